Background: an optimization exercise with open tools, aiming at a short achievable clock period and few clock cycles. Do not read the settings as production practice. Only simulation tests tie the RTL to the original design; equivalence was not proved. The runs stand in the order in which they began. Some may have run side by side, so a run need not build on the results above it, and the first need not be the original design. Not every run is shown, and edits may drop behaviour that the tests do not exercise. Power is estimated from default activity; no workload was simulated.

==> design/flow/run.sh <==
#!/bin/bash
# synth_recipe.tcl (not shown) runs the flow's synth.tcl, then flattens the netlist and writes it again
# the make line also repeats each setting of config.mk as NAME=value (left out here)
make -C /OpenROAD-flow-scripts/flow DESIGN_CONFIG=/design/flow/config.mk WORK_HOME=/design/flow/orfs CLKGATE_MAP_FILE= SYNTH_SCRIPT=/design/flow/synth_recipe.tcl finish
==> design/flow/config.mk <==
export PLATFORM = sky130hd
export DESIGN_NAME = LEGLiteSingle
export DESIGN_NICKNAME = LEGLiteSingle
export VERILOG_FILES = /design/flow/design.v
export SDC_FILE = /design/flow/constraint.sdc
export NUM_CORES = 4
export LEC_CHECK = 0
export CAP_MARGIN = 20
export CORE_MARGIN = 2
export CORE_UTILIZATION = 40
export SLEW_MARGIN = 20
==> design/flow/constraint.sdc <==
create_clock -name core_clock -period 9.0 [get_ports {clock}]
set_input_delay 1.8000 -clock core_clock [delete_from_list [all_inputs] [get_ports {clock}]]
set_output_delay 1.8000 -clock core_clock [all_outputs]
set_load 0.01 [all_outputs]
==> design/flow/design.v <==
module RegFile(
	rdata1,   
	rdata2,   
	clock,		
	wdata,    
	waddr,    
	raddr1,   
	raddr2,   
	write     
	);			
output [15:0] rdata1, rdata2; 	
input clock;
input [15:0] wdata; 			
input [2:0] raddr1, raddr2; 	
input [2:0] waddr; 			
input write;					
reg [15:0] rdata1, rdata2;
reg [15:0] regcell[0:7];		 
always @(posedge clock) if (write==1) regcell[waddr]<=wdata;
always @(*) 
	if (raddr1 == 7) 	rdata1 = 0;
	else 				rdata1 = regcell[raddr1];
always @(*) 
	if (raddr2 == 7) 	rdata2 = 0;
	else 				rdata2 = regcell[raddr2];
endmodule
module ALU(
	result,       
	zero_result,  
	indata0,      
	indata1,      
	select        
	);		
output [15:0] result;
output zero_result;
input [15:0] indata0, indata1;
input [2:0] select;
reg [15:0] result;
reg zero_result;
always @(indata0 or indata1 or select)
	case(select)
	0: result = indata0 + indata1;
	1: result = indata0 - indata1;
	2: result = indata1;
	3: result = indata0 | indata1;
	4: result = indata0 & indata1;
	default: result = 0;
	endcase
always @(result)  
	if (result == 0) 	zero_result = 1;
	else 			  	zero_result = 0;
endmodule
module MUX2(
	result,    
	indata0,   
	indata1,   
	select     
	);	
output [15:0] result;
input [15:0] indata0, indata1;
input select;
reg [15:0] result;
always @(indata0 or indata1 or select)
	case(select)
	0: result = indata0;
	1: result = indata1;
	endcase
endmodule
module Control(
		reg2loc,
		branch,
		memread,
		memtoreg,
		alu_select,
		memwrite,
		alusrc,
		regwrite,
		opcode
		);
output reg2loc;
output branch;
output memread;
output memtoreg;
output [2:0] alu_select;  
output memwrite;
output alusrc;
output regwrite;
input  [2:0] opcode;
reg reg2loc;
reg branch;
reg memread;
reg memtoreg;
reg [2:0] alu_select;
reg memwrite;
reg alusrc;
reg regwrite;
always @(opcode)
	case(opcode)
	0:			 
		begin
		reg2loc = 0;    
		branch = 0;     
		memread = 0;    
		memtoreg = 0;   
		alu_select = 0;  
		memwrite = 0;   
		alusrc = 0;     
		regwrite = 1;   
		end
	3:             
        begin
        reg2loc = 0;    
        branch = 0;     
        memread = 1;    
        memtoreg = 1;   
        alu_select = 0;  
        memwrite = 0;   
        alusrc = 1;     
        regwrite = 1;   
        end
	4:             
        begin
        reg2loc = 1;   
        branch = 0;    
        memread = 0;  
        memtoreg = 0;  
        alu_select = 0; 
        memwrite = 1;  
        alusrc = 1;    
        regwrite = 0;  
        end
	5:             
        begin
        reg2loc = 1;   
        branch = 1;    
        memread = 0;  
        memtoreg = 0;  
        alu_select = 2; 
        memwrite = 0;  
        alusrc = 0;    
        regwrite = 0;  
        end
	6:             
        begin
        reg2loc = 0;   
        branch = 0;    
        memread = 0;  
        memtoreg = 0;  
        alu_select = 0;  
        memwrite = 0;  
        alusrc = 1;    
        regwrite = 1;  
        end
	7:             
        begin
        reg2loc = 0;   
        branch = 0;    
        memread = 0;  
        memtoreg = 0;  
        alu_select = 4;  
        memwrite = 0;  
        alusrc = 1;    
        regwrite = 1;  
        end
	default:   
	begin
	reg2loc = 0;   
	branch = 0;     
	memread = 0;   
	memtoreg = 0;  
	alu_select = 0; 
	memwrite = 0;   
	alusrc = 0;    
	regwrite = 0;   
	end
	endcase
endmodule
module PCLogic(
		pc,		 
		clock,	 
		signext,	 
		branch,	 
		alu_zero,	 
		reset		 
		);
output [15:0] pc;
input clock;
input [15:0] signext;   
input branch;
input alu_zero;
input reset;
reg [15:0] pc; 
always @(posedge clock)
	begin
	if (reset==1) pc <= 0;
	else if(branch==1 && alu_zero==1) pc <= pc + (signext<<1);
	else pc <= pc+2;  
	end
endmodule
module LEGLiteSingle(
	iaddr,		 
	daddr,		 
	dwrite,		 
	dread,		 
	dwdata,		 
	clock,
	idata,		 
	ddata,		 
	reset
	);
output [15:0] iaddr;
output [15:0] daddr;	
output dwrite;
output dread;
output [15:0] dwdata;
input clock;
input [15:0] idata;  
input [15:0] ddata;	
input reset;
wire [2:0] regmux_result;
wire [15:0] signext;
wire reset;
wire [15:0] rdata1, rdata2;
wire [15:0] ALU_result;
wire zero_result;
wire [15:0] ALUmux_result;
wire [15:0] DMemMux_result;
wire reg2loc, branch, memread, memtoreg, memwrite, alusrc, regwrite;
wire [2:0] alu_select;
assign signext = {{9{idata[12]}}, idata[12:6]};
assign daddr = ALU_result;
assign dwrite = memwrite;
assign dread = memread;
assign dwdata = rdata2;
MUX2 ALUMux(ALUmux_result,rdata2,signext,alusrc);
ALU alu(ALU_result,zero_result,rdata1,ALUmux_result,alu_select);
PCLogic ProgramCounter(iaddr,clock,signext,branch,zero_result,reset);
Control ControlUnit(reg2loc,branch,memread,memtoreg,alu_select,memwrite,alusrc,regwrite,idata[15:13]);
MUX2 RegMux(regmux_result,idata[12:10],idata[2:0],reg2loc);
RegFile Registers(rdata1,rdata2,clock,DMemMux_result,idata[2:0],idata[5:3],regmux_result,regwrite);
MUX2 DMemMux(DMemMux_result,ALU_result,ddata,memtoreg);
endmodule
==> results.json, run 1 <==
{
  "wl_per_cell_microns": 22.2,
  "ys_seq_elements": 133,
  "synth.most_common_cell": "edfxtp_1",
  "clk_path_buf_depth": 2,
  "async_flop_share_pct": 0,
  "cp-end-kind": "output port",
  "htreeDepth": 4,
  "r2r_cells": 32,
  "cts_tree": "done",
  "clock-sinks": 133,
  "drive_gt1_share_pct": 23.7,
  "r2r_start": "Registers.regcell[4][0]",
  "start_util_pct": 40.7,
  "core_sq_um": 21800,
  "arrival_ps": 6780,
  "num_vias": 7825,
  "synth.distinct_cells": 84,
  "synth_common_cells": "118 x edfxtp_1, 84 x nor2_1, 78 x nand2_1, 44 x mux2i_1, 37 x o21ai_0",
  "r2r_slack_ps": 2370,
  "skew_ps": 12.3,
  "synth_edf_count": 118,
  "synthTopCellsByArea": "edfxtp_1 40%, mux2i_1 5.0%, ha_1 4.4%",
  "grt_pass1_wl_microns": 44900,
  "required_ps": 7200,
  "routed_wl_microns": 29700,
  "die_w_microns": 153,
  "min_path_type": "reg -> reg",
  "syn2layout_area_growth_pct": 30.6,
  "synth_mux_area_share_pct": 11.9,
  "hold_viol": 0,
  "worst_slew_pin_slew_ps": 956,
  "synth_largest_area_cell": "edfxtp_1",
  "synth_top_family_by_area": "compound AO/OA/AOI/OAI gates",
  "syn_area_sq_um": 8850,
  "critPathMostFrequentCell": "or2_2",
  "cpPeakStageDelay_ps": 610,
  "synthAdderAreaFrac_pct": 4.83,
  "cp_slowest_cell": "clkdlybuf4s50_1",
  "path_class": "in -> out",
  "grt.total_usage_pct": 25.2,
  "start_kind": "input port",
  "path_clk_slew_ps": 70,
  "drtAntennaViolNets": 0,
  "max_freq_mhz": 116,
  "synth_xor_area_share_pct": 3.36,
  "rsz0062_at_grt": "no",
  "yosysTopAreaCellShare_pct": 40.0,
  "top_level_ports": 84,
  "hpwl_microns": 22500,
  "yosysWarnings": 8,
  "crit_chain": "clkdlybuf4s50_1, nor2b_4, buf_4, o21ai_4, buf_12, buf_12, a31oi_1, o32ai_1, or2_2, ha_1, and3_1, xnor2_1, ha_1, nand3_1, a21oi_1, or2_2, buf_4, or2_2, a31oi_1, xor2_1, o21ai_0, clkdlybuf4s50_1",
  "yosysSeqAreaShare_pct": 43.4,
  "cts_buffers": 17,
  "globalRouteOverflowTotal": 0,
  "gp_congestion": 0.915,
  "synth_compound_area_share_pct": 17.5,
  "crit_path_start": "idata[15]",
  "insertion_delay_ps": 440,
  "io_buffer_count": 82,
  "drt_iter0_markers": 800,
  "p_leak_nw": 4.63,
  "dieArea_sq_um": 23300,
  "setup_viol": 0,
  "synthSimpleGateAreaFrac_pct": 15.2,
  "die_y_microns": 153,
  "tns_ps": 0,
  "cp_max_fo": 15,
  "fin_crit_sh_pct": 95.4,
  "grt_antenna_before_repair": 0,
  "viasPerCell": 5.86,
  "r2r-end": "ProgramCounter.pc[15]",
  "syn_inst": 846,
  "rows": 54,
  "drc": 0,
  "fin_util_pct": 53.1,
  "status": "timing/DRC/antenna clean",
  "synth_top_flop_cell": "edfxtp_1",
  "power.density_nw_per_um2": 193,
  "synth.avg_cell_area_sq_um": 10.5,
  "max-cap-violations": 0,
  "irDropWorstVdd_mv": 0.131,
  "num-nets-final": 1108,
  "maxSlewViolCount": 0,
  "crit_end": "daddr[9]",
  "grt_max_degree": 21,
  "cts-root-buf": "clkbuf_16",
  "maxSlewHeadroom_pct": 36.2,
  "finalCriticalPeriod_ps": 8580,
  "first_pass_iters": 5,
  "hold_buffers": 0,
  "fill_cells": 1931,
  "grt_pass1_vias": 7352
}
[kinds of logic after synthesis]
logic type               after synthesis
flip-flops                           133
multiplexers                          81
other                                  1
adder cells (fa/ha/maj)               33
buffers and inverters                 73
AO/OA/AOI/OAI                        218
XOR/XNOR                              34
AND/OR/NAND/NOR                      273
[worst max-delay path, delay by kind of cell]
| family | cells | cell delay, ps |
|---|---|---|
| fa+ha+maj | 2 | 590 |
| xor+xnor | 2 | 230 |
| compound gates | 6 | 950 |
| simple gates | 6 | 1390 |
| buf+inv | 6 | 1800 |
[routing by layer]
layer	vias up	GRT usage, %	part of all wire [%]
met1	3755	35.7	43
met4	0	7.10	2.6
met5	-	0	0
met2	393	40.3	46
li1	3622	-	-
met3	55	4.10	8.2
[placed cells by master, fill, tap and decap left out, drive strengths merged, types with 9 or more instances in the layout]
cell | netlist | final
dfxtp | 15 | 15
clkbuf | 21 | 17
a21o | 14 | 14
o21ai | 39 | 39
nand4 | 9 | 9
nand2b | 14 | 14
mux2i | 44 | 44
mux4 | 17 | 17
clkdlybuf4s50 | 0 | 78
inv | 27 | 35
mux2 | 20 | 20
a21oi | 36 | 36
nor2b | 9 | 9
edfxtp | 118 | 118
xor2 | 15 | 15
nor3 | 9 | 9
nand3 | 22 | 22
xnor2 | 19 | 19
nor2 | 85 | 85
a31oi | 15 | 15
ha | 31 | 31
buf | 25 | 142
a221oi | 11 | 11
nand2 | 78 | 78
o211ai | 17 | 17
[state kept, by name (all words and copies together), names as in the netlist]
name / cells
ProgramCounter.pc: 15
Registers.regcell: 118
[metrics by stage]
step	instance area, sq um	std cells	worst slack (ps)	hold WS (ps)	total power, W
2_1_floorplan	8850	846	755	593	0.00118
4_1_cts	11500	1331	30.9	606	0.00222
3_5_place_dp	10900	1299	-137	587	0.00153
3_3_place_gp	10900	1299	-76.6	583	0.00153
6_report	11600	1335	416	608	0.00224
5_1_grt	11600	1334	20.2	662	0.00233
[report_power, final]
group	internal [W]	leakage, nW	switching, W
clock	0.000391	0.286	0.000303
combinational	0.000345	3.14	0.000425
sequential	0.000758	1.19	0.0000136
[cell type report]
type	instances	area [sq um]	area share, %
antenna	1	2.50	0.0217
clock buffer	17	425	3.68
clock inverter	15	160	1.39
inverter	27	101	0.877
multi-input combinational	640	4770	41.3
sequential	133	3840	33.3
tap	280	350	3.03
timing repair buffer	222	1900	16.5
[what timing repair did]
action                                  4_1_cts  5_1_grt
endpoints found under the setup margin        1        7
hold endpoints to repair                      0        0
gates resized for setup                       1       20
setup buffers                                 0        3
pin swaps                                     0        8
[worst min-delay path by stage]
stage | startpoint | to | slack, ps | cells after the start
after floorplan | ProgramCounter.pc[15] | ProgramCounter.pc[15] | 590 | 3
after global placement | ProgramCounter.pc[15] | ProgramCounter.pc[15] | 580 | 3
after detailed placement | ProgramCounter.pc[15] | ProgramCounter.pc[15] | 590 | 3
after CTS | ProgramCounter.pc[15] | ProgramCounter.pc[15] | 610 | 3
after global routing | ProgramCounter.pc[1] | ProgramCounter.pc[1] | 660 | 2
final | ProgramCounter.pc[15] | ProgramCounter.pc[15] | 610 | 3
Testbench counts, summed over its fixed seeds: cycles 49,799.
==> inputs of run 2 (changes only) <==
==> design/flow/design.v (replaced) <==
module LEGLiteSingle(
	iaddr,
	daddr,
	dwrite,
	dread,
	dwdata,
	clock,
	idata,
	ddata,
	reset
	);
output [15:0] iaddr;
output [15:0] daddr;
output dwrite;
output dread;
output [15:0] dwdata;
input clock;
input [15:0] idata;
input [15:0] ddata;
input reset;
localparam OP_ADD  = 3'd0;
localparam OP_LDUR = 3'd3;
localparam OP_STUR = 3'd4;
localparam OP_CBZ  = 3'd5;
localparam OP_ADDI = 3'd6;
localparam OP_ANDI = 3'd7;
reg [15:0] pc;           
reg        x_valid;      
reg [15:0] x_ins;
reg [15:0] x_target;     
reg        m_ld, m_st;   
reg [2:0]  m_rd;
reg [15:0] m_addr;
reg [15:0] m_wdata;
reg [15:0] rf [0:6];     
wire [15:0] f_sx     = {{9{idata[12]}}, idata[12:6]};
wire [15:0] f_target = pc + {f_sx[14:0], 1'b0};
wire        f_uncond = (idata[15:13] == OP_CBZ) && (idata[2:0] == 3'd7);
wire [2:0]  x_op = x_ins[15:13];
wire [2:0]  x_rt = x_ins[2:0];
wire [2:0]  x_rn = x_ins[5:3];
wire [2:0]  x_rm = x_ins[12:10];
wire [15:0] x_sx = {{9{x_ins[12]}}, x_ins[12:6]};
wire [2:0]  x_rb = (x_op == OP_ADD) ? x_rm : x_rt;
wire [15:0] ra = (x_rn == 3'd7) ? 16'd0 : rf[x_rn];
wire [15:0] rb = (x_rb == 3'd7) ? 16'd0 : rf[x_rb];
wire x_reads_a = (x_op == OP_ADD) || (x_op == OP_LDUR) || (x_op == OP_STUR) ||
                 (x_op == OP_ADDI) || (x_op == OP_ANDI);
wire x_reads_b = (x_op == OP_ADD) || (x_op == OP_STUR) || (x_op == OP_CBZ);
wire stall = x_valid && m_ld && (m_rd != 3'd7) &&
             ((x_reads_a && (x_rn == m_rd)) || (x_reads_b && (x_rb == m_rd)));
wire x_go  = x_valid && !stall;
wire [15:0] sum    = ra + ((x_op == OP_ADD) ? rb : x_sx);
wire [15:0] result = (x_op == OP_ANDI) ? (ra & x_sx) : sum;
wire        x_wr   = x_go && ((x_op == OP_ADD) || (x_op == OP_ADDI) || (x_op == OP_ANDI)) &&
                     (x_rt != 3'd7);
wire        redirect = x_go && (x_op == OP_CBZ) && (x_rt != 3'd7) && (rb == 16'd0);
always @(posedge clock) begin
	if (reset)            pc <= 16'd0;
	else if (redirect)    pc <= x_target;
	else if (stall)       pc <= pc;
	else if (f_uncond)    pc <= f_target;
	else                  pc <= pc + 16'd2;
end
always @(posedge clock) begin
	if (reset)            x_valid <= 1'b0;
	else if (!stall)      x_valid <= !redirect;
	if (!stall) begin
		x_ins    <= idata;
		x_target <= f_target;
	end
end
always @(posedge clock) begin
	if (reset) begin
		m_ld <= 1'b0;
		m_st <= 1'b0;
	end else begin
		m_ld <= x_go && (x_op == OP_LDUR);
		m_st <= x_go && (x_op == OP_STUR);
	end
	m_rd    <= x_rt;
	m_addr  <= sum;
	m_wdata <= rb;
end
integer i;
always @(posedge clock)
	for (i = 0; i < 7; i = i + 1) begin
		if (x_wr && x_rt == i)
			rf[i] <= result;
		else if (m_ld && m_rd == i)
			rf[i] <= ddata;
	end
assign iaddr  = pc;
assign daddr  = m_addr;
assign dread  = m_ld;
assign dwrite = m_st;
assign dwdata = m_wdata;
endmodule
==> run 2 against run 1 <==
Combinational power shrank 31%. Worst hold slack worse by 120 ps. Sequential cell count rose by 65. Largest power group unchanged. Sequential power rose by 39%.
==> results.json, run 2 <==
{
  "core_sq_um": 28900,
  "synth.distinct_cells": 77,
  "path_clk_slew_ps": 80,
  "cts-root-buf": "clkbuf_16",
  "gp_congestion": 0.899,
  "syn_area_sq_um": 11800,
  "fin_crit_sh_pct": 64.7,
  "setup_viol": 0,
  "async_flop_share_pct": 0,
  "first_pass_iters": 6,
  "tns_ps": 0,
  "cpPeakStageDelay_ps": 590,
  "num_vias": 9700,
  "insertion_delay_ps": 450,
  "num-nets-final": 1241,
  "synth_common_cells": "144 x edfxtp_1, 122 x mux2_2, 100 x nand2_1, 71 x o21ai_0, 66 x a21oi_1",
  "largest_register_ffs": 112,
  "drt_iter0_markers": 1201,
  "critical_path_buf_inv_count": 2,
  "maxSlewViolCount": 0,
  "cts_buffers": 17,
  "routed_wl_microns": 38200,
  "finalCriticalPeriod_ps": 5820,
  "largest_register": "rf",
  "wl_per_cell_microns": 24.3,
  "globalRouteOverflowTotal": 0,
  "io_buffer_count": 83,
  "grt.total_usage_pct": 24.7,
  "grt_pass1_vias": 9382,
  "p_leak_nw": 4.95,
  "synthTopCellsByArea": "edfxtp_1 37%, mux2_2 12%, dfxtp_1 9.2%",
  "final_cell_mix": "144 x edfxtp_1, 122 x mux2_2, 100 x nand2_1",
  "htreeDepth": 4,
  "die_y_microns": 176,
  "status": "timing/DRC/antenna clean",
  "viasPerCell": 6.17,
  "cp_slowest_cell": "o41ai_1",
  "p_sw_share_pct": 30.6,
  "start_util_pct": 40.9,
  "synth.avg_cell_area_sq_um": 10.6,
  "start_kind": "register",
  "crit_chain": "nor3_4, buf_4, mux2i_4, buf_4, mux2_2, o221ai_1, a21oi_1, nand2_1, nand2_1, ha_1, nor2b_1, o21ai_0, a21boi_0, o41ai_1, o211ai_1, a31oi_1, mux2i_1, nand2_1, mux2_2",
  "synth_top_flop_cell": "edfxtp_1",
  "maxSlewHeadroom_pct": 33.7,
  "drtAntennaViolNets": 0,
  "hpwl_microns": 26200,
  "synth_largest_area_cell": "edfxtp_1",
  "drive_gt1_share_pct": 18.3,
  "power.density_nw_per_um2": 174,
  "cp_top_family": "compound AO/OA/AOI/OAI gates",
  "max-cap-violations": 0,
  "antenna_cells": 0,
  "p_int_w": 0.00165,
  "dieArea_sq_um": 30900,
  "die_w_microns": 176,
  "grt_antenna_before_repair": 0,
  "ys_seq_elements": 198,
  "cts_setup_buffers": 0,
  "cp_max_fo": 26,
  "hold_ws_ps": 491,
  "skew_ps": 17.4,
  "top_level_ports": 84,
  "max_freq_mhz": 172,
  "pwr-share-clk_pct": 32.6,
  "cts-resized-gates": 0,
  "required_ps": 9200,
  "grt_pass1_wl_microns": 57500,
  "pwr-share-comb_pct": 22.3,
  "rsz0062_at_grt": "no",
  "drc": 0,
  "clock-sinks": 198,
  "hold_buffers": 0,
  "cts_tree": "done",
  "min_path_type": "reg -> reg",
  "syn_inst": 1114,
  "clk_path_buf_depth": 2,
  "rows": 62,
  "grt_max_degree": 43,
  "cp-end-kind": "register",
  "p_seq_share_pct": 45.1,
  "syn2layout_area_growth_pct": 16.1,
  "synth.most_common_cell": "edfxtp_1",
  "hold_viol": 0,
  "critPathMostFrequentCell": "nand2_1",
  "yosysSeqAreaShare_pct": 45.8,
  "path_class": "reg -> reg",
  "irDropWorstVdd_mv": 0.104,
  "final_common_cell": "edfxtp_1",
  "worst_slew_pin_slew_ps": 987,
  "synth_edf_count": 144,
  "yosysTopAreaCellShare_pct": 36.6,
  "yosysWarnings": 2,
  "arrival_ps": 6020,
  "p_switching_w": 0.000728,
  "fin_util_pct": 47.5
}
-- run 2: metal layers --
layer | up-vias | track usage, % | part of all wire (%)
li1 | 4368 | - | -
met1 | 4703 | 33.8 | 43
met2 | 532 | 38.1 | 45
met3 | 97 | 4.87 | 7.8
met4 | 0 | 10.8 | 3.6
met5 | - | 0 | 0
-- run 2: worst register-to-register path, stage by stage, from the launching register on --
cell	delay, ps
edfxtp_1	580
nor3_4	220
buf_4	360
mux2i_4	490
buf_4	380
mux2_2	380
o221ai_1	170
a21oi_1	170
nand2_1	120
nand2_1	60
ha_1	330
nor2b_1	140
o21ai_0	230
a21boi_0	170
o41ai_1	590
o211ai_1	190
a31oi_1	310
mux2i_1	220
nand2_1	160
mux2_2	310
-- run 2: logic make-up (layout without fill, tap and decap cells) --
kind of cell | count (synthesis) | after routing | share of synthesized area [%]
compound gates | 289 | 289 | 16.6
xor+xnor | 43 | 43 | 3.19
fa+ha+maj | 32 | 32 | 3.52
buf+inv | 98 | 172 | 3.43
flops | 198 | 198 | 45.8
mux | 163 | 163 | 15.5
simple gates | 291 | 291 | 12.0
-- run 2: path summary, 6_finish.rpt --
path | from | endpoint | slack (ps) | depth (start not counted)
worst min-delay path | pc[0] | x_target[0] | 490 | 0
worst max-delay path | x_ins[13] | rf[5][14] | 3180 | 19
worst max register to register | x_ins[13] | rf[5][14] | 3180 | 19
worst min register to register | pc[0] | x_target[0] | 490 | 0
-- run 2: through the flow --
stage               setup WS [ps]  cell area (sq um)  cells  power (W)
finish                       3180              13700   1572    0.00238
global route                 2870              13700   1572    0.00247
global placement             3440              13100   1539    0.00161
floorplan                    4480              11800   1114    0.00138
detailed placement           3290              13100   1539    0.00161
CTS                          3310              13700   1571    0.00238
-- run 2: power groups by stage --
stage	clock (W)	sequential [W]	combinational, W
floorplan	0	0.00110	0.000288
global placement	0	0.00109	0.000518
detailed placement	0	0.00109	0.000522
CTS	0.000785	0.00107	0.000525
global route	0.000819	0.00108	0.000569
finish	0.000775	0.00107	0.000532
-- run 2: layout make-up --
class | instances | area (sq um)
fill | 2690 | 15200
multi-input combinational | 818 | 6080
sequential | 198 | 5410
timing repair buffer | 111 | 1050
tap | 384 | 480
clock buffer | 19 | 464
clock inverter | 13 | 110
inverter | 29 | 109
Testbench counts for the RTL of run 2, summed over its fixed seeds: cycles 51,232.
==> inputs of run 3 (changes only) <==
==> design/flow/design.v (replaced) <==
module LL_Add16(a, b, cin, s, co);
input  [15:0] a, b;
input         cin;
output [15:0] s;
output        co;
assign {co, s} = a + b + cin;
endmodule
module LL_Add7(a, b, s);
input  [6:0] a, b;
output [7:0] s;
assign s = a + b;
endmodule
module LL_Inc(pc, pc2);
input  [15:0] pc;
output [15:0] pc2;
assign pc2 = {pc[15:1] + 15'd1, pc[0]};
endmodule
module LL_PCNext(pc, imm, jump, base, next);
input  [15:0] pc;
input  [6:0]  imm;
input         jump;
input  [15:0] base;
output [15:0] next;
wire [7:0] lo;
LL_Add7 add_lo(.a(pc[7:1]), .b(imm), .s(lo));
wire [7:0] hi  = pc[15:8];
wire [7:0] hi1 = pc[15:8] + 8'd1;
wire [7:0] him = pc[15:8] - 8'd1;
wire same = (lo[7] == imm[6]);
wire up   = lo[7] && !imm[6];
wire down = !lo[7] && imm[6];
wire [15:0] target = {({8{same}} & hi) | ({8{up}} & hi1) | ({8{down}} & him), lo[6:0], pc[0]};
assign next = jump ? target : base;
endmodule
module LL_Read(idx, r, q);
input  [2:0]   idx;
input  [111:0] r;
output [15:0]  q;
assign q = (idx == 3'd7) ? 16'd0 : r[idx*16 +: 16];
endmodule
module LEGLiteSingle(
	iaddr,
	daddr,
	dwrite,
	dread,
	dwdata,
	clock,
	idata,
	ddata,
	reset
	);
output [15:0] iaddr;
output [15:0] daddr;
output dwrite;
output dread;
output [15:0] dwdata;
input clock;
input [15:0] idata;
input [15:0] ddata;
input reset;
localparam OP_ADD  = 3'd0;
localparam OP_LDUR = 3'd3;
localparam OP_STUR = 3'd4;
localparam OP_CBZ  = 3'd5;
localparam OP_ADDI = 3'd6;
localparam OP_ANDI = 3'd7;
reg [15:0] pc;           
reg        x_valid;      
reg        x_add;        
reg        x_andi;       
reg        x_alu;        
reg        x_ld;         
reg        x_st;         
reg        x_cbz;        
reg [2:0]  x_rt, x_rn, x_rm;
reg [15:0] x_sx;
reg [15:0] x_pc;         
reg [15:0] x_a;          
reg [15:0] x_opb;        
reg [15:0] x_b;          
reg        x_fwd_b;      
reg        x_wait;       
reg        x_pred;       
reg        m_ld, m_st;   
reg [2:0]  m_rd;
reg [15:0] m_addr;
reg [15:0] m_wdata;
reg [15:0] rf [0:6];     
reg [6:0]  zf;           
wire        stall    = x_valid && x_wait;
wire        x_go     = x_valid && !x_wait;
wire [15:0] sum;
wire        sum_co;
LL_Add16 alu_add(.a(x_a), .b(x_opb), .cin(1'b0), .s(sum), .co(sum_co));
wire [15:0] result   = x_andi ? (x_a & x_opb) : sum;
wire        x_wr     = x_go && x_alu;
wire        redirect = x_go && x_cbz && ((x_b == 16'd0) != x_pred);
wire [15:0] zsum     = (x_a ^ x_opb) ^ {(x_a[14:0] | x_opb[14:0]), 1'b0};
wire        x_zero   = x_andi ? ((x_a & x_opb) == 16'd0) : (zsum == 16'd0);
wire [15:0] x_target;
wire [15:0] x_pc2;
wire        tgt_co;
LL_Add16 tgt_add(.a(x_pc), .b({x_sx[14:0], 1'b0}), .cin(1'b0), .s(x_target), .co(tgt_co));
LL_Inc   x_inc(.pc(x_pc), .pc2(x_pc2));
reg [111:0] rfm;
reg [15:0]  rf_nx [0:6];
reg [6:0]   zf_nx;
integer i;
always @(*)
	for (i = 0; i < 7; i = i + 1) begin
		if (m_ld && m_rd == i) begin
			rfm[i*16 +: 16] = ddata;
			zf_nx[i]        = (ddata == 16'd0);
		end else begin
			rfm[i*16 +: 16] = rf[i];
			zf_nx[i]        = zf[i];
		end
		rf_nx[i] = rfm[i*16 +: 16];
		if (x_wr && x_rt == i) begin
			rf_nx[i] = result;
			zf_nx[i] = x_zero;
		end
	end
always @(posedge clock)
	for (i = 0; i < 7; i = i + 1) begin
		rf[i] <= rf_nx[i];
		zf[i] <= zf_nx[i];
	end
wire [2:0]  f_op = idata[15:13];
wire [2:0]  f_rt = idata[2:0];
wire [2:0]  f_rn = idata[5:3];
wire [2:0]  f_rm = idata[12:10];
wire        f_isadd = (f_op == OP_ADD);
wire [15:0] f_sx = {{9{idata[12]}}, idata[12:6]};
wire [2:0]  idx_a = stall ? x_rn : f_rn;
wire [2:0]  idx_m = stall ? x_rm : f_rm;
wire [2:0]  idx_t = stall ? x_rt : f_rt;
wire [15:0] rd_a, rd_m, rd_t;
LL_Read read_a(.idx(idx_a), .r(rfm), .q(rd_a));
LL_Read read_m(.idx(idx_m), .r(rfm), .q(rd_m));
LL_Read read_t(.idx(idx_t), .r(rfm), .q(rd_t));
wire fx_a = x_wr && (x_rt == f_rn);
wire fx_m = x_wr && (x_rt == f_rm);
wire fx_t = x_wr && (x_rt == f_rt);
wire [15:0] op_a = fx_a ? result : rd_a;
wire [15:0] op_m = fx_m ? result : rd_m;
wire [15:0] op_t = fx_t ? result : rd_t;
wire        n_add = stall ? x_add : f_isadd;
wire [15:0] n_sx  = stall ? x_sx : f_sx;
wire x_ld_rd = x_valid && x_ld && (x_rt != 3'd7);
wire f_zero  = (f_rt == 3'd7) ||
               (zf[f_rt] && !(x_valid && (x_alu || x_ld) && x_rt == f_rt) &&
                            !(m_ld && m_rd == f_rt));
wire f_taken = (f_op == OP_CBZ) && f_zero;
wire f_reads_a = (f_op == OP_ADD) || (f_op == OP_LDUR) || (f_op == OP_STUR) ||
                 (f_op == OP_ADDI) || (f_op == OP_ANDI);
wire f_dep_a = x_ld_rd && f_reads_a && (f_rn == x_rt);
wire f_dep_m = x_ld_rd && f_isadd && (f_rm == x_rt);
wire f_dep_t = x_ld_rd && ((f_op == OP_STUR) || (f_op == OP_CBZ)) && (f_rt == x_rt);
wire        sel_t   = (redirect && !x_pred) || (stall && x_pred);
wire        sel_p2  = (redirect && x_pred) || (stall && !x_pred);
wire [15:0] pc2;
LL_Inc      f_inc(.pc(pc), .pc2(pc2));
wire [15:0] pc_base = reset ? 16'd0 : sel_t ? x_target : sel_p2 ? x_pc2 : pc2;
wire        pc_jump = f_taken && !reset && !redirect && !stall;
wire [15:0] pc_next;
LL_PCNext   f_next(.pc(pc), .imm(idata[12:6]), .jump(pc_jump), .base(pc_base), .next(pc_next));
always @(posedge clock)
	pc <= pc_next;
always @(posedge clock) begin
	x_a   <= op_a;
	x_opb <= n_add ? op_m : n_sx;
	x_b   <= op_t;
	if (reset)            x_valid <= 1'b0;
	else if (!stall)      x_valid <= !redirect;
	if (stall) begin
		x_fwd_b <= 1'b0;
		x_wait  <= 1'b0;
	end else begin
		x_add    <= f_isadd;
		x_andi   <= (f_op == OP_ANDI);
		x_alu    <= (f_isadd || (f_op == OP_ADDI) || (f_op == OP_ANDI)) && (f_rt != 3'd7);
		x_ld     <= (f_op == OP_LDUR);
		x_st     <= (f_op == OP_STUR);
		x_cbz    <= (f_op == OP_CBZ) && (f_rt != 3'd7);
		x_rt     <= f_rt;
		x_rn     <= f_rn;
		x_rm     <= f_rm;
		x_sx     <= f_sx;
		x_pc     <= pc;
		x_fwd_b  <= f_dep_t && (f_op == OP_STUR);
		x_wait   <= f_dep_a || f_dep_m || (f_dep_t && (f_op == OP_CBZ));
		x_pred   <= f_taken;
	end
end
always @(posedge clock) begin
	if (reset) begin
		m_ld <= 1'b0;
		m_st <= 1'b0;
	end else begin
		m_ld <= x_go && x_ld;
		m_st <= x_go && x_st;
	end
	m_rd    <= x_rt;
	m_addr  <= sum;
	m_wdata <= x_fwd_b ? ddata : x_b;
end
assign iaddr  = pc;
assign daddr  = m_addr;
assign dread  = m_ld;
assign dwrite = m_st;
assign dwdata = m_wdata;
endmodule
==> design/flow/flow/run.sh (new file) <==
#!/bin/bash
set -euo pipefail
bash standard.sh SETUP_SLACK_MARGIN=6.4 finish > standard.log 2>&1
==> design/flow/standard.sh (new file) <==
#!/bin/bash
# synth_recipe.tcl (not shown) runs the flow's synth.tcl, then flattens the netlist and writes it again
# the make line also repeats each setting of config.mk as NAME=value (left out here)
make -C /OpenROAD-flow-scripts/flow DESIGN_CONFIG=/design/flow/config.mk WORK_HOME=/design/flow/orfs CLKGATE_MAP_FILE= SYNTH_SCRIPT=/design/flow/synth_recipe.tcl "${@:-finish}"
--- a/design/flow/config.mk
+++ b/design/flow/config.mk
@@ -9,3 +9,6 @@
 export CORE_MARGIN = 2
-export CORE_UTILIZATION = 40
+export CORE_UTILIZATION = 30
 export SLEW_MARGIN = 20
+export SYNTH_HIERARCHICAL = 1
+export SYNTH_MINIMUM_KEEP_SIZE = 0
+export TNS_END_PERCENT = 100
removed: design/flow/run.sh
==> run 3 against run 2 <==
Register-to-register slack better by 2600 ps. Clock-buffer cell count up 25. First-iteration DRC count up 50%. Worst setup slack better by 2600 ps. Power rose to 2.6 times the previous value. Worst hold slack worse by 10 ps. Die area up 100%. Final area up 81%. Synthesized cell count up 68%. Still clean on timing, DRC and antenna. Synthesized area up 56%. Critical endpoint is now pc[12]. Cell count up 83%. Combinational power rose to 5.6 times the previous value.
==> results.json, run 3 <==
{
  "insertion_delay_ps": 590,
  "cp_slowest_cell": "a221o_1",
  "max_freq_mhz": 306,
  "r2r-end": "pc[13]",
  "setup_viol": 0,
  "wl_per_cell_microns": 24.8,
  "maxSlewViolCount": 0,
  "fin_crit_sh_pct": 36.3,
  "htreeDepth": 1,
  "power.density_nw_per_um2": 246,
  "cpPeakStageDelay_ps": 310,
  "final_common_cell": "mux2_2",
  "skew_ps": 16.3,
  "hold_depth": 1,
  "irDropWorstVdd_mv": 0.156,
  "grt.total_usage_pct": 21.4,
  "start_kind": "input port",
  "syn_area_sq_um": 18400,
  "rsz0062_at_grt": "yes",
  "num-nets-final": 2189,
  "seq_area_sq_um": 5810,
  "arrival_ps": 3740,
  "io_buffer_count": 83,
  "drive_gt1_share_pct": 41.6,
  "tns_ps": 0,
  "cp_max_fo": 4,
  "largest_register": "rf",
  "critPathMostFrequentCell": "ha_4",
  "yosysWarnings": 9,
  "syn_inst": 1877,
  "p_leak_nw": 10.1,
  "final_cell_mix": "233 x mux2_2, 203 x dfxtp_1, 168 x mux2i_1",
  "finalCriticalPeriod_ps": 3260,
  "largest_register_ffs": 112,
  "cts-root-buf": "clkbuf_16",
  "dp.cells": 2643,
  "grt_pass1_vias": 16600,
  "hold_start": "x_st",
  "dieArea_sq_um": 63200,
  "routed_wl_microns": 71400,
  "top_level_ports": 84,
  "syn2layout_area_growth_pct": 35.2,
  "globalRouteOverflowTotal": 0,
  "min_path_type": "reg -> reg",
  "grt_pass1_wl_microns": 104000,
  "drtAntennaViolNets": 0,
  "required_ps": 9480,
  "max-cap-violations": 0,
  "crit_chain": "buf_6, ha_4, a21oi_4, nor2b_4, a311oi_4, o21ai_4, ha_4, a21o_1, a221o_1, mux2_4",
  "cp-end-kind": "register",
  "finalNonFillerCells": 2882,
  "r2r_slack_ps": 5790,
  "hold_viol": 0,
  "grt_antenna_before_repair": 0,
  "grt_max_degree": 38,
  "hpwl_microns": 42400,
  "fill_cells": 5518,
  "die_y_microns": 251,
  "rows": 90,
  "dp_slack_ps": 4080,
  "r2r_cells": 8,
  "clock-sinks": 271,
  "path_class": "in -> reg",
  "r2r_start": "x_b[10]",
  "status": "timing/DRC/antenna clean",
  "clk_path_buf_depth": 3,
  "synth.avg_cell_area_sq_um": 9.79,
  "layout_setup_ws_ps": 5740,
  "first_pass_iters": 7,
  "worst_slew_pin_slew_ps": 1090,
  "holdPathEnd": "m_st",
  "cts_tree": "done",
  "viasPerCell": 5.74,
  "multi_input_area_sq_um": 13300,
  "die_w_microns": 251,
  "num_vias": 16600,
  "path_clk_slew_ps": 60,
  "cts_buffers": 31,
  "start_util_pct": 30.4,
  "drc": 0,
  "core_sq_um": 60500,
  "gp_congestion": 0.910,
  "maxSlewHeadroom_pct": 27.2,
  "drt_iter0_markers": 1800
}
==> run 3: metal layers <==
layer,up-vias,share of wire [%],track usage (%)
li1,7304,-,-
met1,8044,39,25.8
met2,898,46,35.7
met3,307,7.3,3.50
met4,0,7.8,13.6
met5,-,0,0
==> run 3: power by group <==
part | internal (W) | leakage, nW | switching (W)
combinational | 0.00139 | 7.23 | 0.00160
sequential | 0.00161 | 2.38 | 0.000172
clock | 0.000780 | 0.527 | 0.000551
total | 0.00378 | 10.1 | 0.00232
==> run 3: worst max path at each step <==
stage / from / end / slack (ps)
after global routing: idata[2] / pc[13] / 5640
after floorplan: idata[9] / pc[12] / 5160
after global placement: idata[12] / x_opb[7] / 4150
final: idata[9] / pc[12] / 5740
after CTS: idata[7] / pc[11] / 5730
after detailed placement: idata[12] / x_opb[2] / 4080
==> run 3: per-stage QoR <==
| step | power [W] | utilization (%) | hold slack [ps] | cell area, sq um |
|---|---|---|---|---|
| after global placement | 0.00405 | 32.7 | 463 | 19800 |
| final | 0.00610 | 41.1 | 481 | 24800 |
| after CTS | 0.00582 | 39.6 | 488 | 24000 |
| after detailed placement | 0.00412 | 32.7 | 467 | 19800 |
| after global routing | 0.00635 | 41.1 | 513 | 24800 |
| after floorplan | 0.00336 | - | 326 | 18700 |
==> run 3: layout make-up <==
type | instances | area share [%]
diodes | 1 | 0.0101
clock buffers | 44 | 3.77
clock inverters | 12 | 0.504
inverters | 59 | 0.942
multi-input cells | 1428 | 53.6
flip-flops and latches | 271 | 23.4
well taps | 782 | 3.94
repair buffers | 285 | 13.9
==> run 3: worst max-delay path: cells and delay by family <==
family,cells,cell delay (ps)
and+or+nand+nor,1,60
adders and majority gates,2,500
muxes,1,250
buffers and inverters,1,100
AOI/OAI and AO/OA,5,1010
==> run 3: repair_timing <==
action,4_1_cts,5_1_grt
endpoints found under the setup margin,245,205
hold buffers,0,0
cloned,26,3
pin swaps,95,71
buffers inserted,120,33
gates resized for setup,697,126
Testbench counts for the RTL of run 3, summed over its fixed seeds: cycles 50,633.
==> inputs of run 4 (changes only) <==
==> design/flow/design.v (replaced) <==
module LL_Add16(a, b, cin, s, co);
input  [15:0] a, b;
input         cin;
output [15:0] s;
output        co;
reg [15:0] p, g, pp, gg;
integer k, d;
always @(*) begin
	p  = a ^ b;
	g  = a & b;
	pp = p;
	gg = g;
	gg[0] = g[0] | (p[0] & cin);
	for (d = 1; d < 16; d = d * 2)
		for (k = 15; k >= d; k = k - 1) begin
			gg[k] = gg[k] | (pp[k] & gg[k-d]);
			pp[k] = pp[k] & pp[k-d];
		end
end
assign s  = p ^ {gg[14:0], cin};
assign co = gg[15];
endmodule
module LL_Add7(a, b, s);
input  [6:0] a, b;
output [7:0] s;
assign s = a + b;
endmodule
module LL_Inc(pc, pc2);
input  [15:0] pc;
output [15:0] pc2;
assign pc2 = {pc[15:1] + 15'd1, pc[0]};
endmodule
module LL_PCNext(pc, pc2, imm, jump, hold, alt, xsel, xpc, next, target);
input  [15:0] pc;
input  [15:0] pc2;
input  [6:0]  imm;
input         jump;
input         hold;
input  [15:0] alt;
input         xsel;
input  [15:0] xpc;
output [15:0] next;
output [15:0] target;
wire [7:0] lo;
LL_Add7 add_lo(.a(pc[7:1]), .b(imm), .s(lo));
wire [15:0] base = xsel ? xpc : pc2;
wire        jmp  = jump && !xsel;
wire        hld  = hold && !xsel;
wire [15:0] seq  = hld ? alt : base;
wire [7:0] hi  = pc[15:8];
wire [7:0] hi1 = pc[15:8] + 8'd1;
wire [7:0] him = pc[15:8] - 8'd1;
wire [7:0] t_c1 = imm[6] ? hi : hi1;
wire [7:0] t_c0 = imm[6] ? him : hi;
wire [7:0] n_c1 = jmp ? t_c1 : seq[15:8];
wire [7:0] n_c0 = jmp ? t_c0 : seq[15:8];
wire [7:0] n_hi, t_hi;
LL_Mux8 next_mux(.sel(lo[7]), .a(n_c0), .b(n_c1), .q(n_hi));
LL_Mux8 tgt_mux(.sel(lo[7]), .a(t_c0), .b(t_c1), .q(t_hi));
assign next   = {n_hi, jmp ? {lo[6:0], pc[0]} : seq[7:0]};
assign target = {t_hi, lo[6:0], pc[0]};
endmodule
module LL_FDec(ins, zok, ldw, taken, hold);
input  [15:0] ins;
input  [6:0]  zok;
input  [6:0]  ldw;
output        taken;
output        hold;
wire [2:0] op = ins[15:13];
wire [7:0] z = {1'b1, zok};
wire [7:0] l = {1'b0, ldw};
wire reads_a = (op == 3'd0) || (op == 3'd3) || (op == 3'd4) || (op == 3'd6) || (op == 3'd7);
assign taken = (op == 3'd5) && z[ins[2:0]];
assign hold  = (reads_a && l[ins[5:3]]) || ((op == 3'd0) && l[ins[12:10]]) ||
               ((op == 3'd5) && l[ins[2:0]]);
endmodule
module LL_Mux8(sel, a, b, q);
input        sel;
input  [7:0] a, b;
output [7:0] q;
assign q = sel ? b : a;
endmodule
module LL_Read(idx, r, q);
input  [2:0]   idx;
input  [111:0] r;
output [15:0]  q;
assign q = (idx == 3'd7) ? 16'd0 : r[idx*16 +: 16];
endmodule
module LEGLiteSingle(
	iaddr,
	daddr,
	dwrite,
	dread,
	dwdata,
	clock,
	idata,
	ddata,
	reset
	);
output [15:0] iaddr;
output [15:0] daddr;
output dwrite;
output dread;
output [15:0] dwdata;
input clock;
input [15:0] idata;
input [15:0] ddata;
input reset;
localparam OP_ADD  = 3'd0;
localparam OP_LDUR = 3'd3;
localparam OP_STUR = 3'd4;
localparam OP_CBZ  = 3'd5;
localparam OP_ADDI = 3'd6;
localparam OP_ANDI = 3'd7;
reg [15:0] pc;           
reg        x_valid;      
reg        x_andi;       
reg        x_ld;         
reg        x_st;         
reg        x_cbz;        
reg [15:0] x_target;     
reg [15:0] x_pc;         
reg [15:0] x_a;          
reg [15:0] x_opb;        
reg [15:0] x_b;          
reg        x_fwd_b;      
reg        x_pred;       
reg [6:0]  x_alu1h;      
reg [6:0]  x_ld1h;       
reg        m_ld, m_st;   
reg [6:0]  m_ld1h;       
reg [15:0] m_addr;
reg [15:0] m_wdata;
reg [15:0] rf [0:6];     
reg [6:0]  zf;           
wire [15:0] sum;
wire        sum_co;
LL_Add16 alu_add(.a(x_a), .b(x_opb), .cin(1'b0), .s(sum), .co(sum_co));
wire [15:0] result   = x_andi ? (x_a & x_opb) : sum;
wire        redirect = x_valid && x_cbz && ((x_b == 16'd0) != x_pred);
wire [15:0] zsum     = (x_a ^ x_opb) ^ {(x_a[14:0] | x_opb[14:0]), 1'b0};
wire        x_zero   = x_andi ? ((x_a & x_opb) == 16'd0) : (zsum == 16'd0);
wire [15:0] x_pc2;
LL_Inc    x_inc(.pc(x_pc), .pc2(x_pc2));
reg [111:0] rfm;
reg [15:0]  rf_nx [0:6];
reg [6:0]   zf_nx;
integer i;
always @(*)
	for (i = 0; i < 7; i = i + 1) begin
		if (m_ld1h[i]) begin
			rfm[i*16 +: 16] = ddata;
			zf_nx[i]        = (ddata == 16'd0);
		end else begin
			rfm[i*16 +: 16] = rf[i];
			zf_nx[i]        = zf[i];
		end
		rf_nx[i] = rfm[i*16 +: 16];
		if (x_valid && x_alu1h[i]) begin
			rf_nx[i] = result;
			zf_nx[i] = x_zero;
		end
	end
always @(posedge clock)
	for (i = 0; i < 7; i = i + 1) begin
		rf[i] <= rf_nx[i];
		zf[i] <= zf_nx[i];
	end
wire [2:0]  f_op = idata[15:13];
wire [2:0]  f_rt = idata[2:0];
wire [2:0]  f_rn = idata[5:3];
wire [2:0]  f_rm = idata[12:10];
wire        f_isadd = (f_op == OP_ADD);
wire [15:0] f_sx = {{9{idata[12]}}, idata[12:6]};
wire [15:0] rd_a, rd_m, rd_t;
LL_Read read_a(.idx(f_rn), .r(rfm), .q(rd_a));
LL_Read read_m(.idx(f_rm), .r(rfm), .q(rd_m));
LL_Read read_t(.idx(f_rt), .r(rfm), .q(rd_t));
wire [7:0] x_wr1h = {1'b0, x_alu1h & {7{x_valid}}};
wire fx_a = x_wr1h[f_rn];
wire fx_m = x_wr1h[f_rm];
wire fx_t = x_wr1h[f_rt];
wire [15:0] op_a = fx_a ? result : rd_a;
wire [15:0] op_m = fx_m ? result : rd_m;
wire [15:0] op_t = fx_t ? result : rd_t;
reg [6:0] zok, ldw;
always @(*)
	for (i = 0; i < 7; i = i + 1) begin
		zok[i] = zf[i] && !(x_valid && (x_alu1h[i] || x_ld1h[i])) && !m_ld1h[i];
		ldw[i] = x_valid && x_ld1h[i];
	end
wire f_taken, f_hold;
LL_FDec f_dec(.ins(idata), .zok(zok), .ldw(ldw), .taken(f_taken), .hold(f_hold));
wire [7:0] ldw8 = {1'b0, ldw};
wire f_dep_t = (f_op == OP_STUR) && ldw8[f_rt];
wire [15:0] pc2;
LL_Inc      f_inc(.pc(pc), .pc2(pc2));
wire [15:0] pc_x    = reset ? 16'd0 : x_pred ? x_pc2 : x_target;
wire [15:0] pc_next;
wire [15:0] f_target;
LL_PCNext   f_next(.pc(pc), .pc2(pc2), .imm(idata[12:6]), .jump(f_taken), .hold(f_hold),
                   .alt(x_pc2), .xsel(reset || redirect), .xpc(pc_x),
                   .next(pc_next), .target(f_target));
always @(posedge clock)
	pc <= pc_next;
always @(posedge clock) begin
	x_valid  <= !reset && !redirect && !f_hold;
	x_andi   <= (f_op == OP_ANDI);
	x_ld     <= (f_op == OP_LDUR);
	x_st     <= (f_op == OP_STUR);
	x_cbz    <= (f_op == OP_CBZ) && (f_rt != 3'd7);
	x_target <= f_target;
	x_pc     <= pc;
	x_a      <= op_a;
	x_opb    <= f_isadd ? op_m : f_sx;
	x_b      <= op_t;
	x_fwd_b  <= f_dep_t;
	x_pred   <= f_taken;
	for (i = 0; i < 7; i = i + 1) begin
		x_alu1h[i] <= (f_isadd || (f_op == OP_ADDI) || (f_op == OP_ANDI)) && (f_rt == i);
		x_ld1h[i]  <= (f_op == OP_LDUR) && (f_rt == i);
	end
end
always @(posedge clock) begin
	if (reset) begin
		m_ld <= 1'b0;
		m_st <= 1'b0;
	end else begin
		m_ld <= x_valid && x_ld;
		m_st <= x_valid && x_st;
	end
	m_ld1h  <= reset ? 7'd0 : (x_valid ? x_ld1h : 7'd0);
	m_addr  <= sum;
	m_wdata <= x_fwd_b ? ddata : x_b;
end
assign iaddr  = pc;
assign daddr  = m_addr;
assign dread  = m_ld;
assign dwrite = m_st;
assign dwdata = m_wdata;
endmodule
==> design/flow/flow/run.sh (replaced) <==
#!/bin/bash
set -euo pipefail
bash standard.sh SETUP_SLACK_MARGIN=6.4 "BUFFER_PORTS_ARGS=-buffer_cell sky130_fd_sc_hd__buf_8" finish > standard.log 2>&1
--- a/design/flow/config.mk
+++ b/design/flow/config.mk
@@ -10,2 +10,4 @@
 export CORE_UTILIZATION = 30
+export CTS_CLUSTER_DIAMETER = 100
+export CTS_CLUSTER_SIZE = 20
 export SLEW_MARGIN = 20
==> run 4 against run 3 <==
First-iteration DRC count down 37%. Combinational power up 32%. Power up 13%. Synthesized cell count down 9.7%. Die area down 5.5%. Final area down 11%. Sequential cell count up 6. Critical path depth down 2. Clock skew up 27 ps. Core utilization down 2.8 points. Worst hold slack worse by 61 ps. Largest power group unchanged. Still clean on timing, DRC and antenna. Non-clock buffer count down 93.
==> results.json, run 4 <==
{
  "status": "timing/DRC/antenna clean",
  "hold_viol": 0,
  "antenna_cells": 0,
  "core_sq_um": 57500,
  "drive_gt1_share_pct": 39.9,
  "min_path_type": "reg -> reg",
  "insertion_delay_ps": 570,
  "grt_max_degree": 40,
  "worst_slew_pin_slew_ps": 1190,
  "r2r_start": "x_b[11]",
  "hpwl_microns": 36400,
  "hold_start": "pc[14]",
  "rsz0062_at_grt": "yes",
  "hold_buffers": 0,
  "globalRouteOverflowTotal": 0,
  "yosysWarnings": 10,
  "max_freq_mhz": 289,
  "power.density_nw_per_um2": 313,
  "io_buffer_count": 83,
  "multi_input_area_sq_um": 11900,
  "cp_max_fo": 8,
  "irDropWorstVdd_mv": 0.185,
  "fin_crit_sh_pct": 38.5,
  "required_ps": 9430,
  "rows": 88,
  "cts_tree": "done",
  "top_level_ports": 84,
  "grt_pass1_vias": 13900,
  "die_w_microns": 244,
  "crit_path_start": "idata[3]",
  "first_pass_iters": 5,
  "htreeDepth": 1,
  "cts_buffers": 19,
  "seq_area_sq_um": 5720,
  "die_y_microns": 244,
  "drc": 0,
  "num_vias": 14200,
  "path_class": "in -> reg",
  "start_util_pct": 30.2,
  "drtAntennaViolNets": 0,
  "syn_inst": 1695,
  "num-nets-final": 1902,
  "start_kind": "input port",
  "largest_register_ffs": 112,
  "grt.total_usage_pct": 19.0,
  "clock-sinks": 277,
  "p_leak_nw": 9.27,
  "design_area_sq_um": 22000,
  "dieArea_sq_um": 59800,
  "synth.avg_cell_area_sq_um": 10.2,
  "finalCriticalPeriod_ps": 3470,
  "path_clk_slew_ps": 80,
  "viasPerCell": 5.49,
  "drt_iter0_markers": 1129,
  "clk_path_buf_depth": 3,
  "setup_viol": 0,
  "fin_util_pct": 38.3,
  "largest_register": "rf",
  "skew_ps": 42.9,
  "dp.cells": 2439,
  "finalNonFillerCells": 2579,
  "maxSlewHeadroom_pct": 20.3,
  "arrival_ps": 3890,
  "cp-end-kind": "register",
  "maxSlewViolCount": 0,
  "tns_ps": 0,
  "wl_per_cell_microns": 23.5,
  "gp_congestion": 0.848,
  "syn2layout_area_growth_pct": 26.7,
  "max-cap-violations": 0,
  "grt_antenna_before_repair": 1,
  "fill_cells": 5623,
  "dpl_cell_area_sq_um": 19200,
  "final_common_cell": "mux2_2",
  "grt_pass1_wl_microns": 87500,
  "cts-root-buf": "clkbuf_16",
  "routed_wl_microns": 60500,
  "syn_area_sq_um": 17400,
  "final_cell_mix": "248 x mux2_2, 218 x dfxtp_1, 178 x mux2i_1"
}
[run 4: through the flow]
stage	worst slack, ps	power (W)	hold slack [ps]
detailed placement	3760	0.00522	426
global route	5480	0.00724	430
finish	5530	0.00688	420
CTS	5540	0.00648	456
floorplan	5240	0.00416	417
global placement	3810	0.00511	423
[run 4: area by class of cell]
class / count / share of cell area (%)
clock buffers: 23 / 2.28
clock inverters: 4 / 0.256
inverters: 64 / 1.09
multi-input cells: 1254 / 54.2
flip-flops and latches: 277 / 26.0
well taps: 765 / 4.35
repair buffers: 192 / 11.8
[run 4: power breakdown]
part / total (W) / internal (W) / switching, W / leakage (nW)
sequential: 0.00205 / 0.00178 / 0.000275 / 2.32
combinational: 0.00394 / 0.00197 / 0.00197 / 6.67
clock: 0.000890 / 0.000408 / 0.000482 / 0.273
[run 4: worst paths after layout]
check	endpoint	slack [ps]	cells after the start
setup / recovery	pc[12]	5530	8
hold reg to reg	x_pc[14]	420	0
hold / removal	x_pc[14]	420	0
setup reg to reg	pc[8]	5620	8
[run 4: layer usage]
layer	wire length, microns	track usage, %
met1	25500	24.3
met2	29000	32.6
met3	3500	2.67
met4	2630	7.16
met5	0	0
[run 4: critical path, stage by stage]
cell and delay, ps:
buf_16 80, mux4_2 480, o211ai_1 300, nand3_4 200, mux2_4 330, o211ai_1 190, a21bo_1 240, mux2_4 260
[run 4: what timing repair did]
item	CTS	global route
pin swaps	28	24
cloned	17	5
buffers inserted	54	37
endpoints found under the setup margin	195	198
gates resized for setup	159	81
Testbench counts for the RTL of run 4, summed over its fixed seeds: cycles 50,633.
==> inputs of run 5 (changes only) <==
--- a/design/flow/design.v
+++ b/design/flow/design.v
@@ -32,3 +32,3 @@
 endmodule
-module LL_PCNext(pc, pc2, imm, jump, hold, alt, xsel, xpc, next, target);
+module LL_PCNext(pc, pc2, imm, jump, xsel, xpc, next, target);
 input  [15:0] pc;
@@ -37,4 +37,2 @@
 input         jump;
-input         hold;
-input  [15:0] alt;
 input         xsel;
@@ -47,4 +45,2 @@
 wire        jmp  = jump && !xsel;
-wire        hld  = hold && !xsel;
-wire [15:0] seq  = hld ? alt : base;
 wire [7:0] hi  = pc[15:8];
@@ -54,4 +50,4 @@
 wire [7:0] t_c0 = imm[6] ? him : hi;
-wire [7:0] n_c1 = jmp ? t_c1 : seq[15:8];
-wire [7:0] n_c0 = jmp ? t_c0 : seq[15:8];
+wire [7:0] n_c1 = jmp ? t_c1 : base[15:8];
+wire [7:0] n_c0 = jmp ? t_c0 : base[15:8];
 wire [7:0] n_hi, t_hi;
@@ -59,3 +55,3 @@
 LL_Mux8 tgt_mux(.sel(lo[7]), .a(t_c0), .b(t_c1), .q(t_hi));
-assign next   = {n_hi, jmp ? {lo[6:0], pc[0]} : seq[7:0]};
+assign next   = {n_hi, jmp ? {lo[6:0], pc[0]} : base[7:0]};
 assign target = {t_hi, lo[6:0], pc[0]};
@@ -127,2 +123,4 @@
 reg        x_pred;       
+reg        f_again;      
+reg [15:0] again_pc;
 reg [6:0]  x_alu1h;      
@@ -197,8 +195,12 @@
 LL_Inc      f_inc(.pc(pc), .pc2(pc2));
-wire [15:0] pc_x    = reset ? 16'd0 : x_pred ? x_pc2 : x_target;
+wire        x_sel   = reset || redirect || f_again;
+wire [15:0] pc_x    = reset ? 16'd0 : f_again ? again_pc : x_pred ? x_pc2 : x_target;
 wire [15:0] pc_next;
 wire [15:0] f_target;
-LL_PCNext   f_next(.pc(pc), .pc2(pc2), .imm(idata[12:6]), .jump(f_taken), .hold(f_hold),
-                   .alt(x_pc2), .xsel(reset || redirect), .xpc(pc_x),
+LL_PCNext   f_next(.pc(pc), .pc2(pc2), .imm(idata[12:6]), .jump(f_taken), .xsel(x_sel), .xpc(pc_x),
                    .next(pc_next), .target(f_target));
+always @(posedge clock) begin
+	f_again  <= !reset && !redirect && !f_again && f_hold;
+	again_pc <= pc;
+end
 always @(posedge clock)
@@ -206,3 +208,3 @@
 always @(posedge clock) begin
-	x_valid  <= !reset && !redirect && !f_hold;
+	x_valid  <= !reset && !redirect && !f_again && !f_hold;
 	x_andi   <= (f_op == OP_ANDI);
==> run 5 against run 4 <==
Routed wire length decreased by 0.83%. Register-to-register slack improved by 320 ps. Power decreased by 5.6%. Core utilization increased by 0.24 points. Non-clock buffer count decreased by 3.
==> results.json, run 5 <==
{
  "hpwl_microns": 35900,
  "start_util_pct": 30.5,
  "first_pass_iters": 5,
  "fin_crit_sh_pct": 34.7,
  "p_seq_share_pct": 31.0,
  "num-nets-final": 1926,
  "routed_wl_microns": 60000,
  "grt_pass1_wl_microns": 87400,
  "htreeDepth": 1,
  "die_w_microns": 244,
  "clock-sinks": 278,
  "arrival_ps": 3550,
  "synth.avg_cell_area_sq_um": 10.0,
  "drc": 0,
  "cts_tree": "done",
  "die_y_microns": 244,
  "min_path_type": "reg -> reg",
  "max-cap-violations": 0,
  "maxSlewHeadroom_pct": 24.9,
  "final_cell_mix": "241 x mux2_2, 218 x dfxtp_1, 182 x mux2i_1",
  "multi_input_area_sq_um": 11700,
  "required_ps": 9420,
  "num_vias": 13900,
  "core_sq_um": 56700,
  "syn2layout_area_growth_pct": 26.3,
  "seq_area_sq_um": 5740,
  "pwr-share-clk_pct": 13.1,
  "syn_area_sq_um": 17300,
  "irDropWorstVdd_mv": 0.145,
  "tns_ps": 0,
  "max_freq_mhz": 320,
  "drt_iter0_markers": 947,
  "p_sw_share_pct": 39.3,
  "p_leak_nw": 9.13,
  "grt_pass1_vias": 14100,
  "path_class": "in -> reg",
  "rows": 87,
  "largest_register_ffs": 112,
  "dpl_cell_area_sq_um": 19200,
  "status": "timing/DRC/antenna clean",
  "pwr-share-comb_pct": 55.9,
  "top_level_ports": 84,
  "finalNonFillerCells": 2595,
  "globalRouteOverflowTotal": 0,
  "grt.total_usage_pct": 19.2,
  "grt_antenna_before_repair": 0,
  "start_kind": "input port",
  "rsz0062_at_grt": "yes",
  "power.density_nw_per_um2": 297,
  "antenna_cells": 0,
  "largest_register": "rf",
  "worst_slew_pin_slew_ps": 1130,
  "drive_gt1_share_pct": 38.7,
  "dieArea_sq_um": 59500,
  "setup_viol": 0,
  "hold_buffers": 0,
  "io_buffer_count": 83,
  "cp_max_fo": 7,
  "insertion_delay_ps": 560,
  "skew_ps": 50.6,
  "cp-end-kind": "register",
  "hold_viol": 0,
  "syn_inst": 1725,
  "finalCriticalPeriod_ps": 3120,
  "p_switching_w": 0.00255,
  "fill_cells": 5527,
  "grt_max_degree": 40,
  "clk_path_buf_depth": 3,
  "wl_per_cell_microns": 23.1,
  "yosysWarnings": 10,
  "viasPerCell": 5.36,
  "maxSlewViolCount": 0,
  "dp.cells": 2465,
  "cts-root-buf": "clkbuf_16",
  "p_int_w": 0.00394,
  "final_common_cell": "mux2_2",
  "cts_buffers": 18,
  "path_clk_slew_ps": 90,
  "design_area_sq_um": 21800,
  "drtAntennaViolNets": 0,
  "gp_congestion": 0.836
}
## run 5: critical path, stage by stage
cell and delay, ps:
buf_16 90, mux4_2 520, mux2i_4 190, nor2_4 80
buf_12 150, nor2_1 100, nor2_1 50, a21oi_1 130
o21ba_2 180, mux2_4 250
## run 5: path summary, 6_finish.rpt
path | cells after the start | slack, ps | start | end
setup / recovery | 10 | 5880 | idata[0] | pc[12]
hold reg to reg | 0 | 410 | pc[15] | again_pc[15]
hold / removal | 0 | 410 | pc[15] | again_pc[15]
setup reg to reg | 14 | 5940 | x_valid | pc[12]
## run 5: per-stage QoR
stage          power (W)  utilization, %  hold slack (ps)  worst slack (ps)
2_1_floorplan    0.00401               -              417              5600
3_3_place_gp     0.00492            33.9              409              4890
3_5_place_dp     0.00502            33.9              421              4820
4_1_cts          0.00624            37.3              426              5870
5_1_grt          0.00684            38.5              423              5840
6_report         0.00649            38.5              414              5880
## run 5: what timing repair did
| item | in CTS | in global routing |
|---|---|---|
| pin swaps | 17 | 23 |
| cloned | 17 | 4 |
| setup buffers | 48 | 33 |
| setup endpoints to repair | 195 | 201 |
| gates resized for setup | 163 | 63 |
## run 5: per-layer routing
metal	up-vias	GRT usage [%]	share of wire, %
met3	153	3.57	7.2
met1	6821	24.1	42
met4	0	7.66	4.3
li1	6434	-	-
met2	509	32.3	47
met5	-	0	0
## run 5: area by class of cell
type	instances	share of cell area, %
multi-input cells	1279	53.7
well taps	756	4.33
clock inverters	3	0.172
inverters	66	1.13
repair buffers	189	12.2
flip-flops and latches	278	26.3
clock buffers	24	2.21
## run 5: power by group through the flow
stage               Clock (W)  Sequential (W)  Combinational (W)
global placement            0         0.00206            0.00286
detailed placement          0         0.00207            0.00295
floorplan                   0         0.00198            0.00203
global route         0.000918         0.00206            0.00386
CTS                  0.000872         0.00203            0.00334
finish               0.000851         0.00201            0.00363
Testbench counts for the RTL of run 5, summed over its fixed seeds: cycles 51,154.
==> inputs of run 6 (changes only) <==
--- a/design/flow/design.v
+++ b/design/flow/design.v
@@ -32,9 +32,7 @@
 endmodule
-module LL_PCNext(pc, pc2, imm, jump, xsel, xpc, next, target);
+module LL_PCNext(pc, imm, jump, base, next, target);
 input  [15:0] pc;
-input  [15:0] pc2;
 input  [6:0]  imm;
 input         jump;
-input         xsel;
-input  [15:0] xpc;
+input  [15:0] base;
 output [15:0] next;
@@ -43,4 +41,2 @@
 LL_Add7 add_lo(.a(pc[7:1]), .b(imm), .s(lo));
-wire [15:0] base = xsel ? xpc : pc2;
-wire        jmp  = jump && !xsel;
 wire [7:0] hi  = pc[15:8];
@@ -50,9 +46,13 @@
 wire [7:0] t_c0 = imm[6] ? him : hi;
-wire [7:0] n_c1 = jmp ? t_c1 : base[15:8];
-wire [7:0] n_c0 = jmp ? t_c0 : base[15:8];
 wire [7:0] n_hi, t_hi;
-LL_Mux8 next_mux(.sel(lo[7]), .a(n_c0), .b(n_c1), .q(n_hi));
-LL_Mux8 tgt_mux(.sel(lo[7]), .a(t_c0), .b(t_c1), .q(t_hi));
-assign next   = {n_hi, jmp ? {lo[6:0], pc[0]} : base[7:0]};
+LL_Pick8 next_pick(.jump(jump), .c(lo[7]), .t0(t_c0), .t1(t_c1), .base(base[15:8]), .q(n_hi));
+LL_Mux8  tgt_mux(.sel(lo[7]), .a(t_c0), .b(t_c1), .q(t_hi));
+assign next   = {n_hi, jump ? {lo[6:0], pc[0]} : base[7:0]};
 assign target = {t_hi, lo[6:0], pc[0]};
+endmodule
+module LL_Pick8(jump, c, t0, t1, base, q);
+input        jump, c;
+input  [7:0] t0, t1, base;
+output [7:0] q;
+assign q = jump ? (c ? t1 : t0) : base;
 endmodule
@@ -60,3 +60,3 @@
 input  [15:0] ins;
-input  [6:0]  zok;
+input  [7:0]  zok;
 input  [6:0]  ldw;
@@ -65,3 +65,3 @@
 wire [2:0] op = ins[15:13];
-wire [7:0] z = {1'b1, zok};
+wire [7:0] z = zok;
 wire [7:0] l = {1'b0, ldw};
@@ -126,2 +126,4 @@
 reg [6:0]  x_alu1h;      
+reg        x_wr;         
+reg [2:0]  x_rt;
 reg [6:0]  x_ld1h;       
@@ -176,6 +178,5 @@
 LL_Read read_t(.idx(f_rt), .r(rfm), .q(rd_t));
-wire [7:0] x_wr1h = {1'b0, x_alu1h & {7{x_valid}}};
-wire fx_a = x_wr1h[f_rn];
-wire fx_m = x_wr1h[f_rm];
-wire fx_t = x_wr1h[f_rt];
+wire fx_a = x_wr && (x_rt == f_rn);
+wire fx_m = x_wr && (x_rt == f_rm);
+wire fx_t = x_wr && (x_rt == f_rt);
 wire [15:0] op_a = fx_a ? result : rd_a;
@@ -183,8 +184,12 @@
 wire [15:0] op_t = fx_t ? result : rd_t;
-reg [6:0] zok, ldw;
-always @(*)
-	for (i = 0; i < 7; i = i + 1) begin
-		zok[i] = zf[i] && !(x_valid && (x_alu1h[i] || x_ld1h[i])) && !m_ld1h[i];
+wire x_sel = reset || redirect || f_again;
+reg [7:0] zok;
+reg [6:0] ldw;
+always @(*) begin
+	zok[7] = !x_sel;
+	for (i = 0; i < 7; i = i + 1) begin
+		zok[i] = zf[i] && !(x_valid && (x_alu1h[i] || x_ld1h[i])) && !m_ld1h[i] && !x_sel;
 		ldw[i] = x_valid && x_ld1h[i];
 	end
+end
 wire f_taken, f_hold;
@@ -195,7 +200,7 @@
 LL_Inc      f_inc(.pc(pc), .pc2(pc2));
-wire        x_sel   = reset || redirect || f_again;
 wire [15:0] pc_x    = reset ? 16'd0 : f_again ? again_pc : x_pred ? x_pc2 : x_target;
+wire [15:0] pc_base = x_sel ? pc_x : pc2;
 wire [15:0] pc_next;
 wire [15:0] f_target;
-LL_PCNext   f_next(.pc(pc), .pc2(pc2), .imm(idata[12:6]), .jump(f_taken), .xsel(x_sel), .xpc(pc_x),
+LL_PCNext   f_next(.pc(pc), .imm(idata[12:6]), .jump(f_taken), .base(pc_base),
                    .next(pc_next), .target(f_target));
@@ -220,2 +225,5 @@
 	x_pred   <= f_taken;
+	x_wr     <= !reset && !redirect && !f_again && !f_hold &&
+	            (f_isadd || (f_op == OP_ADDI) || (f_op == OP_ANDI)) && (f_rt != 3'd7);
+	x_rt     <= f_rt;
 	for (i = 0; i < 7; i = i + 1) begin
==> run 6 against run 5 <==
First-iteration DRC count rose by 29%. Synthesized cell count fell by 3.6%. Sequential share of layout area rose by 0.80 points. Sequential power fell by 7%. Fmax rose by 6.3%. Core utilization fell by 0.24 points. Clock-buffer cell count fell by 3. Combinational power fell by about 20%. Global-route usage fell by 0.41 points. Die area fell by 1.6%. Via count fell by 1.8%.
==> results.json, run 6 <==
{
  "cp-end-kind": "register",
  "hold_ws_ps": 471,
  "tns_ps": 0,
  "largest_register_ffs": 112,
  "largest_register": "rf",
  "die_w_microns": 242,
  "layout_setup_ws_ps": 6060,
  "globalRouteOverflowTotal": 0,
  "p_switching_w": 0.00215,
  "final_cell_mix": "275 x mux2_2, 219 x dfxtp_1, 182 x mux2i_1",
  "grt.total_usage_pct": 18.8,
  "dp_slack_ps": 4910,
  "hpwl_microns": 34800,
  "wl_per_cell_microns": 23.4,
  "cts_buffers": 19,
  "pwr-share-comb_pct": 51.6,
  "grt_antenna_before_repair": 0,
  "dp.cells": 2407,
  "first_pass_iters": 5,
  "die_y_microns": 242,
  "maxSlewViolCount": 0,
  "synth.avg_cell_area_sq_um": 10.2,
  "insertion_delay_ps": 530,
  "syn_area_sq_um": 17000,
  "hold_buffers": 0,
  "p_int_w": 0.00350,
  "finalNonFillerCells": 2531,
  "finalCriticalPeriod_ps": 2940,
  "setup_viol": 0,
  "cts_tree": "done",
  "min_path_type": "reg -> reg",
  "required_ps": 9430,
  "final_common_cell": "mux2_2",
  "p_seq_share_pct": 33.1,
  "gp_congestion": 0.860,
  "rows": 87,
  "syn2layout_area_growth_pct": 26.3,
  "p_sw_share_pct": 38.1,
  "routed_wl_microns": 59100,
  "rsz0062_at_grt": "yes",
  "htreeDepth": 1,
  "max-cap-violations": 0,
  "cp_slowest_cell": "mux4_2",
  "start_util_pct": 30.3,
  "drc": 0,
  "antenna_cells": 0,
  "drtAntennaViolNets": 0,
  "viasPerCell": 5.40,
  "dieArea_sq_um": 58600,
  "maxSlewHeadroom_pct": 25.1,
  "path_class": "in -> reg",
  "seq_area_sq_um": 5830,
  "status": "timing/DRC/antenna clean",
  "multi_input_area_sq_um": 11500,
  "path_clk_slew_ps": 90,
  "irDropWorstVdd_mv": 0.130,
  "hold_viol": 0,
  "max_freq_mhz": 340,
  "drt_iter0_markers": 1219,
  "top_level_ports": 84,
  "start_kind": "input port",
  "num-nets-final": 1865,
  "grt_max_degree": 35,
  "fill_cells": 5529,
  "cp_max_fo": 6,
  "yosysWarnings": 10,
  "grt_pass1_vias": 13400,
  "cpPeakStageDelay_ps": 470,
  "core_sq_um": 56200,
  "fin_util_pct": 38.3,
  "num_vias": 13700,
  "syn_inst": 1663,
  "power.density_nw_per_um2": 263,
  "skew_ps": 24.9,
  "crit_chain": "buf_12, nor2_4, nand2_4, nor3_2, mux4_2, mux2i_2, nor2_2, buf_6, buf_16, mux2_4",
  "p_leak_nw": 8.87,
  "arrival_ps": 3360,
  "clock-sinks": 282,
  "io_buffer_count": 83,
  "cts-root-buf": "clkbuf_16",
  "drive_gt1_share_pct": 40.3,
  "clk_path_buf_depth": 3,
  "pwr-share-clk_pct": 15.4,
  "fin_crit_sh_pct": 32.6,
  "worst_slew_pin_slew_ps": 1120,
  "grt_pass1_wl_microns": 85500
}
## run 6: power groups by stage
stage | Sequential (W) | Clock [W] | Combinational (W)
finish | 0.00187 | 0.000867 | 0.00291
global route | 0.00191 | 0.000930 | 0.00308
CTS | 0.00187 | 0.000890 | 0.00258
detailed placement | 0.00189 | 0 | 0.00232
global placement | 0.00188 | 0 | 0.00226
floorplan | 0.00183 | 0 | 0.00159
## run 6: final timing paths
| check | startpoint | endpoint | slack (ps) | depth (start not counted) |
|---|---|---|---|---|
| min | x_st | m_st | 470 | 1 |
| min reg2reg | x_st | m_st | 470 | 1 |
| max | reset | pc[0] | 6060 | 10 |
| max reg2reg | x_b[11] | pc[0] | 6130 | 12 |
## run 6: timing repair
action | CTS | global route
setup buffers | 63 | 15
setup endpoints to repair | 198 | 190
resized for setup | 164 | 80
hold endpoints to repair | 0 | 0
pin swaps | 20 | 18
cloned | 14 | 7
## run 6: critical path, delay by kind of cell
kind	cells	cell delay (ps)
multiplexers	3	940
buffers and inverters	3	360
AND/OR/NAND/NOR	4	270
## run 6: per-layer routing
layer / up-vias / track usage, % / part of all wire (%)
li1: 6225 / - / -
met1: 6766 / 25.2 / 44
met2: 552 / 31.0 / 46
met3: 126 / 1.86 / 6.3
met4: 0 / 7.35 / 3.8
met5: - / 0 / 0
## run 6: cell type report
class | instances | area share, %
Multi-Input combinational cell | 1227 | 53.3
Sequential cell | 282 | 27.1
Timing Repair Buffer | 181 | 11.6
Tap cell | 756 | 4.40
Clock buffer | 21 | 2.25
Inverter | 60 | 1.05
Clock inverter | 4 | 0.221
## run 6: through the flow
step	instance area [sq um]	power [W]
final	21500	0.00565
after global routing	21500	0.00592
after detailed placement	18800	0.00421
after global placement	18800	0.00413
after CTS	20900	0.00534
after floorplan	17300	0.00342
Testbench counts for the RTL of run 6, summed over its fixed seeds: cycles 51,154.
==> inputs of run 7 (changes only) <==
--- a/design/flow/design.v
+++ b/design/flow/design.v
@@ -32,3 +32,3 @@
 endmodule
-module LL_PCNext(pc, imm, jump, base, next, target);
+module LL_PCNext(pc, imm, jump, base, next);
 input  [15:0] pc;
@@ -38,2 +38,16 @@
 output [15:0] next;
+wire [7:0] lo;
+LL_Add7 add_lo(.a(pc[7:1]), .b(imm), .s(lo));
+wire [7:0] hi  = pc[15:8];
+wire [7:0] hi1 = pc[15:8] + 8'd1;
+wire [7:0] him = pc[15:8] - 8'd1;
+wire [7:0] t_c1 = imm[6] ? hi : hi1;
+wire [7:0] t_c0 = imm[6] ? him : hi;
+wire [7:0] n_hi;
+LL_Pick8 next_pick(.jump(jump), .c(lo[7]), .t0(t_c0), .t1(t_c1), .base(base[15:8]), .q(n_hi));
+assign next = {n_hi, jump ? {lo[6:0], pc[0]} : base[7:0]};
+endmodule
+module LL_Target(pc, imm, target);
+input  [15:0] pc;
+input  [6:0]  imm;
 output [15:0] target;
@@ -46,6 +60,4 @@
 wire [7:0] t_c0 = imm[6] ? him : hi;
-wire [7:0] n_hi, t_hi;
-LL_Pick8 next_pick(.jump(jump), .c(lo[7]), .t0(t_c0), .t1(t_c1), .base(base[15:8]), .q(n_hi));
-LL_Mux8  tgt_mux(.sel(lo[7]), .a(t_c0), .b(t_c1), .q(t_hi));
-assign next   = {n_hi, jump ? {lo[6:0], pc[0]} : base[7:0]};
+wire [7:0] t_hi;
+LL_Mux8 tgt_mux(.sel(lo[7]), .a(t_c0), .b(t_c1), .q(t_hi));
 assign target = {t_hi, lo[6:0], pc[0]};
@@ -77,2 +89,8 @@
 assign q = sel ? b : a;
+endmodule
+module LL_Fwd(fwd, andi, sum, andv, rd, q);
+input         fwd, andi;
+input  [15:0] sum, andv, rd;
+output [15:0] q;
+assign q = fwd ? (andi ? andv : sum) : rd;
 endmodule
@@ -121,2 +139,3 @@
 reg [15:0] x_b;          
+reg        x_bz;         
 reg        x_fwd_b;      
@@ -138,4 +157,5 @@
 LL_Add16 alu_add(.a(x_a), .b(x_opb), .cin(1'b0), .s(sum), .co(sum_co));
-wire [15:0] result   = x_andi ? (x_a & x_opb) : sum;
-wire        redirect = x_valid && x_cbz && ((x_b == 16'd0) != x_pred);
+wire [15:0] andv     = x_a & x_opb;
+wire [15:0] result   = x_andi ? andv : sum;
+wire        redirect = x_valid && x_cbz && (x_bz != x_pred);
 wire [15:0] zsum     = (x_a ^ x_opb) ^ {(x_a[14:0] | x_opb[14:0]), 1'b0};
@@ -181,6 +201,7 @@
 wire fx_t = x_wr && (x_rt == f_rt);
-wire [15:0] op_a = fx_a ? result : rd_a;
-wire [15:0] op_m = fx_m ? result : rd_m;
-wire [15:0] op_t = fx_t ? result : rd_t;
-wire x_sel = reset || redirect || f_again;
+wire [15:0] op_a, op_m, op_t;
+LL_Fwd fwd_a(.fwd(fx_a), .andi(x_andi), .sum(sum), .andv(andv), .rd(rd_a), .q(op_a));
+LL_Fwd fwd_m(.fwd(fx_m), .andi(x_andi), .sum(sum), .andv(andv), .rd(rd_m), .q(op_m));
+LL_Fwd fwd_t(.fwd(fx_t), .andi(x_andi), .sum(sum), .andv(andv), .rd(rd_t), .q(op_t));
+wire x_sel = redirect || f_again;
 reg [7:0] zok;
@@ -197,2 +218,9 @@
 wire [7:0] ldw8 = {1'b0, ldw};
+reg [7:0] zfm;
+always @(*) begin
+	zfm[7] = 1'b1;
+	for (i = 0; i < 7; i = i + 1)
+		zfm[i] = m_ld1h[i] ? (ddata == 16'd0) : zf[i];
+end
+wire f_bz = fx_t ? x_zero : zfm[f_rt];
 wire f_dep_t = (f_op == OP_STUR) && ldw8[f_rt];
@@ -200,3 +228,3 @@
 LL_Inc      f_inc(.pc(pc), .pc2(pc2));
-wire [15:0] pc_x    = reset ? 16'd0 : f_again ? again_pc : x_pred ? x_pc2 : x_target;
+wire [15:0] pc_x    = f_again ? again_pc : x_pred ? x_pc2 : x_target;
 wire [15:0] pc_base = x_sel ? pc_x : pc2;
@@ -204,4 +232,4 @@
 wire [15:0] f_target;
-LL_PCNext   f_next(.pc(pc), .imm(idata[12:6]), .jump(f_taken), .base(pc_base),
-                   .next(pc_next), .target(f_target));
+LL_PCNext   f_next(.pc(pc), .imm(idata[12:6]), .jump(f_taken), .base(pc_base), .next(pc_next));
+LL_Target   f_tgt(.pc(pc), .imm(idata[12:6]), .target(f_target));
 always @(posedge clock) begin
@@ -211,3 +239,4 @@
 always @(posedge clock)
-	pc <= pc_next;
+	if (reset) pc <= 16'd0;
+	else       pc <= pc_next;
 always @(posedge clock) begin
@@ -223,2 +252,3 @@
 	x_b      <= op_t;
+	x_bz     <= f_bz;
 	x_fwd_b  <= f_dep_t;
==> run 7 against run 6 <==
Sequential share of layout area shrank 2.3 points. First-iteration DRC count up 7.1%. Final area increased by 8.3%. Clock power is essentially flat. Die area is 8.4% higher. Combinational power increased by 7.9%. Clock-buffer cell count decreased by 1. Synthesized area increased by 8.6%. Sequential cell count rose by 1. Critical path type unchanged. Largest cell class unchanged.
==> results.json, run 7 <==
{
  "largest_register": "rf",
  "r2r-end": "pc[0]",
  "grt_max_degree": 58,
  "design_area_sq_um": 23300,
  "io_buffer_count": 83,
  "syn_inst": 1880,
  "viasPerCell": 5.35,
  "final_cell_mix": "227 x dfxtp_1, 217 x mux2i_1, 216 x mux2_2",
  "r2r_cells": 7,
  "syn_area_sq_um": 18500,
  "htreeDepth": 1,
  "rows": 90,
  "hpwl_microns": 37400,
  "dpl_cell_area_sq_um": 20100,
  "irDropWorstVdd_mv": 0.126,
  "drc": 0,
  "r2r_slack_ps": 6160,
  "maxSlewViolCount": 0,
  "num_vias": 14800,
  "hold_depth": 0,
  "dieArea_sq_um": 63500,
  "die_w_microns": 252,
  "core_sq_um": 60600,
  "wl_per_cell_microns": 22.0,
  "fin_crit_sh_pct": 32.9,
  "antenna_cells": 0,
  "fill_cells": 5824,
  "worst_slew_pin_slew_ps": 1080,
  "start_kind": "input port",
  "r2r_start": "x_valid",
  "status": "timing/DRC/antenna clean",
  "cp_slowest_cell": "fa_2",
  "drt_iter0_markers": 1306,
  "grt_antenna_before_repair": 0,
  "setup_viol": 0,
  "required_ps": 9430,
  "cts_tree": "done",
  "skew_ps": 25.9,
  "path_clk_slew_ps": 80,
  "top_level_ports": 84,
  "hold_start": "pc[0]",
  "arrival_ps": 3390,
  "num-nets-final": 2097,
  "grt_pass1_wl_microns": 90200,
  "syn2layout_area_growth_pct": 26.0,
  "max-cap-violations": 0,
  "hold_viol": 0,
  "drtAntennaViolNets": 0,
  "start_util_pct": 30.5,
  "tns_ps": 0,
  "maxSlewHeadroom_pct": 28.2,
  "clock-sinks": 283,
  "synth.avg_cell_area_sq_um": 9.82,
  "max_freq_mhz": 337,
  "cpPeakStageDelay_ps": 360,
  "cts-root-buf": "clkbuf_16",
  "clk_path_buf_depth": 3,
  "cp_max_fo": 2,
  "rsz0062_at_grt": "yes",
  "drive_gt1_share_pct": 37.2,
  "path_class": "in -> reg",
  "insertion_delay_ps": 550,
  "power.density_nw_per_um2": 253,
  "hold_ws_ps": 401,
  "final_common_cell": "dfxtp_1",
  "die_y_microns": 252,
  "cp-end-kind": "register",
  "crit_path_start": "idata[6]",
  "crit_chain": "buf_8, ha_4, inv_2, fa_2, nor2b_2, o31a_1, mux2i_1, nand2_1, mux2_4, nor2b_4",
  "gp_congestion": 0.838,
  "finalCriticalPeriod_ps": 2960,
  "min_path_type": "reg -> reg",
  "grt.total_usage_pct": 18.3,
  "first_pass_iters": 5,
  "cts_buffers": 18,
  "yosysWarnings": 10,
  "grt_pass1_vias": 14800,
  "largest_register_ffs": 112,
  "globalRouteOverflowTotal": 0,
  "holdPathEnd": "again_pc[0]",
  "routed_wl_microns": 61100,
  "p_leak_nw": 9.60
}
[run 7: worst max path at each step]
| stage | endpoint | slack [ps] |
|---|---|---|
| floorplan | pc[7] | 5680 |
| global placement | pc[5] | 4800 |
| detailed placement | pc[1] | 4750 |
| CTS | pc[7] | 6110 |
| global route | pc[7] | 5990 |
| finish | pc[7] | 6040 |
[run 7: what timing repair did]
| action | in CTS | in global routing |
|---|---|---|
| resized for setup | 197 | 95 |
| endpoints found under the setup margin | 214 | 199 |
| hold buffers | 0 | 0 |
| cloned | 12 | 4 |
| buffers inserted | 65 | 36 |
| endpoints found under the hold margin | 0 | 0 |
| pin swaps | 48 | 55 |
[run 7: layer usage]
metal	track usage [%]	share of wire, %
met2	30.9	47
met4	7.61	3.9
met1	23.4	43
met5	0	0
met3	2.40	5.5
[run 7: area by class of cell]
type	count	area [sq um]	area share [%]
multi-input combinational	1415	12900	55.6
sequential	283	5770	24.8
timing repair buffer	212	2820	12.1
tap	782	978	4.20
clock buffer	20	479	2.06
inverter	63	236	1.02
clock inverter	2	46.3	0.199
[run 7: report_power, final]
| part | switching, W | total [W] | leakage [nW] | internal (W) |
|---|---|---|---|---|
| clock | 0.000457 | 0.000868 | 0.256 | 0.000411 |
| combinational | 0.00157 | 0.00314 | 6.97 | 0.00157 |
| sequential | 0.000184 | 0.00187 | 2.37 | 0.00168 |
| total | 0.00221 | 0.00588 | 9.60 | 0.00367 |
[run 7: critical path: cells and delay by family]
family | cells | cell delay, ps
AOI/OAI and AO/OA | 1 | 200
adders and majority gates | 2 | 490
buffers and inverters | 2 | 120
muxes | 2 | 470
and+or+nand+nor | 3 | 320
[run 7: per-stage QoR]
| step | total power (W) | utilization [%] | instances | setup slack, ps |
|---|---|---|---|---|
| CTS | 0.00558 | 36.9 | 2737 | 6110 |
| global route | 0.00619 | 38.4 | 2777 | 5990 |
| floorplan | 0.00362 | - | 1880 | 5680 |
| detailed placement | 0.00445 | 33.2 | 2638 | 4750 |
| finish | 0.00588 | 38.4 | 2777 | 6040 |
| global placement | 0.00434 | 33.2 | 2638 | 4800 |
Testbench counts for the RTL of run 7, summed over its fixed seeds: cycles 51,154.
==> inputs of run 8 (changes only) <==
--- a/design/flow/design.v
+++ b/design/flow/design.v
@@ -32,3 +32,3 @@
 endmodule
-module LL_PCNext(pc, imm, jump, base, next);
+module LL_PCNext(pc, imm, jump, base, next, target);
 input  [15:0] pc;
@@ -38,16 +38,2 @@
 output [15:0] next;
-wire [7:0] lo;
-LL_Add7 add_lo(.a(pc[7:1]), .b(imm), .s(lo));
-wire [7:0] hi  = pc[15:8];
-wire [7:0] hi1 = pc[15:8] + 8'd1;
-wire [7:0] him = pc[15:8] - 8'd1;
-wire [7:0] t_c1 = imm[6] ? hi : hi1;
-wire [7:0] t_c0 = imm[6] ? him : hi;
-wire [7:0] n_hi;
-LL_Pick8 next_pick(.jump(jump), .c(lo[7]), .t0(t_c0), .t1(t_c1), .base(base[15:8]), .q(n_hi));
-assign next = {n_hi, jump ? {lo[6:0], pc[0]} : base[7:0]};
-endmodule
-module LL_Target(pc, imm, target);
-input  [15:0] pc;
-input  [6:0]  imm;
 output [15:0] target;
@@ -60,4 +46,6 @@
 wire [7:0] t_c0 = imm[6] ? him : hi;
-wire [7:0] t_hi;
-LL_Mux8 tgt_mux(.sel(lo[7]), .a(t_c0), .b(t_c1), .q(t_hi));
+wire [7:0] n_hi, t_hi;
+LL_Pick8 next_pick(.jump(jump), .c(lo[7]), .t0(t_c0), .t1(t_c1), .base(base[15:8]), .q(n_hi));
+LL_Mux8  tgt_mux(.sel(lo[7]), .a(t_c0), .b(t_c1), .q(t_hi));
+assign next   = {n_hi, jump ? {lo[6:0], pc[0]} : base[7:0]};
 assign target = {t_hi, lo[6:0], pc[0]};
@@ -89,8 +77,2 @@
 assign q = sel ? b : a;
-endmodule
-module LL_Fwd(fwd, andi, sum, andv, rd, q);
-input         fwd, andi;
-input  [15:0] sum, andv, rd;
-output [15:0] q;
-assign q = fwd ? (andi ? andv : sum) : rd;
 endmodule
@@ -139,7 +121,8 @@
 reg [15:0] x_b;          
-reg        x_bz;         
 reg        x_fwd_b;      
 reg        x_pred;       
-reg        f_again;      
-reg [15:0] again_pc;
+reg        x_wait;       
+reg        x_add;        
+reg [2:0]  x_rn, x_rm;
+reg [15:0] x_sx;
 reg [6:0]  x_alu1h;      
@@ -157,5 +140,6 @@
 LL_Add16 alu_add(.a(x_a), .b(x_opb), .cin(1'b0), .s(sum), .co(sum_co));
-wire [15:0] andv     = x_a & x_opb;
-wire [15:0] result   = x_andi ? andv : sum;
-wire        redirect = x_valid && x_cbz && (x_bz != x_pred);
+wire [15:0] result   = x_andi ? (x_a & x_opb) : sum;
+wire        stall    = x_valid && x_wait;
+wire        x_go     = x_valid && !x_wait;
+wire        redirect = x_go && x_cbz && ((x_b == 16'd0) != x_pred);
 wire [15:0] zsum     = (x_a ^ x_opb) ^ {(x_a[14:0] | x_opb[14:0]), 1'b0};
@@ -178,3 +162,3 @@
 		rf_nx[i] = rfm[i*16 +: 16];
-		if (x_valid && x_alu1h[i]) begin
+		if (x_go && x_alu1h[i]) begin
 			rf_nx[i] = result;
@@ -194,14 +178,17 @@
 wire [15:0] f_sx = {{9{idata[12]}}, idata[12:6]};
+wire [2:0]  idx_a = stall ? x_rn : f_rn;
+wire [2:0]  idx_m = stall ? x_rm : f_rm;
+wire [2:0]  idx_t = stall ? x_rt : f_rt;
 wire [15:0] rd_a, rd_m, rd_t;
-LL_Read read_a(.idx(f_rn), .r(rfm), .q(rd_a));
-LL_Read read_m(.idx(f_rm), .r(rfm), .q(rd_m));
-LL_Read read_t(.idx(f_rt), .r(rfm), .q(rd_t));
-wire fx_a = x_wr && (x_rt == f_rn);
-wire fx_m = x_wr && (x_rt == f_rm);
-wire fx_t = x_wr && (x_rt == f_rt);
-wire [15:0] op_a, op_m, op_t;
-LL_Fwd fwd_a(.fwd(fx_a), .andi(x_andi), .sum(sum), .andv(andv), .rd(rd_a), .q(op_a));
-LL_Fwd fwd_m(.fwd(fx_m), .andi(x_andi), .sum(sum), .andv(andv), .rd(rd_m), .q(op_m));
-LL_Fwd fwd_t(.fwd(fx_t), .andi(x_andi), .sum(sum), .andv(andv), .rd(rd_t), .q(op_t));
-wire x_sel = redirect || f_again;
+LL_Read read_a(.idx(idx_a), .r(rfm), .q(rd_a));
+LL_Read read_m(.idx(idx_m), .r(rfm), .q(rd_m));
+LL_Read read_t(.idx(idx_t), .r(rfm), .q(rd_t));
+wire x_fw = x_wr && !x_wait;
+wire fx_a = x_fw && (x_rt == f_rn);
+wire fx_m = x_fw && (x_rt == f_rm);
+wire fx_t = x_fw && (x_rt == f_rt);
+wire [15:0] op_a = fx_a ? result : rd_a;
+wire [15:0] op_m = fx_m ? result : rd_m;
+wire [15:0] op_t = fx_t ? result : rd_t;
+wire x_sel = reset || redirect || stall;
 reg [7:0] zok;
@@ -218,9 +205,2 @@
 wire [7:0] ldw8 = {1'b0, ldw};
-reg [7:0] zfm;
-always @(*) begin
-	zfm[7] = 1'b1;
-	for (i = 0; i < 7; i = i + 1)
-		zfm[i] = m_ld1h[i] ? (ddata == 16'd0) : zf[i];
-end
-wire f_bz = fx_t ? x_zero : zfm[f_rt];
 wire f_dep_t = (f_op == OP_STUR) && ldw8[f_rt];
@@ -228,3 +208,3 @@
 LL_Inc      f_inc(.pc(pc), .pc2(pc2));
-wire [15:0] pc_x    = f_again ? again_pc : x_pred ? x_pc2 : x_target;
+wire [15:0] pc_x    = reset ? 16'd0 : (x_pred || stall) ? x_pc2 : x_target;
 wire [15:0] pc_base = x_sel ? pc_x : pc2;
@@ -232,31 +212,37 @@
 wire [15:0] f_target;
-LL_PCNext   f_next(.pc(pc), .imm(idata[12:6]), .jump(f_taken), .base(pc_base), .next(pc_next));
-LL_Target   f_tgt(.pc(pc), .imm(idata[12:6]), .target(f_target));
+LL_PCNext   f_next(.pc(pc), .imm(idata[12:6]), .jump(f_taken), .base(pc_base),
+                   .next(pc_next), .target(f_target));
+always @(posedge clock)
+	pc <= pc_next;
 always @(posedge clock) begin
-	f_again  <= !reset && !redirect && !f_again && f_hold;
-	again_pc <= pc;
-end
-always @(posedge clock)
-	if (reset) pc <= 16'd0;
-	else       pc <= pc_next;
-always @(posedge clock) begin
-	x_valid  <= !reset && !redirect && !f_again && !f_hold;
-	x_andi   <= (f_op == OP_ANDI);
-	x_ld     <= (f_op == OP_LDUR);
-	x_st     <= (f_op == OP_STUR);
-	x_cbz    <= (f_op == OP_CBZ) && (f_rt != 3'd7);
-	x_target <= f_target;
-	x_pc     <= pc;
-	x_a      <= op_a;
-	x_opb    <= f_isadd ? op_m : f_sx;
-	x_b      <= op_t;
-	x_bz     <= f_bz;
-	x_fwd_b  <= f_dep_t;
-	x_pred   <= f_taken;
-	x_wr     <= !reset && !redirect && !f_again && !f_hold &&
-	            (f_isadd || (f_op == OP_ADDI) || (f_op == OP_ANDI)) && (f_rt != 3'd7);
-	x_rt     <= f_rt;
-	for (i = 0; i < 7; i = i + 1) begin
-		x_alu1h[i] <= (f_isadd || (f_op == OP_ADDI) || (f_op == OP_ANDI)) && (f_rt == i);
-		x_ld1h[i]  <= (f_op == OP_LDUR) && (f_rt == i);
+	if (reset)       x_valid <= 1'b0;
+	else if (!stall) x_valid <= !redirect;
+	x_a <= op_a;
+	x_b <= op_t;
+	if (stall) begin
+		x_opb   <= x_add ? op_m : x_sx;
+		x_fwd_b <= 1'b0;
+		x_wait  <= 1'b0;
+	end else begin
+		x_opb    <= f_isadd ? op_m : f_sx;
+		x_fwd_b  <= f_dep_t;
+		x_wait   <= f_hold;
+		x_andi   <= (f_op == OP_ANDI);
+		x_ld     <= (f_op == OP_LDUR);
+		x_st     <= (f_op == OP_STUR);
+		x_cbz    <= (f_op == OP_CBZ) && (f_rt != 3'd7);
+		x_add    <= f_isadd;
+		x_sx     <= f_sx;
+		x_target <= f_target;
+		x_pc     <= pc;
+		x_pred   <= f_taken;
+		x_wr     <= !reset && !redirect &&
+		            (f_isadd || (f_op == OP_ADDI) || (f_op == OP_ANDI)) && (f_rt != 3'd7);
+		x_rt     <= f_rt;
+		x_rn     <= f_rn;
+		x_rm     <= f_rm;
+		for (i = 0; i < 7; i = i + 1) begin
+			x_alu1h[i] <= (f_isadd || (f_op == OP_ADDI) || (f_op == OP_ANDI)) && (f_rt == i);
+			x_ld1h[i]  <= (f_op == OP_LDUR) && (f_rt == i);
+		end
 	end
@@ -268,6 +254,6 @@
 	end else begin
-		m_ld <= x_valid && x_ld;
-		m_st <= x_valid && x_st;
-	end
-	m_ld1h  <= reset ? 7'd0 : (x_valid ? x_ld1h : 7'd0);
+		m_ld <= x_go && x_ld;
+		m_st <= x_go && x_st;
+	end
+	m_ld1h  <= (reset || !x_go) ? 7'd0 : x_ld1h;
 	m_addr  <= sum;
==> run 8 against run 7 <==
Still clean. Critical path type is now reg -> reg. Combinational power is 17% higher. Global-route usage is 0.87 points higher. Largest power group unchanged. Largest cell class unchanged. Clock-buffer cell count is 5 higher. Critical endpoint is now x_pred.
==> results.json, run 8 <==
{
  "hpwl_microns": 38600,
  "r2r_cells": 11,
  "fill_cells": 5652,
  "grt_pass1_vias": 14700,
  "maxSlewHeadroom_pct": 28.2,
  "hold_start": "pc[0]",
  "max-cap-violations": 0,
  "r2r-end": "x_pred",
  "num_vias": 14900,
  "hold_buffers": 0,
  "clk_path_buf_depth": 3,
  "htreeDepth": 1,
  "skew_ps": 21.7,
  "status": "timing/DRC/antenna clean",
  "critical_path_buf_inv_count": 3,
  "num-nets-final": 2010,
  "rsz0062_at_grt": "yes",
  "viasPerCell": 5.51,
  "tns_ps": 0,
  "max_freq_mhz": 316,
  "cp_max_fo": 8,
  "holdPathEnd": "x_target[0]",
  "dp.cells": 2520,
  "grt_max_degree": 51,
  "gp_congestion": 0.874,
  "globalRouteOverflowTotal": 0,
  "final_cell_mix": "257 x mux2_2, 173 x dfxtp_1, 157 x mux2i_1",
  "start_kind": "register",
  "syn_area_sq_um": 18300,
  "io_buffer_count": 83,
  "clock-sinks": 296,
  "irDropWorstVdd_mv": 0.132,
  "grt_pass1_wl_microns": 92500,
  "power.density_nw_per_um2": 275,
  "maxSlewViolCount": 0,
  "drive_gt1_share_pct": 43.1,
  "top_level_ports": 84,
  "drtAntennaViolNets": 0,
  "yosysWarnings": 10,
  "synth.avg_cell_area_sq_um": 10.5,
  "r2r_start": "x_b[3]",
  "insertion_delay_ps": 540,
  "setup_viol": 0,
  "final_common_cell": "mux2_2",
  "cp-end-kind": "register",
  "finalNonFillerCells": 2706,
  "fin_crit_sh_pct": 35.2,
  "core_sq_um": 60400,
  "arrival_ps": 3460,
  "cts_tree": "done",
  "syn_inst": 1742,
  "largest_register": "rf",
  "wl_per_cell_microns": 23.7,
  "p_leak_nw": 9.75,
  "largest_register_ffs": 112,
  "die_w_microns": 251,
  "worst_slew_pin_slew_ps": 1070,
  "hold_depth": 0,
  "syn2layout_area_growth_pct": 32.5,
  "first_pass_iters": 5,
  "path_clk_slew_ps": 100,
  "r2r_slack_ps": 5830,
  "cts-root-buf": "clkbuf_16",
  "finalCriticalPeriod_ps": 3170,
  "crit_chain": "nor4_2, nand4_1, buf_6, mux2_4, and3_4, and4b_1, mux4_2, mux2i_4, nor2_4, buf_6, buf_16",
  "dieArea_sq_um": 62900,
  "hold_viol": 0,
  "required_ps": 9290,
  "min_path_type": "reg -> reg",
  "cpPeakStageDelay_ps": 490,
  "start_util_pct": 30.3,
  "routed_wl_microns": 64200,
  "path_class": "reg -> reg",
  "grt_antenna_before_repair": 2,
  "fin_util_pct": 40.2,
  "seq_area_sq_um": 6710,
  "cp_slowest_cell": "mux4_2",
  "drt_iter0_markers": 1367,
  "drc": 0,
  "critPathMostFrequentCell": "buf_6",
  "rows": 90,
  "multi_input_area_sq_um": 12100,
  "cts_buffers": 19,
  "die_y_microns": 251,
  "grt.total_usage_pct": 19.2,
  "cp_top_family": "simple AND/OR/NAND/NOR gates"
}
[run 8: cell types whose count changed in the layout (fill, tap and decap cells not counted), moves of 41 or more]
cell,previous run,this run
nor2_1,108,51
a21oi_1,79,17
dfxtp_1,227,173
mux2_2,216,257
mux2i_1,217,157
edfxtp_1,0,67
[run 8: where the power goes]
part           switching, W  internal (W)  leakage, nW
Sequential         0.000239       0.00187         2.67
Combinational       0.00184       0.00183         6.83
Clock              0.000488      0.000395        0.252
Total               0.00257       0.00410         9.75
[run 8: what timing repair did]
item / in CTS / in global routing
endpoints found under the setup margin: 258 / 202
hold endpoints to repair: 0 / 0
pin swaps: 61 / 78
gates resized for setup: 286 / 95
setup buffers: 85 / 39
cloned: 26 / 7
[run 8: routing by layer]
metal / track usage, % / wire, microns / vias up
met5: 0 / 7 / -
met4: 6.39 / 2390 / 2
met3: 2.54 / 4370 / 129
met2: 31.1 / 29400 / 671
met1: 26.3 / 28000 / 7404
li1: - / - / 6703
[run 8: metrics by stage]
stage | hold WS, ps | cell area [sq um] | power (W) | setup slack (ps)
2_1_floorplan | 407 | 18700 | 0.00406 | 5470
3_3_place_gp | 477 | 20300 | 0.00498 | 4200
3_5_place_dp | 476 | 20300 | 0.00505 | 4540
4_1_cts | 515 | 23400 | 0.00639 | 5900
5_1_grt | 509 | 24200 | 0.00699 | 5720
6_report | 499 | 24200 | 0.00667 | 5830
[run 8: how the worst max path moves through the flow]
stage,from,end,slack (ps),cells after the start
after floorplan,reset,pc[0],5470,10
after global placement,x_valid,x_opb[4],4200,11
after detailed placement,x_valid,x_opb[3],4540,12
after CTS,x_b[7],x_pred,5900,11
after global routing,x_b[7],pc[5],5720,11
final,x_b[3],x_pred,5830,11
[run 8: worst register-to-register path, stage by stage, from the launching register on]
cell	delay, ps
dfxtp_1	350
nor4_2	410
nand4_1	180
buf_6	180
mux2_4	310
and3_4	210
and4b_1	190
mux4_2	490
mux2i_4	230
nor2_4	90
buf_6	150
buf_16	140
[run 8: layout make-up]
| cell class | instances | area share [%] |
|---|---|---|
| diodes | 1 | 0.0103 |
| clock buffers | 25 | 2.05 |
| clock inverters | 3 | 0.134 |
| inverters | 56 | 0.981 |
| multi-input cells | 1281 | 50.0 |
| flip-flops and latches | 296 | 27.7 |
| well taps | 782 | 4.04 |
| repair buffers | 262 | 15.1 |
Testbench counts for the RTL of run 8, summed over its fixed seeds: cycles 50,633.

-- static timing again, ports no longer ideal --
No port has a modelled driver above. Below, the same layouts with a new extraction and two added sets of constraints. Step 1: set_driving_cell puts a clkbuf_16 on clock and a buf_2 on each other input, an assumption about the parent block. Step 2 moves the port delays by t, midway between the first and last clock arrival at a register: inputs arrive t later, outputs are due t later. That takes back most of the time a late clock gives input paths. Slacks: ideal / step 1 / step 2; pairs: ideal / step 1.
run	t (ns)	setup WS [ns]	latest minus earliest clock arrival (ns)
run 1	0.481	0.416 / 0.389 / 0.066	0.012 / 0.012
run 2	0.488	3.177 / 3.177 / 3.177	0.017 / 0.017
run 3	0.639	5.735 / 5.743 / 5.104	0.017 / 0.017
run 4	0.601	5.535 / 5.377 / 4.776	0.044 / 0.043
run 5	0.592	5.879 / 5.729 / 5.137	0.051 / 0.052
run 6	0.585	6.063 / 5.943 / 5.358	0.029 / 0.029
run 7	0.597	6.036 / 6.005 / 5.408	0.025 / 0.026
run 8	0.595	5.834 / 5.834 / 5.290	0.023 / 0.023
After both steps every run listed still meets setup and hold. The setup slack of run 4, which loses most, moves by -0.158 ns with the drivers and by -0.759 ns with both steps.
